Source: an optimization exercise on an open RTL-to-GDS flow (aim: small area). Production flows keep margins and buffers that such runs may drop. Where RTL was checked, it was by simulation tests only, not by an equivalence proof against the original. Runs are listed by start time; runs that overlapped did not see each other's results, and the first one shown may already differ from the original design. Some runs may be left out. An edit can pass the tests and still lose a function that they never use. No functional check of the RTL was part of runs 1 to 3.

**flow/design.v**
```verilog
module pe #(
  parameter  int unsigned DATA_WIDTH = 16,
  localparam int unsigned PSUM_WIDTH = 2 * DATA_WIDTH
)
(
  input                         clk,
  input                         rstn,  
  input                         en_in,
  input                         w_invalid,
  input                         global_w_wen_in,
  input                         w_wen_in,
  input [DATA_WIDTH-1:0]        in,
  input [DATA_WIDTH-1:0]        w_in,
  input [PSUM_WIDTH-1:0]        psum_in,
  output logic                  w_wen_out,
  output logic                  en_out,
  output logic [DATA_WIDTH-1:0] pass_out,
  output logic [DATA_WIDTH-1:0] w_out,
  output logic [PSUM_WIDTH-1:0] psum_out
);
logic                  m_w_wen;
logic                  m_en;
logic [DATA_WIDTH-1:0] m_pass_out;
logic [PSUM_WIDTH-1:0] m_psum_out;
logic [DATA_WIDTH-1:0] w;   
logic [DATA_WIDTH-1:0] w2;  
logic [DATA_WIDTH-1:0] m_w;
logic [DATA_WIDTH-1:0] m_w2;
logic [DATA_WIDTH-1:0] m_w_out;
logic                  valid, valid2;
logic                  m_valid, m_valid2;
logic                  prev_global_w_wen;
logic                  w_set_done;
always_ff @(posedge clk) begin
  w_wen_out <= m_w_wen;
  en_out <= m_en;
  pass_out <= m_pass_out;
  psum_out <= m_psum_out;
  w <= m_w;
  w2 <= m_w2;
  w_out <= m_w_out;
  valid <= m_valid;
  valid2 <= m_valid2;
end
always_comb begin
  m_en = en_in;
  if (en_in) begin
    m_pass_out = in;
    m_psum_out = in * w + psum_in;
  end else begin
    m_pass_out = pass_out;
    m_psum_out = psum_out;
  end
  if (!rstn) begin
    m_en = 1'b0;
    m_pass_out = {DATA_WIDTH{1'd0}};
    m_psum_out = {PSUM_WIDTH{1'd0}};
  end
end
assign w_set_done = !global_w_wen_in && prev_global_w_wen;
always_ff @(posedge clk) begin
  prev_global_w_wen <= global_w_wen_in;
end
always_comb begin
  m_w_wen = w_wen_in;
  if (global_w_wen_in && w_wen_in) begin
    m_w2 = w_in;
    m_w_out = w_in;
    m_valid2 = 1'b1;
  end else begin
    m_w2 = w2;
    m_w_out = {DATA_WIDTH{1'b0}};
    m_valid2 = valid2;
  end
  if (w_set_done && !valid && valid2) begin
    m_w = w2;
    m_valid = 1'b1;
    m_valid2 = 1'b0;
  end else begin
    m_w = w;
    m_valid = valid;
  end
  if (w_invalid) begin
    if (valid2) begin
      m_w = w2;
      m_valid = 1'b1;
      m_valid2 = 1'b0;
    end else begin
      m_w = {DATA_WIDTH{1'b0}};
      m_valid = 1'b0;
    end
  end
  if (!rstn) begin
    m_w_wen = 1'b0;
    m_w = {DATA_WIDTH{1'b0}};
    m_w2 = {DATA_WIDTH{1'b0}};
    m_w_out = {DATA_WIDTH{1'b0}};
    m_valid = 1'b0;
    m_valid2 = 1'b0;
  end
end
endmodule
module sys_row #(
  parameter  int unsigned SYS_COL = 16,
  parameter  int unsigned DATA_WIDTH = 16,
  localparam int unsigned PSUM_WIDTH = DATA_WIDTH * 2
) (
  input                   clk,
  input                   rstn,
  input [SYS_COL-1:0]     en_in,
  input                   w_invalid,
  input [SYS_COL-1:0]     global_w_wen_in,
  input [SYS_COL-1:0]     w_wen_in,
  input [DATA_WIDTH-1:0]  in,
  input [0:SYS_COL-1][DATA_WIDTH-1:0]  w_in,
  input [0:SYS_COL-1][PSUM_WIDTH-1:0]  psum_in,
  output [SYS_COL-1:0]    w_wen_out,
  output [SYS_COL-1:0]    en_out,
  output [0:SYS_COL-1][DATA_WIDTH-1:0] w_out,
  output [0:SYS_COL-1][PSUM_WIDTH-1:0] psum_out
);
logic [0:SYS_COL-2][DATA_WIDTH-1:0]    m_pass_out;
logic [SYS_COL-1:0]       m_en_out;
assign en_out = m_en_out;
genvar i;
generate
  for (i = 0; i < SYS_COL; i = i + 1) begin : pe_arr
    if (i == 0) begin
      pe #(.DATA_WIDTH(DATA_WIDTH))
      m_first_pe(
        .clk            (clk),
        .rstn           (rstn),
        .en_in          (en_in[0]),
        .w_invalid      (w_invalid),
        .global_w_wen_in(global_w_wen_in[i]),
        .w_wen_in       (w_wen_in[i]),
        .in             (in),
        .w_in           (w_in[i]),
        .psum_in        (psum_in[i]),
        .w_wen_out      (w_wen_out[i]),
        .en_out         (m_en_out[i]),
        .pass_out       (m_pass_out[i]),
        .w_out          (w_out[i]),
        .psum_out       (psum_out[i])
      );
    end else if (i == SYS_COL - 1) begin
      pe #(.DATA_WIDTH(DATA_WIDTH))
      m_last_pe(
        .clk            (clk),
        .rstn           (rstn),
        .en_in          (m_en_out[i-1]),
        .w_invalid      (w_invalid),
        .global_w_wen_in(global_w_wen_in[i]),
        .w_wen_in       (w_wen_in[i]),
        .in             (m_pass_out[i-1]),
        .w_in           (w_in[i]),
        .psum_in        (psum_in[i]),
        .w_wen_out      (w_wen_out[i]),
        .en_out         (m_en_out[i]),
        .pass_out       (),
        .w_out          (w_out[i]),
        .psum_out       (psum_out[i])
      );
    end else begin
      pe #(.DATA_WIDTH(DATA_WIDTH))
      m_middle_pe(
        .clk            (clk),
        .rstn           (rstn),
        .en_in          (m_en_out[i-1]),
        .w_invalid      (w_invalid),
        .global_w_wen_in(global_w_wen_in[i]),
        .w_wen_in       (w_wen_in[i]),
        .in             (m_pass_out[i-1]),
        .w_in           (w_in[i]),
        .psum_in        (psum_in[i]),
        .w_wen_out      (w_wen_out[i]),
        .en_out         (m_en_out[i]),
        .pass_out       (m_pass_out[i]),
        .w_out          (w_out[i]),
        .psum_out       (psum_out[i])
      );
    end
  end
endgenerate
endmodule
module sys_array #(
  parameter  int unsigned SYS_ROW = 16,
  parameter  int unsigned SYS_COL = 16,
  parameter  int unsigned DATA_WIDTH = 16,
  localparam int unsigned PSUM_WIDTH = DATA_WIDTH * 2
) (
  input                   clk,
  input                   rstn,
  input                   en,
  input [SYS_ROW-1:0]     w_invalid,
  input [SYS_COL-1:0]     w_wen,
  input [0:SYS_ROW-1][DATA_WIDTH-1:0]  in,
  input [0:SYS_COL-1][DATA_WIDTH-1:0]  w_in,
  output [0:SYS_COL-1][PSUM_WIDTH-1:0] psum_out,
  output [SYS_COL-1:0]    en_out
);
logic [0:SYS_ROW-2][0:SYS_COL-1][DATA_WIDTH-1:0]    m_w_out;
logic [0:SYS_ROW-2][0:SYS_COL-1][PSUM_WIDTH-1:0]    m_psum_out;
logic [0:SYS_ROW-2][SYS_COL-1:0]       m_en;
logic [0:SYS_ROW-2][SYS_COL-1:0]       m_w_wen;
logic [0:SYS_COL-1][PSUM_WIDTH-1:0]    zero_psum;
genvar i;
generate
  for (i = 0; i < SYS_ROW; i = i + 1) begin : sys_row_arr
    if (i == 0) begin
      sys_row #(
        .SYS_COL(SYS_COL),
        .DATA_WIDTH(DATA_WIDTH)
      ) m_first_sys_row
      (
        .clk        (clk),
        .rstn       (rstn),
        .en_in      ({SYS_COL{en}}),
        .w_invalid  (w_invalid[i]),
        .global_w_wen_in(w_wen),
        .w_wen_in   (w_wen),
        .in         (in[i]),
        .w_in       (w_in),
        .psum_in    (zero_psum),
        .w_wen_out  (m_w_wen[i]),
        .en_out     (m_en[i]),
        .w_out      (m_w_out[i]),
        .psum_out   (m_psum_out[i])
      );
    end else if (i == SYS_ROW - 1) begin
      sys_row #(
        .SYS_COL(SYS_COL),
        .DATA_WIDTH(DATA_WIDTH)
      ) m_last_sys_row 
      (
        .clk        (clk),
        .rstn       (rstn),
        .en_in      (m_en[i-1]),
        .w_invalid  (w_invalid[i]),
        .global_w_wen_in(w_wen),
        .w_wen_in   (m_w_wen[i-1]),
        .in         (in[i]),
        .w_in       (m_w_out[i-1]),
        .psum_in    (m_psum_out[i-1]),
        .w_wen_out  (),
        .en_out     (en_out),
        .w_out      (),
        .psum_out   (psum_out)
      );
    end else begin
      sys_row #(
        .SYS_COL(SYS_COL),
        .DATA_WIDTH(DATA_WIDTH)
      ) m_middle_sys_row 
      (
        .clk        (clk),
        .rstn       (rstn),
        .en_in      (m_en[i-1]),
        .w_invalid  (w_invalid[i]),
        .global_w_wen_in   (w_wen),
        .w_wen_in   (m_w_wen[i-1]),
        .in         (in[i]),
        .w_in       (m_w_out[i-1]),
        .psum_in    (m_psum_out[i-1]),
        .w_wen_out  (m_w_wen[i]),
        .en_out     (m_en[i]),
        .w_out      (m_w_out[i]),
        .psum_out   (m_psum_out[i])
      );
    end
  end
endgenerate
int j;
always_comb begin
  for (j = 0; j < SYS_COL; j = j + 1) begin
    zero_psum[j] = {PSUM_WIDTH{1'b0}};
  end
end
endmodule
module sys_array_top #(
  parameter  int unsigned SYS_ROW = 4,
  parameter  int unsigned SYS_COL = 4,
  parameter  int unsigned DATA_WIDTH = 16,
  localparam int unsigned PSUM_WIDTH = DATA_WIDTH * 2
) (
  input                             clk,
  input                             rstn,
  input                             en,
  input  [SYS_ROW-1:0]              w_invalid,
  input  [SYS_COL-1:0]              w_wen,
  input  [SYS_ROW*DATA_WIDTH-1:0]   in,
  input  [SYS_COL*DATA_WIDTH-1:0]   w_in,
  output [SYS_COL*PSUM_WIDTH-1:0]   psum_out,
  output [SYS_COL-1:0]              en_out
);
logic [0:SYS_ROW-1][DATA_WIDTH-1:0] in_arr;
logic [0:SYS_COL-1][DATA_WIDTH-1:0] w_in_arr;
logic [0:SYS_COL-1][PSUM_WIDTH-1:0] psum_arr;
genvar g;
generate
  for (g = 0; g < SYS_ROW; g = g + 1) begin : in_unpack
    assign in_arr[g] = in[g*DATA_WIDTH +: DATA_WIDTH];
  end
  for (g = 0; g < SYS_COL; g = g + 1) begin : col_unpack
    assign w_in_arr[g] = w_in[g*DATA_WIDTH +: DATA_WIDTH];
    assign psum_out[g*PSUM_WIDTH +: PSUM_WIDTH] = psum_arr[g];
  end
endgenerate
sys_array #(
  .SYS_ROW(SYS_ROW), .SYS_COL(SYS_COL), .DATA_WIDTH(DATA_WIDTH)
) SYS_ARR (
  .clk      (clk),
  .rstn     (rstn),
  .en       (en),
  .w_invalid(w_invalid),
  .w_wen    (w_wen),
  .in       (in_arr),
  .w_in     (w_in_arr),
  .psum_out (psum_arr),
  .en_out   (en_out)
);
endmodule
```
**flow/run.sh**
```bash
#!/bin/bash
# synth_recipe.tcl (not shown) runs the flow's synth.tcl, then flattens the netlist and writes it again
# the make line also repeats each setting of config.mk as NAME=value (left out here)
make -C /OpenROAD-flow-scripts/flow DESIGN_CONFIG=/design/flow/config.mk WORK_HOME=/design/flow/orfs CLKGATE_MAP_FILE= SYNTH_SCRIPT=/design/flow/synth_recipe.tcl finish
```
**flow/config.mk**
```make
export PLATFORM = sky130hd
export DESIGN_NAME = sys_array_top
export DESIGN_NICKNAME = sys_array_top
export VERILOG_FILES = /design/flow/design.v
export SDC_FILE = /design/flow/constraint.sdc
export NUM_CORES = 4
export LEC_CHECK = 0
export CAP_MARGIN = 20
export CORE_MARGIN = 2
export CORE_UTILIZATION = 40
export PLACE_DENSITY = 0.6
export SLEW_MARGIN = 20
```
**flow/constraint.sdc**
```tcl
create_clock -name core_clock -period 10.0 [get_ports {clk}]
set_input_delay 2.0000 -clock core_clock [delete_from_list [all_inputs] [get_ports {clk}]]
set_output_delay 2.0000 -clock core_clock [all_outputs]
set_load 0.01 [all_outputs]
```
==> impl_metrics.ini, run 1 <==
[run_status]
status = finished clean

[setup_path]
slowest_delay_ns = 1.02
crit_top_cell = fa_1
end_kind = flop
arrival_ns = 8.95
crit_buf_inv = 4
crit_required_ns = 10.79
worst_path_max_delay_cell = clkdlybuf4s50_1
critPathMaxFanout = 17
cp_top_family = adder cells
worstSetupStartpointType = input port
crit_type = in -> reg
crit_chain = clkdlybuf4s50_1 > nand2_1 > fa_1 > fa_1 > fa_1 > fa_1 > inv_1 > fa_1 > inv_1 > fa_1 > inv_1 > ha_1 > and4_1 > o21ai_1 > a31oi_1 > a311oi_1 > o41ai_1 > a31oi_1 > o21ai_1 > xnor2_1 > o21ai_1

[final_layout]
area_delta_synth_final_pct = 7.62
final_nets = 26897
drive_gt1_share_pct = 2.74
stdcell_count = 28285

[clocking]
cts_sinks = 1463
htreeDepth = 4
clk_pin_slew_ns = 0.06
cts_resized = 0
cts_hold_buf = 0
cts_setup_buffers = 0
cts_root_buffer = clkbuf_16
clkLatencyLatePin_ns = 0.93
cts_tree = done
numCtsBuffers = 176
cts_buffer_depth = 4

[timing]
finClkSkew_ns = 0.0863
tightest_slew_ns = 1.15
rsz0062_at_grt = no
setup_viol = 0
tns_ns = 0
finalMaxSlewViolations = 0
period_needed_ns = 8.16
relSlewSlack_pct = 23.4
finalCritPeriodShare_pct = 81.6
fmax_ghz = 0.123
hold_viol = 0

[floorplan]
start_util_pct = 40.1
dieHeight_um = 701
core-area_sq_um = 485000
die_area_sq_um = 492000
num_io_pins = 271
die_x_um = 701
num_rows = 256

[synth]
synth.distinct_cells = 89
seq_area_frac_synth_pct = 15.1
syn_area_sq_um = 195000
synth-seq-cells = 1463
async_reset_ff_share_pct = 0
syn_inst = 22023
synth_area_per_cell_sq_um = 8.83
ys_warn_count = 2
synth_flop_cell = dfxtp_1
synth_edf_count = 0

[routing]
drtIter0Drc = 9624
num_vias = 142618
drtAntennaViolNets = 0
avgViaCountPerCell = 5.04
routed_wl_um = 552000
wire_per_inst_um = 19.5
dr.pass1.iters = 5
drc_errors = 0

[placed_design]
port_buffers = 270
gp_congestion = 0.887
hpwlAfterDp_um = 432000
place_inst = 27950

[min_path]
hold_class = reg -> reg

[global_route]
gr-total-overflow = 0
grt_pass1_wl_um = 874000
grt_max_degree = 161
track_usage_pct = 22.5
grt_pass1_vias = 149639
antenna_found_initial = 28

[run]
max_cap_violations = 0
-- cells by family (layout without fill, tap and decap cells) --
family	after synthesis	count (layout)	share of synthesized area, %
compound gates	1905	1905	6.31
xor+xnor	388	388	1.75
fa+ha+maj	5080	5080	46.1
buf+inv	5969	5768	11.5
flops	1463	1463	15.1
mux	574	574	2.96
other cells	0	13	0
simple gates	6644	6644	16.3
-- worst min-delay path: cells and delay by family, from the launching register on --
kind	cells	cell delay (ns)
AOI/OAI and AO/OA	1	0.05
and+or+nand+nor	1	0.05
DFF	1	0.30
-- metrics by stage --
step	utilization [%]	cell area (sq um)	setup WS (ns)	hold slack, ns
finish	43.1	209000	1.84	0.432
floorplan	-	195000	2.30	0.417
global placement	41.9	203000	1.02	0.428
detailed placement	41.9	203000	0.996	0.432
CTS	43.1	209000	1.95	0.439
global route	43.1	209000	1.52	0.452
-- area by class of cell --
type,instances,area [sq um]
multi-input cells,14591,143000
inverters,4976,18700
clock inverters,90,1200
clock buffers,232,4990
fillers,47753,276000
flip-flops and latches,1463,29300
well taps,6450,8070
diodes,13,32.5
repair buffers,470,4220
-- synthesized netlist by cell type, types with 67 or more instances --
master	number	area share, %
nor2_1	953	1.8
and2_1	1989	6.4
and3_1	222	0.71
a22o_1	116	0.52
clkbuf_1	945	1.8
a22oi_1	67	0.26
nand3_1	209	0.54
mux2i_1	563	2.9
dfxtp_1	1463	15
inv_1	4974	9.6
a21o_1	251	0.97
xor2_1	125	0.56
nor2b_1	68	0.22
xnor2_1	263	1.2
fa_1	3476	36
nand2_1	2883	5.6
nor3_1	72	0.19
o21ai_0	229	0.59
a31oi_1	77	0.25
ha_1	1604	10
a21oi_1	724	1.9
-- layout by cell type, fill, tap and decap left out, types with 24 or more instances in the layout --
master	instances
a21o_1	251
xor2_1	125
inv_1	4970
and3_1	222
nand3_1	209
o21bai_1	53
xnor2_1	263
nor2b_1	68
o21ai_1	35
nor2_1	946
o21ai_0	229
mux2i_1	563
and2_1	1989
a211oi_1	58
nand2b_1	55
or3_1	48
fa_1	3476
a21oi_1	722
clkbuf_8	31
a22o_1	116
o211ai_1	34
o31ai_1	24
o21a_1	45
ha_1	1604
a22oi_1	67
a31oi_1	77
nand4_1	53
clkdlybuf4s50_1	263
nor3_1	72
nand2_1	2882
dfxtp_1	1456
clkbuf_16	179
buf_4	198
-- final timing paths --
check,start,end,slack (ns),cells after the start
setup / recovery,in[58],flop,1.84,21
hold reg to reg,flop,flop,0.43,2
hold / removal,flop,flop,0.43,2
setup reg to reg,flop,flop,2.49,22
-- per-layer routing --
metal  track usage [%]  vias up  part of all wire, %
met5                 0        -               0.0049
met2              36.1     3994                   45
li1                  -    65507                    -
met4              4.71        4                  2.2
met3              3.07      626                  6.3
met1              32.6    72487                   47
Power of run 1 is not shown: the default activity estimate is doubtful for this run.
## Run 2: large edit since run 1, in outline
flow/design.v: 322 -> 6114 lines; modules unchanged: 1
  pe: edited, 102 -> 61 lines
  mac_add_c0: new, 1531 lines, shown in part
  mac_add: new, 1506 lines, not shown
  mac_mul_c0: new, 1426 lines, not shown
  mac_mul: new, 1401 lines, not shown
  fa: new, 4 lines
  or2m: new, 3 lines
  nor2m: new, 3 lines
  oai21: new, 3 lines
  aoi21: new, 3 lines
  sys_row: edited, 83 -> 50 lines
  sys_array: edited, 94 -> 80 lines
==> module pe as of run 2 <==
module pe #(
  parameter  int unsigned DATA_WIDTH = 16,
  parameter  bit          FIRST      = 1'b0,   
  parameter  bit          LAST       = 1'b0,   
  parameter  bit          COL0       = 1'b0,   
  localparam int unsigned PSUM_WIDTH = 2 * DATA_WIDTH
)
(
  input                         clk,
  input                         rstn,
  input                         en_in,       
  input                         w_invalid,
  input                         cap,         
  input                         set_done,    
  input [DATA_WIDTH-1:0]        in,
  input [DATA_WIDTH-1:0]        w_in,
  input                         w_in_ok,     
  input [PSUM_WIDTH-1:0]        psum_in_n,   
  output logic [DATA_WIDTH-1:0] w2,
  output logic [PSUM_WIDTH-1:0] psum_out     
);
logic [DATA_WIDTH-1:0] w;
logic                  valid, valid2;
logic                  load, clr;
logic                  w2_ld, w2_keep, w_ld, w_keep;
assign load = (w_invalid | (set_done & !valid)) & valid2;
assign clr  = w_invalid & !valid2;
assign w2_ld   = cap & (FIRST | w_in_ok);
assign w2_keep = !cap;
assign w_ld    = rstn & load;
assign w_keep  = rstn & !load & !clr;
always_ff @(posedge clk) begin
  w2     <= ({DATA_WIDTH{w2_ld}} & w_in) | ({DATA_WIDTH{w2_keep}} & w2);
  w      <= ({DATA_WIDTH{w_ld}}  & w2)   | ({DATA_WIDTH{w_keep}}  & w);
  valid  <= rstn & (load | (valid & !clr));
  valid2 <= rstn & !load & (cap | valid2);
end
logic [PSUM_WIDTH-1:0] mac_n;
generate
  if (FIRST && COL0) begin : g_mul_c0
    mac_mul_c0 u_mac (.x(in), .w(w), .yn(mac_n));
  end else if (FIRST) begin : g_mul
    mac_mul u_mac (.x(in), .w(w), .yn(mac_n));
  end else if (COL0) begin : g_mac_c0
    mac_add_c0 u_mac (.x(in), .w(w), .pn(psum_in_n), .yn(mac_n));
  end else begin : g_mac
    mac_add u_mac (.x(in), .w(w), .pn(psum_in_n), .yn(mac_n));
  end
endgenerate
generate
  if (LAST) begin : g_last
    logic p_ld, p_keep;
    assign p_ld   = rstn & en_in;
    assign p_keep = rstn & !en_in;
    always_ff @(posedge clk)
      psum_out <= ({PSUM_WIDTH{p_ld}} & ~mac_n) | ({PSUM_WIDTH{p_keep}} & psum_out);
  end else begin : g_mid
    always_ff @(posedge clk) psum_out <= mac_n;
  end
endgenerate
endmodule
==> module mac_add_c0 as of run 2, first 156 of 1531 lines <==
module mac_add_c0 (
  input  [15:0] x,
  input  [15:0] w,
  input  [31:0] pn,
  output [31:0] yn
);
wire pp0;
wire pp1;
wire pp2;
wire pp3;
wire pp4;
wire pp5;
wire pp6;
wire pp7;
wire pp8;
wire pp9;
wire pp10;
wire pp11;
wire pp12;
wire pp13;
wire pp14;
wire pp15;
wire pp16;
wire pp17;
wire pp18;
wire pp19;
wire pp20;
wire pp21;
wire pp22;
wire pp23;
wire pp24;
wire pp25;
wire pp26;
wire pp27;
wire pp28;
wire pp29;
wire pp30;
wire pp31;
wire pp32;
wire pp33;
wire pp34;
wire pp35;
wire pp36;
wire pp37;
wire pp38;
wire pp39;
wire pp40;
wire pp41;
wire pp42;
wire pp43;
wire pp44;
wire pp45;
wire pp46;
wire pp47;
wire pp48;
wire pp49;
wire pp50;
wire pp51;
wire pp52;
wire pp53;
wire pp54;
wire pp55;
wire pp56;
wire pp57;
wire pp58;
wire pp59;
wire pp60;
wire pp61;
wire pp62;
wire pp63;
wire pp64;
wire pp65;
wire pp66;
wire pp67;
wire pp68;
wire pp69;
wire pp70;
wire pp71;
wire pp72;
wire pp73;
wire pp74;
wire pp75;
wire pp76;
wire pp77;
wire pp78;
wire pp79;
wire pp80;
wire pp81;
wire pp82;
wire pp83;
wire pp84;
wire pp85;
wire pp86;
wire pp87;
wire pp88;
wire pp89;
wire pp90;
wire pp91;
wire pp92;
wire pp93;
wire pp94;
wire pp95;
wire pp96;
wire pp97;
wire pp98;
wire pp99;
wire pp100;
wire pp101;
wire pp102;
wire pp103;
wire pp104;
wire pp105;
wire pp106;
wire pp107;
wire pp108;
wire pp109;
wire pp110;
wire pp111;
wire pp112;
wire pp113;
wire pp114;
wire pp115;
wire pp116;
wire pp117;
wire pp118;
wire pp119;
wire pp120;
wire pp121;
wire pp122;
wire pp123;
wire pp124;
wire pp125;
wire pp126;
wire pp127;
wire pp128;
wire pp129;
wire pp130;
wire pp131;
wire pp132;
wire pp133;
wire pp134;
wire pp135;
wire pp136;
wire pp137;
wire pp138;
wire pp139;
wire pp140;
wire pp141;
wire pp142;
wire pp143;
wire pp144;
wire pp145;
wire pp146;
wire pp147;
wire pp148;
wire pp149;
==> module fa as of run 2 <==
module fa (input a, b, c, output s, co);
assign s  = a ^ b ^ c;
assign co = (a & b) | (c & (a ^ b));
endmodule
==> module or2m as of run 2 <==
module or2m (input a, b, output y);
assign y = a | b;
endmodule
==> module nor2m as of run 2 <==
module nor2m (input a, b, output y);
assign y = ~(a | b);
endmodule
==> module oai21 as of run 2 <==
module oai21 (input a1, a2, b1, output y);
assign y = ~((a1 | a2) & b1);
endmodule
==> module aoi21 as of run 2 <==
module aoi21 (input a1, a2, b1, output y);
assign y = ~((a1 & a2) | b1);
endmodule
==> module sys_row as of run 2 <==
module sys_row #(
  parameter  int unsigned SYS_COL = 4,
  parameter  int unsigned DATA_WIDTH = 16,
  parameter  bit          FIRST = 1'b0,
  parameter  bit          LAST = 1'b0,
  localparam int unsigned PSUM_WIDTH = DATA_WIDTH * 2
) (
  input                   clk,
  input                   rstn,
  input [SYS_COL-1:0]     en_in,
  input                   w_invalid,
  input [SYS_COL-1:0]     cap,
  input [SYS_COL-1:0]     set_done,
  input [DATA_WIDTH-1:0]  in,
  input [0:SYS_COL-1][DATA_WIDTH-1:0]  w_in,
  input [SYS_COL-1:0]     w_in_ok,
  input [0:SYS_COL-1][PSUM_WIDTH-1:0]  psum_in_n,
  output [0:SYS_COL-1][DATA_WIDTH-1:0] w2,
  output [0:SYS_COL-1][PSUM_WIDTH-1:0] psum_out
);
logic [0:SYS_COL-1][DATA_WIDTH-1:0] x;
logic [0:SYS_COL-2][DATA_WIDTH-1:0] pass;
assign x[0] = in;
always_ff @(posedge clk) begin
  pass[0] <= in;
  for (int k = 1; k < SYS_COL - 1; k++) pass[k] <= pass[k-1];
end
genvar i;
generate
  for (i = 0; i < SYS_COL; i = i + 1) begin : pe_arr
    if (i > 0) begin : g_x
      assign x[i] = pass[i-1];
    end
    pe #(.DATA_WIDTH(DATA_WIDTH), .FIRST(FIRST), .LAST(LAST), .COL0(i == 0)) m_pe (
      .clk      (clk),
      .rstn     (rstn),
      .en_in    (en_in[i]),
      .w_invalid(w_invalid),
      .cap      (cap[i]),
      .set_done (set_done[i]),
      .in       (x[i]),
      .w_in     (w_in[i]),
      .w_in_ok  (w_in_ok[i]),
      .psum_in_n(psum_in_n[i]),
      .w2       (w2[i]),
      .psum_out (psum_out[i])
    );
  end
endgenerate
endmodule
==> module sys_array as of run 2 <==
module sys_array #(
  parameter  int unsigned SYS_ROW = 4,
  parameter  int unsigned SYS_COL = 4,
  parameter  int unsigned DATA_WIDTH = 16,
  localparam int unsigned PSUM_WIDTH = DATA_WIDTH * 2
) (
  input                   clk,
  input                   rstn,
  input                   en,
  input [SYS_ROW-1:0]     w_invalid,
  input [SYS_COL-1:0]     w_wen,
  input [0:SYS_ROW-1][DATA_WIDTH-1:0]  in,
  input [0:SYS_COL-1][DATA_WIDTH-1:0]  w_in,
  output [0:SYS_COL-1][PSUM_WIDTH-1:0] psum_out,
  output [SYS_COL-1:0]    en_out
);
localparam int unsigned NE = SYS_ROW + SYS_COL - 1;
logic [NE:0] e;
logic [NE:1] e_q;
assign e = {e_q, en};
always_ff @(posedge clk) begin
  for (int k = 1; k <= NE; k++) e_q[k] <= rstn & e[k-1];
end
generate
  for (genvar c = 0; c < SYS_COL; c++) begin : g_en_out
    assign en_out[c] = e[SYS_ROW + c];
  end
endgenerate
logic [0:SYS_ROW-1][SYS_COL-1:0] d;
logic [1:SYS_ROW-1][SYS_COL-1:0] d_q;
logic [SYS_COL-1:0] prev_w_wen;    
assign d[0] = w_wen;
always_ff @(posedge clk) begin
  prev_w_wen <= w_wen;
  for (int r = 1; r < SYS_ROW; r++) d_q[r] <= {SYS_COL{rstn}} & d[r-1];
end
generate
  for (genvar r = 1; r < SYS_ROW; r++) begin : g_d
    assign d[r] = d_q[r];
  end
endgenerate
logic [SYS_COL-1:0] set_done;
assign set_done = ~w_wen & prev_w_wen;
logic [0:SYS_ROW-1][0:SYS_COL-1][DATA_WIDTH-1:0] w2;
logic [0:SYS_ROW-1][0:SYS_COL-1][DATA_WIDTH-1:0] wi;
logic [0:SYS_ROW-1][0:SYS_COL-1][PSUM_WIDTH-1:0] ps;
logic [0:SYS_ROW-1][0:SYS_COL-1][PSUM_WIDTH-1:0] pi;
logic [0:SYS_ROW-1][SYS_COL-1:0]                 en_r;
generate
  for (genvar r = 0; r < SYS_ROW; r++) begin : sys_row_arr
    for (genvar c = 0; c < SYS_COL; c++) begin : g_col
      assign en_r[r][c] = e[r + c];
      if (r == 0) begin : g_top
        assign wi[r][c] = w_in[c];
        assign pi[r][c] = '0;
      end else begin : g_below
        assign wi[r][c] = w2[r-1][c];
        assign pi[r][c] = ps[r-1][c];
      end
    end
    sys_row #(
      .SYS_COL(SYS_COL), .DATA_WIDTH(DATA_WIDTH), .FIRST(r == 0), .LAST(r == SYS_ROW - 1)
    ) m_sys_row (
      .clk      (clk),
      .rstn     (rstn),
      .en_in    (en_r[r]),
      .w_invalid(w_invalid[r]),
      .cap      (w_wen & d[r]),
      .set_done (set_done),
      .in       (in[r]),
      .w_in     (wi[r]),
      .w_in_ok  (prev_w_wen),
      .psum_in_n(pi[r]),
      .w2       (w2[r]),
      .psum_out (ps[r])
    );
  end
endgenerate
assign psum_out = ps[SYS_ROW-1];
endmodule
--- a/flow/config.mk
+++ b/flow/config.mk
@@ -7,6 +7,8 @@
 export LEC_CHECK = 0
 export CAP_MARGIN = 20
 export CORE_MARGIN = 2
-export CORE_UTILIZATION = 40
-export PLACE_DENSITY = 0.6
+export CORE_UTILIZATION = 60
+export PLACE_DENSITY = 0.7
 export SLEW_MARGIN = 20
+export SYNTH_HIERARCHICAL = 1
+export SYNTH_MINIMUM_KEEP_SIZE = 0
==> run 2 against run 1 <==
Clock skew is 0.051 ns lower. Register-to-register slack worse by 1.3 ns. Worst hold slack better by 0.011 ns. Sequential share of layout area is 3.1 points higher. Utilization is 19 points higher. Cell area is 27% lower. Critical path depth is 14 higher. Count of clock-buffer cells in the layout is 38 lower. Non-clock buffer count is 129 higher. Global-route usage is 10 points higher. Cell count is 41% lower. Routed wire length is 28% lower.
==> impl_metrics.ini, run 2 <==
[clocking]
clkLatencyLatePin_ns = 0.86
cts_resized = 0
cts_tree = done
cts_setup_buffers = 0
htreeDepth = 4
cts_buffer_depth = 3
numCtsBuffers = 149
cts_sinks = 1271
clk_pin_slew_ns = 0.06
cts_root_buffer = clkbuf_16
cts_hold_buf = 0

[synth]
synth_area_per_cell_sq_um = 10.4
syn_area_sq_um = 148000
syn_inst = 14135
ys_warn_count = 16

[setup_path]
end_kind = flop
crit_type = in -> reg
crit_required_ns = 10.74
rrSetupSlack_ns = 1.17
critPathMaxFanout = 7
timing.rr.start = SYS_ARR.sys_row_arr[3].m_sys_row.pe_arr[1].m_pe.w[0]
cp-startpoint = in[53]
worst-path-stages = 35
worstSetupStartpointType = input port
worst_path_max_delay_cell = clkdlybuf4s50_1
reg2reg_depth = 36
slowest_delay_ns = 0.66
cp_top_family = compound AO/OA/AOI/OAI gates
arrival_ns = 10.01
crit_buf_inv = 1

[routing]
wire_per_inst_um = 23.9
drtAntennaViolNets = 0
dr.pass1.iters = 6
routed_wl_um = 396000
drtIter0Drc = 9056
drc_errors = 0
num_vias = 97685
avgViaCountPerCell = 5.88

[floorplan]
dieHeight_um = 500
start_util_pct = 60.2
die_x_um = 500
num_rows = 182
core-area_sq_um = 245000
die_area_sq_um = 250000
num_io_pins = 271

[final_layout]
top_register = SYS_ARR.sys_row_arr.m_sys_row.pe_arr.m_pe.psum_out
fillerInstances = 19655
area_delta_synth_final_pct = 3.09
drive_gt1_share_pct = 7.36
final_common_cell = nand2_1
largest_reg_flops = 512
final_nets = 16930
final_cell_mix = nand2_1 (4284), fa_1 (3544), dfxtp_1 (1203)
reg_top3 = SYS_ARR.sys_row_arr.m_sys_row.pe_arr.m_pe.psum_out: 512 flops, SYS_ARR.sys_row_arr.m_sys_row.pe_arr.m_pe.w: 256 flops

[timing]
tightest_slew_ns = 1.10
finalCritPeriodShare_pct = 92.6
period_needed_ns = 9.26
finClkSkew_ns = 0.0348
setup_viol = 0
fmax_ghz = 0.108
hold_viol = 0
finalMaxSlewViolations = 0
tns_ns = 0
relSlewSlack_pct = 26.8
rsz0062_at_grt = no

[global_route]
gr-total-overflow = 0
grtUsageMet1_pct = 44.9
busiest_layer = met2
grt_max_degree = 96
met3_usage_pct = 9.59
grt_use_met2_pct = 49.9
antenna_found_initial = 27
grt_pass1_vias = 109305
track_usage_pct = 32.8
grt_pass1_wl_um = 629000

[placed_design]
gp_congestion = 0.948
hpwlAfterDp_um = 310000
port_buffers = 270

[min_path]
hold_class = reg -> reg

[run_status]
status = finished clean

[run]
max_cap_violations = 0
==> run 2: cell types whose count changed in the layout (fill, tap and decap cells not counted), sizes merged, moves of 209 or more <==
cell   change
a21o     -251
a21oi    -511
and2    -1822
and3     -222
dfxtp    -256
ha      -1604
inv     -4627
mux2i    -439
nand2   +1425
nand3    -209
nor2     -756
or2      +453
xnor2    +632
==> run 2: final cells by class <==
cell class / instances / area, sq um / area share [%]
flip-flops and latches: 1271 / 26100 / 17.1
clock buffers: 194 / 4180 / 2.75
repair buffers: 599 / 5180 / 3.40
diodes: 16 / 40.0 / 0.0263
well taps: 3220 / 4030 / 2.65
clock inverters: 83 / 1150 / 0.756
multi-input cells: 10875 / 110000 / 72.4
inverters: 351 / 1320 / 0.866
==> run 2: layer usage <==
| metal | up-vias | part of all wire (%) |
|---|---|---|
| met5 | - | 0.033 |
| met4 | 16 | 4.0 |
| met3 | 1010 | 12 |
| met2 | 5623 | 45 |
| met1 | 50579 | 39 |
| li1 | 40457 | - |
==> run 2: how the worst min path moves through the flow <==
stage	to	slack, ns	startpoint	depth (start not counted)
floorplan	SYS_ARR.sys_row_arr[0].m_sys_row.pass[18]	0.33	SYS_ARR.sys_row_arr[0].m_sys_row.pass[34]	0
global placement	SYS_ARR.e_q[2]	0.44	SYS_ARR.e_q[1]	1
detailed placement	SYS_ARR.e_q[3]	0.43	SYS_ARR.e_q[2]	1
CTS	SYS_ARR.d_q[2]	0.45	SYS_ARR.d_q[6]	1
global route	SYS_ARR.d_q[2]	0.47	SYS_ARR.d_q[6]	1
finish	SYS_ARR.d_q[2]	0.44	SYS_ARR.d_q[6]	1
==> run 2: metrics by stage <==
step	hold slack, ns	instances	util [%]	cell area (sq um)	worst slack [ns]
5_1_grt	0.471	16605	62.0	152000	0.244
3_5_place_dp	0.432	16316	59.9	147000	0.0243
6_report	0.443	16609	62.1	152000	0.735
2_1_floorplan	0.326	14135	-	148000	1.18
3_3_place_gp	0.438	16316	59.9	147000	0.0302
4_1_cts	0.451	16593	62.0	152000	0.869
Power of run 2 is not shown: the default activity estimate is doubtful for this run.
==> run 3, diff against run 2 <==
--- a/flow/config.mk
+++ b/flow/config.mk
@@ -7,8 +7,8 @@
 export LEC_CHECK = 0
 export CAP_MARGIN = 20
 export CORE_MARGIN = 2
-export CORE_UTILIZATION = 60
-export PLACE_DENSITY = 0.7
+export CORE_UTILIZATION = 40
+export PLACE_DENSITY = 0.6
 export SLEW_MARGIN = 20
 export SYNTH_HIERARCHICAL = 1
 export SYNTH_MINIMUM_KEEP_SIZE = 0
==> run 3 against run 2 <==
Sequential share of layout area fell by 0.28 points. Routed wire length grew 2.5%. Flip-flop and latch count unchanged. Still clean on timing, DRC and antenna. Fmax increased by 0.90%. Synthesized cell count unchanged. Area after synthesis unchanged. Utilization decreased by 20 points. Worst hold slack gained 0.0078 ns.
==> impl_metrics.ini, run 3 <==
[final_layout]
utilization_pct = 42.0
final_cell_mix = nand2_1 (4284), fa_1 (3544), dfxtp_1 (1203)
largest_reg_flops = 512
reg_top3 = SYS_ARR.sys_row_arr.m_sys_row.pe_arr.m_pe.psum_out: 512 flops, SYS_ARR.sys_row_arr.m_sys_row.pe_arr.m_pe.w: 256 flops
final_nets = 17004
top_register = SYS_ARR.sys_row_arr.m_sys_row.pe_arr.m_pe.psum_out
area_delta_synth_final_pct = 4.84
final_common_cell = nand2_1
final_area_sq_um = 155000
drive_gt1_share_pct = 7.93

[global_route]
grt_pass1_wl_um = 640000
busiest_layer = met2
gr-total-overflow = 0
antenna_found_initial = 33
grtUsageMet1_pct = 31.1
met3_usage_pct = 4.31
track_usage_pct = 22.3
grt_max_degree = 146
grt_pass1_vias = 104252
grt_use_met2_pct = 34.7

[synth]
ys_warn_count = 16
syn_inst = 14135
synth_area_per_cell_sq_um = 10.4
syn_area_sq_um = 148000

[timing]
relSlewSlack_pct = 20.5
finClkSkew_ns = 0.0700
fmax_ghz = 0.109
finalMaxSlewViolations = 0
fin_hold_ws_ns = 0.451
finalCritPeriodShare_pct = 91.8
setup_slack_ns = 0.818
period_needed_ns = 9.18
setup_viol = 0
rsz0062_at_grt = no
tightest_slew_ns = 1.19
hold_viol = 0

[floorplan]
num_io_pins = 271
die_area_sq_um = 374000
num_rows = 223
core-area_sq_um = 368000
die_x_um = 612
start_util_pct = 40.1
dieHeight_um = 612

[clocking]
cts_buffer_depth = 4
cts_setup_buffers = 0
clkLatencyLatePin_ns = 0.90
cts_hold_buf = 0
cts_resized = 0
clk_pin_slew_ns = 0.07
cts_sinks = 1271
numCtsBuffers = 159
htreeDepth = 4
cts_tree = done
cts_root_buffer = clkbuf_16

[setup_path]
crit_type = in -> reg
rrSetupSlack_ns = 1.28
crit_top_cell = o21ai_1
critPathMaxFanout = 12
worst_path_max_delay_cell = clkdlybuf4s50_1
worstSetupStartpointType = input port
end_kind = flop
cp-startpoint = in[51]
arrival_ns = 9.96
slowest_delay_ns = 0.66
reg2reg_depth = 34
crit_required_ns = 10.78
timing.rr.start = SYS_ARR.sys_row_arr[2].m_sys_row.pe_arr[2].m_pe.w[0]

[placed_design]
gp_congestion = 0.894
place_ws_ns = -0.0695
placed_area_sq_um = 149000
hpwlAfterDp_um = 320000
port_buffers = 270

[routing]
dr.pass1.iters = 6
drtIter0Drc = 7410
avgViaCountPerCell = 5.18
wire_per_inst_um = 22.2
drtAntennaViolNets = 0
drc_errors = 0
num_vias = 94796
routed_wl_um = 406000

[run_status]
status = finished clean

[min_path]
hold_class = reg -> reg

[run]
max_cap_violations = 0
==> run 3: final cells by class <==
cell class	count	area, sq um
repair buffers	663	5660
inverters	351	1320
clock buffers	195	4350
well taps	4837	6050
fillers	34984	214000
multi-input cells	10875	110000
diodes	16	40.0
flip-flops and latches	1271	26100
clock inverters	92	1060
==> run 3: how the worst min path moves through the flow <==
stage,slack [ns],end,from,cells after the start
after detailed placement,0.43,SYS_ARR.e_q[3],SYS_ARR.e_q[2],1
final,0.45,SYS_ARR.e_q[3],SYS_ARR.e_q[2],1
after global placement,0.44,SYS_ARR.e_q[3],SYS_ARR.e_q[2],1
after CTS,0.45,SYS_ARR.e_q[3],SYS_ARR.e_q[2],1
after global routing,0.45,SYS_ARR.sys_row_arr[1].m_sys_row.pass[4],SYS_ARR.sys_row_arr[1].m_sys_row.pass[20],0
after floorplan,0.33,SYS_ARR.sys_row_arr[0].m_sys_row.pass[18],SYS_ARR.sys_row_arr[0].m_sys_row.pass[34],0
==> run 3: critical path: cells and delay by family <==
kind | cells | cell delay, ns
muxes | 1 | 0.08
xor gates and xnor gates | 3 | 0.48
and+or+nand+nor | 2 | 0.27
adders and majority gates | 4 | 1.85
buffers and inverters | 2 | 0.94
AOI/OAI and AO/OA | 23 | 4.32
==> run 3: through the flow <==
stage,TNS [ns],cells
6_report,0,18300
5_1_grt,0,18294
4_1_cts,0,18284
3_5_place_dp,-0.0695,17997
3_3_place_gp,0,17997
2_1_floorplan,0,14135
==> run 3: per-layer routing <==
metal / vias to the layer above / routed length (um)
li1: 40631 / -
met1: 49624 / 174000
met2: 3841 / 183000
met3: 690 / 33600
met4: 10 / 15900
met5: - / 61
Power of run 3 is not shown: the default activity estimate is doubtful for this run.
--- run 4: outline of the changes from run 3 ---
flow/design.v: 6114 -> 7508 lines; modules unchanged: 6
  pe: edited, 61 -> 91 lines
  mac_add_c0: edited, 1531 -> 1011 lines, not shown
  mac_add: edited, 1506 -> 991 lines, not shown
  mac_mul_c0: edited, 1426 -> 906 lines, not shown
  mac_mul: edited, 1401 -> 881 lines, not shown
  mac2_c0: new, 1694 lines, shown in part
  mac2: new, 1674 lines, not shown
  aoi222: new, 3 lines
  times3: new, 17 lines
  ha: new, 4 lines
  hold_reg: new, 3 lines
  sys_row: edited, 50 -> 85 lines
  sys_array: edited, 80 -> 89 lines
==> module pe as of run 4 <==
module pe #(
  parameter  int unsigned DATA_WIDTH = 16,
  parameter  bit          FIRST      = 1'b0,   
  parameter  bit          LAST       = 1'b0,   
  parameter  bit          COL0       = 1'b0,   
  parameter  bit          NOMAC      = 1'b0,   
  parameter  bit          TWO        = 1'b0,   
  localparam int unsigned PSUM_WIDTH = 2 * DATA_WIDTH
)
(
  input                         clk,
  input                         rstn,
  input                         en_in,       
  input                         w_invalid,
  input                         cap,         
  input                         set_done,    
  input [DATA_WIDTH-1:0]        in,
  input [DATA_WIDTH+1:0]        in3,         
  input [DATA_WIDTH-1:0]        w_in,
  input                         w_in_ok,     
  input [PSUM_WIDTH-1:0]        psum_in_n,   
  input [DATA_WIDTH-1:0]        xa,          
  input [DATA_WIDTH+1:0]        xa3,         
  input [DATA_WIDTH-1:0]        wa,          
  output logic [DATA_WIDTH-1:0] w2,
  output logic [DATA_WIDTH-1:0] w_d,         
  output logic [PSUM_WIDTH-1:0] psum_out     
);
logic [DATA_WIDTH-1:0] w;
logic                  valid, valid2;
logic                  load, clr;
logic                  w2_ld, w2_keep, w_ld, w_keep;
assign load = (w_invalid | (set_done & !valid)) & valid2;
assign clr  = w_invalid & !valid2;
assign w2_ld   = cap & (FIRST | w_in_ok);
assign w2_keep = !cap;
assign w_ld    = rstn & load;
assign w_keep  = rstn & !load & !clr;
logic [DATA_WIDTH+1:0] w3;
generate
  if (COL0 && !NOMAC) begin : g_w3
    logic [DATA_WIDTH+1:0] w2x3;
    logic [DATA_WIDTH+1:1] w3_q;
    times3 u_times3 (.x(w2), .y(w2x3));
    always_ff @(posedge clk)
      w3_q <= ({(DATA_WIDTH+1){w_ld}} & w2x3[DATA_WIDTH+1:1]) | ({(DATA_WIDTH+1){w_keep}} & w3_q);
    assign w3 = {w3_q, w[0]};
  end else begin : g_no_w3
    assign w3 = '0;
  end
endgenerate
always_ff @(posedge clk) begin
  w2     <= ({DATA_WIDTH{w2_ld}} & w_in) | ({DATA_WIDTH{w2_keep}} & w2);
  w      <= ({DATA_WIDTH{w_ld}}  & w2)   | ({DATA_WIDTH{w_keep}}  & w);
  valid  <= rstn & (load | (valid & !clr));
  valid2 <= rstn & !load & (cap | valid2);
end
logic [PSUM_WIDTH-1:0] mac_n;
generate
  if (NOMAC) begin : g_nomac
    always_ff @(posedge clk) w_d <= w;
    assign mac_n    = '1;
    assign psum_out = '0;
  end else begin : g_mac
    assign w_d = '0;
    if (TWO && COL0) begin : g_mac2_c0
      mac2_c0 u_mac (.x(w), .x3(w3), .w(in), .xa(xa), .xa3(xa3), .wa(wa), .yn(mac_n));
    end else if (TWO) begin : g_mac2
      mac2 u_mac (.x(in), .x3(in3), .w(w), .xa(xa), .xa3(xa3), .wa(wa), .yn(mac_n));
    end else if (FIRST && COL0) begin : g_mul_c0
      mac_mul_c0 u_mac (.x(w), .x3(w3), .w(in), .yn(mac_n));
    end else if (FIRST) begin : g_mul
      mac_mul u_mac (.x(in), .x3(in3), .w(w), .yn(mac_n));
    end else if (COL0) begin : g_mac_c0
      mac_add_c0 u_mac (.x(w), .x3(w3), .w(in), .pn(psum_in_n), .yn(mac_n));
    end else begin : g_mac_add
      mac_add u_mac (.x(in), .x3(in3), .w(w), .pn(psum_in_n), .yn(mac_n));
    end
    if (LAST) begin : g_last
      logic p_ld_n, p_keep;
      assign p_ld_n = !(rstn & en_in);
      assign p_keep = rstn & !en_in;
      for (genvar k = 0; k < PSUM_WIDTH; k++) begin : g_hold
        hold_reg u_hold (.clk(clk), .dn(mac_n[k]), .ld_n(p_ld_n), .keep(p_keep), .q(psum_out[k]));
      end
    end else begin : g_mid
      always_ff @(posedge clk) psum_out <= mac_n;
    end
  end
endgenerate
endmodule
==> module mac2_c0 as of run 4, first 153 of 1694 lines <==
module mac2_c0 (
  input  [15:0] x,
  input  [17:0] x3,
  input  [15:0] w,
  input  [15:0] xa,
  input  [17:0] xa3,
  input  [15:0] wa,
  output [31:0] yn
);
wire d1_0;
wire d2_1;
wire d3_2;
wire pp3;
wire pp4;
wire pp5;
wire pp6;
wire pp7;
wire pp8;
wire pp9;
wire pp10;
wire pp11;
wire pp12;
wire pp13;
wire pp14;
wire pp15;
wire pp16;
wire pp17;
wire pp18;
wire pp19;
wire pp20;
wire d1_21;
wire d2_22;
wire d3_23;
wire pp24;
wire pp25;
wire pp26;
wire pp27;
wire pp28;
wire pp29;
wire pp30;
wire pp31;
wire pp32;
wire pp33;
wire pp34;
wire pp35;
wire pp36;
wire pp37;
wire pp38;
wire pp39;
wire pp40;
wire pp41;
wire d1_42;
wire d2_43;
wire d3_44;
wire pp45;
wire pp46;
wire pp47;
wire pp48;
wire pp49;
wire pp50;
wire pp51;
wire pp52;
wire pp53;
wire pp54;
wire pp55;
wire pp56;
wire pp57;
wire pp58;
wire pp59;
wire pp60;
wire pp61;
wire pp62;
wire d1_63;
wire d2_64;
wire d3_65;
wire pp66;
wire pp67;
wire pp68;
wire pp69;
wire pp70;
wire pp71;
wire pp72;
wire pp73;
wire pp74;
wire pp75;
wire pp76;
wire pp77;
wire pp78;
wire pp79;
wire pp80;
wire pp81;
wire pp82;
wire pp83;
wire d1_84;
wire d2_85;
wire d3_86;
wire pp87;
wire pp88;
wire pp89;
wire pp90;
wire pp91;
wire pp92;
wire pp93;
wire pp94;
wire pp95;
wire pp96;
wire pp97;
wire pp98;
wire pp99;
wire pp100;
wire pp101;
wire pp102;
wire pp103;
wire pp104;
wire d1_105;
wire d2_106;
wire d3_107;
wire pp108;
wire pp109;
wire pp110;
wire pp111;
wire pp112;
wire pp113;
wire pp114;
wire pp115;
wire pp116;
wire pp117;
wire pp118;
wire pp119;
wire pp120;
wire pp121;
wire pp122;
wire pp123;
wire pp124;
wire pp125;
wire d1_126;
wire d2_127;
wire d3_128;
wire pp129;
wire pp130;
wire pp131;
wire pp132;
wire pp133;
wire pp134;
wire pp135;
wire pp136;
wire pp137;
wire pp138;
wire pp139;
wire pp140;
wire pp141;
wire pp142;
wire pp143;
==> module aoi222 as of run 4 <==
module aoi222 (input a1, a2, b1, b2, c1, c2, output y);
assign y = ~((a1 & a2) | (b1 & b2) | (c1 & c2));
endmodule
==> module times3 as of run 4 <==
module times3 (
  input  [15:0] x,
  output [17:0] y
);
wire [17:0] c;
assign y[0] = x[0];
ha u_h1 (.a(x[1]), .b(x[0]), .s(y[1]), .co(c[2]));
genvar j;
generate
  for (j = 2; j < 16; j = j + 1) begin : g_fa
    fa u_fa (.a(x[j]), .b(x[j-1]), .c(c[j]), .s(y[j]), .co(c[j+1]));
  end
endgenerate
ha u_h16 (.a(x[15]), .b(c[16]), .s(y[16]), .co(y[17]));
assign c[0] = 1'b0;
assign c[1] = 1'b0;
endmodule
==> module ha as of run 4 <==
module ha (input a, b, output s, co);
assign s  = a ^ b;
assign co = a & b;
endmodule
==> module hold_reg as of run 4 <==
module hold_reg (input clk, dn, ld_n, keep, output logic q);
always_ff @(posedge clk) q <= (~dn & ~ld_n) | (keep & q);
endmodule
==> module sys_row as of run 4 <==
module sys_row #(
  parameter  int unsigned SYS_COL = 4,
  parameter  int unsigned DATA_WIDTH = 16,
  parameter  bit          FIRST = 1'b0,
  parameter  bit          LAST = 1'b0,
  parameter  bit          NOMAC = 1'b0,    
  parameter  bit          TWO = 1'b0,      
  localparam int unsigned PSUM_WIDTH = DATA_WIDTH * 2
) (
  input                   clk,
  input                   rstn,
  input [SYS_COL-1:0]     en_in,
  input                   w_invalid,
  input [SYS_COL-1:0]     cap,
  input [SYS_COL-1:0]     set_done,
  input [DATA_WIDTH-1:0]  in,
  input [0:SYS_COL-1][DATA_WIDTH-1:0]  w_in,
  input [SYS_COL-1:0]     w_in_ok,
  input [0:SYS_COL-1][PSUM_WIDTH-1:0]  psum_in_n,
  input [0:SYS_COL-2][DATA_WIDTH-1:0]  xa,     
  input [0:SYS_COL-2][DATA_WIDTH+1:0]  xa3,    
  input [0:SYS_COL-2][DATA_WIDTH-1:0]  wa,     
  output [0:SYS_COL-1][DATA_WIDTH-1:0] w2,
  output [0:SYS_COL-2][DATA_WIDTH-1:0] xp,     
  output [0:SYS_COL-2][DATA_WIDTH+1:0] x3p,    
  output [0:SYS_COL-2][DATA_WIDTH-1:0] wd,     
  output [0:SYS_COL-1][PSUM_WIDTH-1:0] psum_out
);
logic [0:SYS_COL-1][DATA_WIDTH-1:0] x;
logic [0:SYS_COL-1][DATA_WIDTH+1:0] x3;
logic [0:SYS_COL-2][DATA_WIDTH-1:0] pass;
logic [0:SYS_COL-2][DATA_WIDTH+1:1] pass3;
logic [DATA_WIDTH+1:0]              in3;
times3 u_times3 (.x(in), .y(in3));
assign x[0]  = in;
assign x3[0] = '0;
always_ff @(posedge clk) begin
  pass[0]  <= in;
  pass3[0] <= in3[DATA_WIDTH+1:1];
  for (int k = 1; k < SYS_COL - 1; k++) begin
    pass[k]  <= pass[k-1];
    pass3[k] <= pass3[k-1];
  end
end
generate
  for (genvar k = 0; k < SYS_COL - 1; k++) begin : g_xp
    assign xp[k]  = pass[k];
    assign x3p[k] = {pass3[k], pass[k][0]};
  end
endgenerate
logic [0:SYS_COL-1][DATA_WIDTH-1:0] w_d;
genvar i;
generate
  for (i = 0; i < SYS_COL; i = i + 1) begin : pe_arr
    if (i > 0) begin : g_x
      assign x[i]  = pass[i-1];
      assign x3[i] = {pass3[i-1], pass[i-1][0]};
    end
    localparam bit MERGED = (i < SYS_COL - 1);
    if (MERGED) begin : g_wd
      assign wd[i] = w_d[i];
    end
    pe #(.DATA_WIDTH(DATA_WIDTH), .FIRST(FIRST), .LAST(LAST), .COL0(i == 0),
         .NOMAC(NOMAC && MERGED), .TWO(TWO && MERGED)) m_pe (
      .clk      (clk),
      .rstn     (rstn),
      .en_in    (en_in[i]),
      .w_invalid(w_invalid),
      .cap      (cap[i]),
      .set_done (set_done[i]),
      .in       (x[i]),
      .in3      (x3[i]),
      .w_in     (w_in[i]),
      .w_in_ok  (w_in_ok[i]),
      .psum_in_n(psum_in_n[i]),
      .xa       (MERGED ? xa[MERGED ? i : 0] : '0),
      .xa3      (MERGED ? xa3[MERGED ? i : 0] : '0),
      .wa       (MERGED ? wa[MERGED ? i : 0] : '0),
      .w_d      (w_d[i]),
      .w2       (w2[i]),
      .psum_out (psum_out[i])
    );
  end
endgenerate
endmodule
==> module sys_array, changes in run 4 <==
@@ -46,6 +46,8 @@
 logic [0:SYS_ROW-1][0:SYS_COL-1][PSUM_WIDTH-1:0] ps;
 logic [0:SYS_ROW-1][0:SYS_COL-1][PSUM_WIDTH-1:0] pi;
 logic [0:SYS_ROW-1][SYS_COL-1:0]                 en_r;
+logic [0:SYS_ROW-1][0:SYS_COL-2][DATA_WIDTH-1:0] xp, wd;
+logic [0:SYS_ROW-1][0:SYS_COL-2][DATA_WIDTH+1:0] x3p;
 generate
   for (genvar r = 0; r < SYS_ROW; r++) begin : sys_row_arr
     for (genvar c = 0; c < SYS_COL; c++) begin : g_col
@@ -59,7 +61,8 @@
       end
     end
     sys_row #(
-      .SYS_COL(SYS_COL), .DATA_WIDTH(DATA_WIDTH), .FIRST(r == 0), .LAST(r == SYS_ROW - 1)
+      .SYS_COL(SYS_COL), .DATA_WIDTH(DATA_WIDTH), .FIRST(r == 0), .LAST(r == SYS_ROW - 1),
+      .NOMAC(r == 0), .TWO(r == 1)
     ) m_sys_row (
       .clk      (clk),
       .rstn     (rstn),
@@ -71,7 +74,13 @@
       .w_in     (wi[r]),
       .w_in_ok  (prev_w_wen),
       .psum_in_n(pi[r]),
+      .xa       (xp[r == 0 ? 0 : r - 1]),
+      .xa3      (x3p[r == 0 ? 0 : r - 1]),
+      .wa       (wd[r == 0 ? 0 : r - 1]),
       .w2       (w2[r]),
+      .xp       (xp[r]),
+      .x3p      (x3p[r]),
+      .wd       (wd[r]),
       .psum_out (ps[r])
     );
   end
--- a/flow/config.mk
+++ b/flow/config.mk
@@ -6,9 +6,10 @@
 export NUM_CORES = 4
 export LEC_CHECK = 0
 export CAP_MARGIN = 20
+export CELL_PAD_IN_SITES_DETAIL_PLACEMENT = 1
 export CORE_MARGIN = 2
-export CORE_UTILIZATION = 40
-export PLACE_DENSITY = 0.6
+export CORE_UTILIZATION = 30
+export PLACE_DENSITY = 0.45
 export SLEW_MARGIN = 20
 export SYNTH_HIERARCHICAL = 1
 export SYNTH_MINIMUM_KEEP_SIZE = 0
==> run 4 against run 3 <==
Still clean. Synthesized cell count down 31%. Die area up 7.9%. Global-route usage up 2.9 points. First-iteration DRC count rose to 3.0 times the previous value. Clock skew up 0.014 ns. Utilization down 7.8 points. Sequential share of layout area up 5.4 points. Register-to-register slack worse by 0.63 ns.
==> impl_metrics.ini, run 4 <==
[routing]
routed_wl_um = 523000
drtAntennaViolNets = 0
dr.pass1.iters = 17
drtIter0Drc = 22098
num_vias = 98039
avgViaCountPerCell = 6.26
drc_errors = 0
wire_per_inst_um = 33.4

[timing]
hold_viol = 0
period_needed_ns = 9.35
tightest_slew_ns = 1.16
rsz0062_at_grt = no
tns_ns = 0
finalCritPeriodShare_pct = 93.5
finClkSkew_ns = 0.0845
fmax_ghz = 0.107
finalMaxSlewViolations = 0
relSlewSlack_pct = 22.8
setup_viol = 0

[synth]
syn_inst = 9749
ys_warn_count = 21
synth_area_per_cell_sq_um = 12.3
syn_area_sq_um = 120000

[setup_path]
crit_required_ns = 10.68
end_kind = flop
crit_type = reg -> reg
slowest_delay_ns = 0.95
worstSetupStartpointType = flop
arrival_ns = 10.03
worst_path_max_delay_cell = a222oi_1
critPathMaxFanout = 16
rrSetupSlack_ns = 0.65

[final_layout]
final_common_cell = a222oi_1
final_nets = 12297
seq_area_sq_um = 30200
drive_gt1_share_pct = 14.4
fillerInstances = 42425
final_cell_mix = a222oi_1 (1920), fa_1 (1902), dfxtp_1 (1412)
multi_input_area_sq_um = 84500
area_delta_synth_final_pct = 13.5

[floorplan]
num_rows = 231
dieHeight_um = 635
num_io_pins = 271
start_util_pct = 30.2
die_x_um = 635
core-area_sq_um = 396000
die_area_sq_um = 404000

[global_route]
grt_pass1_vias = 104474
grt_pass1_wl_um = 760000
track_usage_pct = 25.2
gr-total-overflow = 0
antenna_found_initial = 40
grt_max_degree = 55

[placed_design]
port_buffers = 270
hpwlAfterDp_um = 398000
gp_congestion = 0.947

[run]
max_cap_violations = 0

[clocking]
cts_root_buffer = clkbuf_16
cts_buffer_depth = 4
numCtsBuffers = 183
htreeDepth = 4
clkLatencyLatePin_ns = 0.93
cts_setup_buffers = 0
clk_pin_slew_ns = 0.06
cts_sinks = 1478
cts_tree = done

[min_path]
hold_class = reg -> reg

[run_status]
status = finished clean
## run 4: area by class of cell
type | instances | area share [%]
Multi-Input combinational cell | 7510 | 62.3
Tap cell | 5242 | 4.83
Sequential cell | 1478 | 22.3
Antenna cell | 23 | 0.0424
Clock inverter | 85 | 0.906
Inverter | 225 | 0.622
Timing Repair Buffer | 844 | 5.20
Clock buffer | 248 | 3.83
## run 4: worst paths after layout
check	startpoint	endpoint	cells past startpoint
min reg2reg	flop	flop	0
max reg2reg	flop	flop	32
min	flop	flop	0
max	flop	flop	32
## run 4: worst max-delay path, delay by kind of cell (launching register included)
kind                     cells  cell delay, ns
XOR/XNOR                     1            0.65
AO/OA/AOI/OAI               25            5.40
flip-flops                   1            0.36
AND/OR/NAND/NOR              1            0.38
adder cells (fa/ha/maj)      5            2.30
## run 4: what timing repair did
action	4_1_cts	5_1_grt
resized for setup	0	1
endpoints found under the hold margin	0	0
hold buffers	0	0
endpoints found under the setup margin	0	1
## run 4: metal layers
layer	routed length, um	GRT usage, %	vias to the layer above	share of wire, %
met5	94	0	-	0.018
met4	38300	15.3	14	7.3
met3	46400	3.97	1289	8.9
met2	244000	41.3	6629	47
met1	194000	31.2	50756	37
li1	-	-	39351	-
## run 4: per-stage QoR
step                      hold slack [ns]  std cells  area (sq um)  utilization [%]  setup slack, ns
after floorplan                     0.326       9749        120000                -             1.24
after global placement              0.340      15296        129000             32.6          -0.0451
after detailed placement            0.338      15296        129000             32.6           0.0820
after CTS                           0.320      15629        136000             34.2            0.666
after global routing                0.313      15647        136000             34.2           0.0344
final                               0.301      15655        136000             34.2            0.652
Power of run 4 is not shown: the default activity estimate is doubtful for this run.
==> run 5, diff against run 4 <==
==> flow/flow/run.sh (new file) <==
#!/bin/bash
# The standard layout (standard.sh: standard synthesis, floorplan,
# placement, CTS, routing, finish) with these changes:
#  - the buffers that synthesis leaves (ABC's and the pass-through ones) are
#    removed at floorplan (REMOVE_ABC_BUFFERS=1), and global placement is not
#    timing driven (GPL_TIMING_DRIVEN=0 in config.mk), so it adds no buffers
#    of its own; later repair steps still fix slew, capacitance and timing;
#  - the port buffers are the smallest buffer (buf_1) instead of the
#    default choice (clkdlybuf4s50_1);
#  - clock tree synthesis without dummy loads.
# make's full output goes to flow.log; ORFS's own per-step logs stay under
# orfs/logs.
set -uo pipefail
bash standard.sh \
  "REMOVE_ABC_BUFFERS=1" \
  "CTS_ARGS=-sink_clustering_enable -repair_clock_nets -dont_use_dummy_load" \
  "BUFFER_PORTS_ARGS=-buffer_cell sky130_fd_sc_hd__buf_1" \
  finish > flow.log 2>&1
status=$?
tail -20 flow.log
exit $status
==> flow/standard.sh (new file) <==
#!/bin/bash
# synth_recipe.tcl (not shown) runs the flow's synth.tcl, then flattens the netlist and writes it again
# the make line also repeats each setting of config.mk as NAME=value (left out here)
make -C /OpenROAD-flow-scripts/flow DESIGN_CONFIG=/design/flow/config.mk WORK_HOME=/design/flow/orfs CLKGATE_MAP_FILE= SYNTH_SCRIPT=/design/flow/synth_recipe.tcl "${@:-finish}"
--- a/flow/config.mk
+++ b/flow/config.mk
@@ -9,6 +9,7 @@
 export CELL_PAD_IN_SITES_DETAIL_PLACEMENT = 1
 export CORE_MARGIN = 2
 export CORE_UTILIZATION = 30
+export GPL_TIMING_DRIVEN = 0
 export PLACE_DENSITY = 0.45
 export SLEW_MARGIN = 20
 export SYNTH_HIERARCHICAL = 1
removed: flow/run.sh
==> run 5 against run 4 <==
Cell count fell by 4.4%. Critical path depth shrank 1. Via count shrank 2.6%. Fmax down 3.1%. Non-clock buffer count shrank 534. Global-route usage down 1.5 points.
==> impl_metrics.ini, run 5 <==
[placed_design]
hpwlAfterDp_um = 368000
port_buffers = 270
gp_congestion = 0.939

[synth]
syn_inst = 9749
syn_area_sq_um = 120000
ys_warn_count = 21
synth_area_per_cell_sq_um = 12.3

[global_route]
grt_pass1_wl_um = 722000
grt_pass1_vias = 102761
track_usage_pct = 23.7
gr-total-overflow = 0
grt_max_degree = 35
antenna_found_initial = 35

[run]
max_cap_violations = 0

[timing]
period_needed_ns = 9.65
tightest_slew_ns = 1.30
tns_ns = 0
finalCritPeriodShare_pct = 96.5
hold_viol = 0
rsz0062_at_grt = yes
finClkSkew_ns = 0.0966
relSlewSlack_pct = 13.4
finalMaxSlewViolations = 0
setup_viol = 0
fin_hold_ws_ns = 0.321
fmax_ghz = 0.104

[routing]
num_vias = 95499
wire_per_inst_um = 32.8
routed_wl_um = 491000
dr.pass1.iters = 17
drc_errors = 0
drtAntennaViolNets = 0
drtIter0Drc = 21420
avgViaCountPerCell = 6.38

[clocking]
cts_tree = done
clkLatencyLatePin_ns = 0.92
htreeDepth = 4
clk_pin_slew_ns = 0.06
cts_setup_buffers = 0
numCtsBuffers = 184
cts_root_buffer = clkbuf_16
cts_sinks = 1478
cts_buffer_depth = 4

[setup_path]
crit_type = in -> reg
rrSetupSlack_ns = 0.44
reg2reg_depth = 34
critPathMaxFanout = 15
arrival_ns = 10.39
end_kind = flop
crit_top_cell = o21ai_1
slowest_delay_ns = 0.79
worstSetupStartpointType = input port
cp-startpoint = in[23]
crit_required_ns = 10.74
worst_path_max_delay_cell = nor2b_2

[final_layout]
final_nets = 11764
final_common_cell = a222oi_1
fillerInstances = 42668
drive_gt1_share_pct = 11.6
final_cell_mix = a222oi_1 (1920), fa_1 (1902), dfxtp_1 (1392)
utilization_pct = 32.6
area_delta_synth_final_pct = 8.12

[floorplan]
die_area_sq_um = 404000
dieHeight_um = 635
start_util_pct = 30.2
die_x_um = 635
num_io_pins = 271
num_rows = 231
core-area_sq_um = 396000

[min_path]
hold_class = reg -> reg
hold_path_depth = 0

[run_status]
status = finished clean
## run 5: metrics by stage
| stage | worst slack (ns) | instance area, sq um | std cells |
|---|---|---|---|
| after floorplan | 1.36 | 116000 | 9213 |
| after global placement | -1.87 | 123000 | 14725 |
| after detailed placement | -1.33 | 124000 | 14765 |
| after CTS | 0.0114 | 129000 | 14949 |
| after global routing | -0.0290 | 129000 | 14961 |
| final | 0.351 | 129000 | 14968 |
## run 5: metal layers
layer | vias up | GRT usage, % | share of wire [%]
met3 | 1281 | 4.51 | 9.5
met2 | 6428 | 38.5 | 46
li1 | 38105 | - | -
met5 | - | 0.118 | 0.028
met1 | 49671 | 29.1 | 37
met4 | 14 | 14.4 | 7.3
## run 5: critical path, delay by kind of cell
kind | cells | cell delay, ns
and+or+nand+nor | 1 | 0.79
buffers and inverters | 1 | 0.65
xor gates and xnor gates | 3 | 0.73
AOI/OAI and AO/OA | 22 | 4.21
adders and majority gates | 4 | 1.97
## run 5: layout make-up
| cell class | instances | area, sq um | area share, % |
|---|---|---|---|
| Antenna cell | 19 | 47.5 | 0.0368 |
| Clock buffer | 184 | 4600 | 3.56 |
| Inverter | 225 | 845 | 0.653 |
| Multi-Input combinational cell | 7510 | 85200 | 65.9 |
| Sequential cell | 1478 | 30300 | 23.4 |
| Tap cell | 5242 | 6560 | 5.07 |
| Timing Repair Buffer | 310 | 1790 | 1.39 |
## run 5: worst max-delay path by stage
stage	endpoint	slack [ns]	depth (start not counted)
after floorplan	flop	1.36	35
after global placement	flop	-1.87	3
after detailed placement	flop	-1.33	33
after CTS	flop	0.01	34
after global routing	flop	-0.03	34
final	flop	0.35	31
## run 5: timing repair
item	4_1_cts	5_1_grt
endpoints found under the setup margin	3	4
hold buffers	0	0
pin swaps	0	0
resized for setup	13	28
Power of run 5 is not shown: the default activity estimate is doubtful for this run.
==> run 6, diff against run 5 <==
--- a/flow/design.v
+++ b/flow/design.v
@@ -657,7 +657,7 @@
 aoi222 u_pp16 (.a1(d1_0), .a2(x[13]), .b1(d2_1), .b2(x[12]), .c1(d3_2), .c2(x3[13]), .y(pp16));
 aoi222 u_pp17 (.a1(d1_0), .a2(x[14]), .b1(d2_1), .b2(x[13]), .c1(d3_2), .c2(x3[14]), .y(pp17));
 aoi222 u_pp18 (.a1(d1_0), .a2(x[15]), .b1(d2_1), .b2(x[14]), .c1(d3_2), .c2(x3[15]), .y(pp18));
-assign pp19 = ~((d2_1 & x[15]) | (d3_2 & x3[16]));
+aoi22 u_pp19 (.a1(d2_1), .a2(x[15]), .b1(d3_2), .b2(x3[16]), .y(pp19));
 assign pp20 = ~((d3_2 & x3[17]));
 assign d1_21 = w[2] & ~w[3];
 assign d2_22 = ~w[2] & w[3];
@@ -678,7 +678,7 @@
 aoi222 u_pp37 (.a1(d1_21), .a2(x[13]), .b1(d2_22), .b2(x[12]), .c1(d3_23), .c2(x3[13]), .y(pp37));
 aoi222 u_pp38 (.a1(d1_21), .a2(x[14]), .b1(d2_22), .b2(x[13]), .c1(d3_23), .c2(x3[14]), .y(pp38));
 aoi222 u_pp39 (.a1(d1_21), .a2(x[15]), .b1(d2_22), .b2(x[14]), .c1(d3_23), .c2(x3[15]), .y(pp39));
-assign pp40 = ~((d2_22 & x[15]) | (d3_23 & x3[16]));
+aoi22 u_pp40 (.a1(d2_22), .a2(x[15]), .b1(d3_23), .b2(x3[16]), .y(pp40));
 assign pp41 = ~((d3_23 & x3[17]));
 assign d1_42 = w[4] & ~w[5];
 assign d2_43 = ~w[4] & w[5];
@@ -699,7 +699,7 @@
 aoi222 u_pp58 (.a1(d1_42), .a2(x[13]), .b1(d2_43), .b2(x[12]), .c1(d3_44), .c2(x3[13]), .y(pp58));
 aoi222 u_pp59 (.a1(d1_42), .a2(x[14]), .b1(d2_43), .b2(x[13]), .c1(d3_44), .c2(x3[14]), .y(pp59));
 aoi222 u_pp60 (.a1(d1_42), .a2(x[15]), .b1(d2_43), .b2(x[14]), .c1(d3_44), .c2(x3[15]), .y(pp60));
-assign pp61 = ~((d2_43 & x[15]) | (d3_44 & x3[16]));
+aoi22 u_pp61 (.a1(d2_43), .a2(x[15]), .b1(d3_44), .b2(x3[16]), .y(pp61));
 assign pp62 = ~((d3_44 & x3[17]));
 assign d1_63 = w[6] & ~w[7];
 assign d2_64 = ~w[6] & w[7];
@@ -720,7 +720,7 @@
 aoi222 u_pp79 (.a1(d1_63), .a2(x[13]), .b1(d2_64), .b2(x[12]), .c1(d3_65), .c2(x3[13]), .y(pp79));
 aoi222 u_pp80 (.a1(d1_63), .a2(x[14]), .b1(d2_64), .b2(x[13]), .c1(d3_65), .c2(x3[14]), .y(pp80));
 aoi222 u_pp81 (.a1(d1_63), .a2(x[15]), .b1(d2_64), .b2(x[14]), .c1(d3_65), .c2(x3[15]), .y(pp81));
-assign pp82 = ~((d2_64 & x[15]) | (d3_65 & x3[16]));
+aoi22 u_pp82 (.a1(d2_64), .a2(x[15]), .b1(d3_65), .b2(x3[16]), .y(pp82));
 assign pp83 = ~((d3_65 & x3[17]));
 assign d1_84 = w[8] & ~w[9];
 assign d2_85 = ~w[8] & w[9];
@@ -741,7 +741,7 @@
 aoi222 u_pp100 (.a1(d1_84), .a2(x[13]), .b1(d2_85), .b2(x[12]), .c1(d3_86), .c2(x3[13]), .y(pp100));
 aoi222 u_pp101 (.a1(d1_84), .a2(x[14]), .b1(d2_85), .b2(x[13]), .c1(d3_86), .c2(x3[14]), .y(pp101));
 aoi222 u_pp102 (.a1(d1_84), .a2(x[15]), .b1(d2_85), .b2(x[14]), .c1(d3_86), .c2(x3[15]), .y(pp102));
-assign pp103 = ~((d2_85 & x[15]) | (d3_86 & x3[16]));
+aoi22 u_pp103 (.a1(d2_85), .a2(x[15]), .b1(d3_86), .b2(x3[16]), .y(pp103));
 assign pp104 = ~((d3_86 & x3[17]));
 assign d1_105 = w[10] & ~w[11];
 assign d2_106 = ~w[10] & w[11];
@@ -762,7 +762,7 @@
 aoi222 u_pp121 (.a1(d1_105), .a2(x[13]), .b1(d2_106), .b2(x[12]), .c1(d3_107), .c2(x3[13]), .y(pp121));
 aoi222 u_pp122 (.a1(d1_105), .a2(x[14]), .b1(d2_106), .b2(x[13]), .c1(d3_107), .c2(x3[14]), .y(pp122));
 aoi222 u_pp123 (.a1(d1_105), .a2(x[15]), .b1(d2_106), .b2(x[14]), .c1(d3_107), .c2(x3[15]), .y(pp123));
-assign pp124 = ~((d2_106 & x[15]) | (d3_107 & x3[16]));
+aoi22 u_pp124 (.a1(d2_106), .a2(x[15]), .b1(d3_107), .b2(x3[16]), .y(pp124));
 assign pp125 = ~((d3_107 & x3[17]));
 assign d1_126 = w[12] & ~w[13];
 assign d2_127 = ~w[12] & w[13];
@@ -783,7 +783,7 @@
 aoi222 u_pp142 (.a1(d1_126), .a2(x[13]), .b1(d2_127), .b2(x[12]), .c1(d3_128), .c2(x3[13]), .y(pp142));
 aoi222 u_pp143 (.a1(d1_126), .a2(x[14]), .b1(d2_127), .b2(x[13]), .c1(d3_128), .c2(x3[14]), .y(pp143));
 aoi222 u_pp144 (.a1(d1_126), .a2(x[15]), .b1(d2_127), .b2(x[14]), .c1(d3_128), .c2(x3[15]), .y(pp144));
-assign pp145 = ~((d2_127 & x[15]) | (d3_128 & x3[16]));
+aoi22 u_pp145 (.a1(d2_127), .a2(x[15]), .b1(d3_128), .b2(x3[16]), .y(pp145));
 assign pp146 = ~((d3_128 & x3[17]));
 assign d1_147 = w[14] & ~w[15];
 assign d2_148 = ~w[14] & w[15];
@@ -804,7 +804,7 @@
 aoi222 u_pp163 (.a1(d1_147), .a2(x[13]), .b1(d2_148), .b2(x[12]), .c1(d3_149), .c2(x3[13]), .y(pp163));
 aoi222 u_pp164 (.a1(d1_147), .a2(x[14]), .b1(d2_148), .b2(x[13]), .c1(d3_149), .c2(x3[14]), .y(pp164));
 aoi222 u_pp165 (.a1(d1_147), .a2(x[15]), .b1(d2_148), .b2(x[14]), .c1(d3_149), .c2(x3[15]), .y(pp165));
-assign pp166 = ~((d2_148 & x[15]) | (d3_149 & x3[16]));
+aoi22 u_pp166 (.a1(d2_148), .a2(x[15]), .b1(d3_149), .b2(x3[16]), .y(pp166));
 assign pp167 = ~((d3_149 & x3[17]));
 assign s168 = ~(pn[10] ^ pp108);
 or2m u_c169 (.a(pn[10]), .b(pp108), .y(c169));
@@ -1660,7 +1660,7 @@
 aoi222 u_pp16 (.a1(d1_0), .a2(x[13]), .b1(d2_1), .b2(x[12]), .c1(d3_2), .c2(x3[13]), .y(pp16));
 aoi222 u_pp17 (.a1(d1_0), .a2(x[14]), .b1(d2_1), .b2(x[13]), .c1(d3_2), .c2(x3[14]), .y(pp17));
 aoi222 u_pp18 (.a1(d1_0), .a2(x[15]), .b1(d2_1), .b2(x[14]), .c1(d3_2), .c2(x3[15]), .y(pp18));
-assign pp19 = ~((d2_1 & x[15]) | (d3_2 & x3[16]));
+aoi22 u_pp19 (.a1(d2_1), .a2(x[15]), .b1(d3_2), .b2(x3[16]), .y(pp19));
 assign pp20 = ~((d3_2 & x3[17]));
 assign d1_21 = w[2] & ~w[3];
 assign d2_22 = ~w[2] & w[3];
@@ -1681,7 +1681,7 @@
 aoi222 u_pp37 (.a1(d1_21), .a2(x[13]), .b1(d2_22), .b2(x[12]), .c1(d3_23), .c2(x3[13]), .y(pp37));
 aoi222 u_pp38 (.a1(d1_21), .a2(x[14]), .b1(d2_22), .b2(x[13]), .c1(d3_23), .c2(x3[14]), .y(pp38));
 aoi222 u_pp39 (.a1(d1_21), .a2(x[15]), .b1(d2_22), .b2(x[14]), .c1(d3_23), .c2(x3[15]), .y(pp39));
-assign pp40 = ~((d2_22 & x[15]) | (d3_23 & x3[16]));
+aoi22 u_pp40 (.a1(d2_22), .a2(x[15]), .b1(d3_23), .b2(x3[16]), .y(pp40));
 assign pp41 = ~((d3_23 & x3[17]));
 assign d1_42 = w[4] & ~w[5];
 assign d2_43 = ~w[4] & w[5];
@@ -1702,7 +1702,7 @@
 aoi222 u_pp58 (.a1(d1_42), .a2(x[13]), .b1(d2_43), .b2(x[12]), .c1(d3_44), .c2(x3[13]), .y(pp58));
 aoi222 u_pp59 (.a1(d1_42), .a2(x[14]), .b1(d2_43), .b2(x[13]), .c1(d3_44), .c2(x3[14]), .y(pp59));
 aoi222 u_pp60 (.a1(d1_42), .a2(x[15]), .b1(d2_43), .b2(x[14]), .c1(d3_44), .c2(x3[15]), .y(pp60));
-assign pp61 = ~((d2_43 & x[15]) | (d3_44 & x3[16]));
+aoi22 u_pp61 (.a1(d2_43), .a2(x[15]), .b1(d3_44), .b2(x3[16]), .y(pp61));
 assign pp62 = ~((d3_44 & x3[17]));
 assign d1_63 = w[6] & ~w[7];
 assign d2_64 = ~w[6] & w[7];
@@ -1723,7 +1723,7 @@
 aoi222 u_pp79 (.a1(d1_63), .a2(x[13]), .b1(d2_64), .b2(x[12]), .c1(d3_65), .c2(x3[13]), .y(pp79));
 aoi222 u_pp80 (.a1(d1_63), .a2(x[14]), .b1(d2_64), .b2(x[13]), .c1(d3_65), .c2(x3[14]), .y(pp80));
 aoi222 u_pp81 (.a1(d1_63), .a2(x[15]), .b1(d2_64), .b2(x[14]), .c1(d3_65), .c2(x3[15]), .y(pp81));
-assign pp82 = ~((d2_64 & x[15]) | (d3_65 & x3[16]));
+aoi22 u_pp82 (.a1(d2_64), .a2(x[15]), .b1(d3_65), .b2(x3[16]), .y(pp82));
 assign pp83 = ~((d3_65 & x3[17]));
 assign d1_84 = w[8] & ~w[9];
 assign d2_85 = ~w[8] & w[9];
@@ -1744,7 +1744,7 @@
 aoi222 u_pp100 (.a1(d1_84), .a2(x[13]), .b1(d2_85), .b2(x[12]), .c1(d3_86), .c2(x3[13]), .y(pp100));
 aoi222 u_pp101 (.a1(d1_84), .a2(x[14]), .b1(d2_85), .b2(x[13]), .c1(d3_86), .c2(x3[14]), .y(pp101));
 aoi222 u_pp102 (.a1(d1_84), .a2(x[15]), .b1(d2_85), .b2(x[14]), .c1(d3_86), .c2(x3[15]), .y(pp102));
-assign pp103 = ~((d2_85 & x[15]) | (d3_86 & x3[16]));
+aoi22 u_pp103 (.a1(d2_85), .a2(x[15]), .b1(d3_86), .b2(x3[16]), .y(pp103));
 assign pp104 = ~((d3_86 & x3[17]));
 assign d1_105 = w[10] & ~w[11];
 assign d2_106 = ~w[10] & w[11];
@@ -1765,7 +1765,7 @@
 aoi222 u_pp121 (.a1(d1_105), .a2(x[13]), .b1(d2_106), .b2(x[12]), .c1(d3_107), .c2(x3[13]), .y(pp121));
 aoi222 u_pp122 (.a1(d1_105), .a2(x[14]), .b1(d2_106), .b2(x[13]), .c1(d3_107), .c2(x3[14]), .y(pp122));
 aoi222 u_pp123 (.a1(d1_105), .a2(x[15]), .b1(d2_106), .b2(x[14]), .c1(d3_107), .c2(x3[15]), .y(pp123));
-assign pp124 = ~((d2_106 & x[15]) | (d3_107 & x3[16]));
+aoi22 u_pp124 (.a1(d2_106), .a2(x[15]), .b1(d3_107), .b2(x3[16]), .y(pp124));
 assign pp125 = ~((d3_107 & x3[17]));
 assign d1_126 = w[12] & ~w[13];
 assign d2_127 = ~w[12] & w[13];
@@ -1786,7 +1786,7 @@
 aoi222 u_pp142 (.a1(d1_126), .a2(x[13]), .b1(d2_127), .b2(x[12]), .c1(d3_128), .c2(x3[13]), .y(pp142));
 aoi222 u_pp143 (.a1(d1_126), .a2(x[14]), .b1(d2_127), .b2(x[13]), .c1(d3_128), .c2(x3[14]), .y(pp143));
 aoi222 u_pp144 (.a1(d1_126), .a2(x[15]), .b1(d2_127), .b2(x[14]), .c1(d3_128), .c2(x3[15]), .y(pp144));
-assign pp145 = ~((d2_127 & x[15]) | (d3_128 & x3[16]));
+aoi22 u_pp145 (.a1(d2_127), .a2(x[15]), .b1(d3_128), .b2(x3[16]), .y(pp145));
 assign pp146 = ~((d3_128 & x3[17]));
 assign d1_147 = w[14] & ~w[15];
 assign d2_148 = ~w[14] & w[15];
@@ -1807,7 +1807,7 @@
 aoi222 u_pp163 (.a1(d1_147), .a2(x[13]), .b1(d2_148), .b2(x[12]), .c1(d3_149), .c2(x3[13]), .y(pp163));
 aoi222 u_pp164 (.a1(d1_147), .a2(x[14]), .b1(d2_148), .b2(x[13]), .c1(d3_149), .c2(x3[14]), .y(pp164));
 aoi222 u_pp165 (.a1(d1_147), .a2(x[15]), .b1(d2_148), .b2(x[14]), .c1(d3_149), .c2(x3[15]), .y(pp165));
-assign pp166 = ~((d2_148 & x[15]) | (d3_149 & x3[16]));
+aoi22 u_pp166 (.a1(d2_148), .a2(x[15]), .b1(d3_149), .b2(x3[16]), .y(pp166));
 assign pp167 = ~((d3_149 & x3[17]));
 assign s168 = ~(pn[10] ^ pp108);
 or2m u_c169 (.a(pn[10]), .b(pp108), .y(c169));
@@ -2591,7 +2591,7 @@
 aoi222 u_pp16 (.a1(d1_0), .a2(x[13]), .b1(d2_1), .b2(x[12]), .c1(d3_2), .c2(x3[13]), .y(pp16));
 aoi222 u_pp17 (.a1(d1_0), .a2(x[14]), .b1(d2_1), .b2(x[13]), .c1(d3_2), .c2(x3[14]), .y(pp17));
 aoi222 u_pp18 (.a1(d1_0), .a2(x[15]), .b1(d2_1), .b2(x[14]), .c1(d3_2), .c2(x3[15]), .y(pp18));
-assign pp19 = ~((d2_1 & x[15]) | (d3_2 & x3[16]));
+aoi22 u_pp19 (.a1(d2_1), .a2(x[15]), .b1(d3_2), .b2(x3[16]), .y(pp19));
 assign pp20 = ~((d3_2 & x3[17]));
 assign d1_21 = w[2] & ~w[3];
 assign d2_22 = ~w[2] & w[3];
@@ -2612,7 +2612,7 @@
 aoi222 u_pp37 (.a1(d1_21), .a2(x[13]), .b1(d2_22), .b2(x[12]), .c1(d3_23), .c2(x3[13]), .y(pp37));
 aoi222 u_pp38 (.a1(d1_21), .a2(x[14]), .b1(d2_22), .b2(x[13]), .c1(d3_23), .c2(x3[14]), .y(pp38));
 aoi222 u_pp39 (.a1(d1_21), .a2(x[15]), .b1(d2_22), .b2(x[14]), .c1(d3_23), .c2(x3[15]), .y(pp39));
-assign pp40 = ~((d2_22 & x[15]) | (d3_23 & x3[16]));
+aoi22 u_pp40 (.a1(d2_22), .a2(x[15]), .b1(d3_23), .b2(x3[16]), .y(pp40));
 assign pp41 = ~((d3_23 & x3[17]));
 assign d1_42 = w[4] & ~w[5];
 assign d2_43 = ~w[4] & w[5];
@@ -2633,7 +2633,7 @@
 aoi222 u_pp58 (.a1(d1_42), .a2(x[13]), .b1(d2_43), .b2(x[12]), .c1(d3_44), .c2(x3[13]), .y(pp58));
 aoi222 u_pp59 (.a1(d1_42), .a2(x[14]), .b1(d2_43), .b2(x[13]), .c1(d3_44), .c2(x3[14]), .y(pp59));
 aoi222 u_pp60 (.a1(d1_42), .a2(x[15]), .b1(d2_43), .b2(x[14]), .c1(d3_44), .c2(x3[15]), .y(pp60));
-assign pp61 = ~((d2_43 & x[15]) | (d3_44 & x3[16]));
+aoi22 u_pp61 (.a1(d2_43), .a2(x[15]), .b1(d3_44), .b2(x3[16]), .y(pp61));
 assign pp62 = ~((d3_44 & x3[17]));
 assign d1_63 = w[6] & ~w[7];
 assign d2_64 = ~w[6] & w[7];
@@ -2654,7 +2654,7 @@
 aoi222 u_pp79 (.a1(d1_63), .a2(x[13]), .b1(d2_64), .b2(x[12]), .c1(d3_65), .c2(x3[13]), .y(pp79));
 aoi222 u_pp80 (.a1(d1_63), .a2(x[14]), .b1(d2_64), .b2(x[13]), .c1(d3_65), .c2(x3[14]), .y(pp80));
 aoi222 u_pp81 (.a1(d1_63), .a2(x[15]), .b1(d2_64), .b2(x[14]), .c1(d3_65), .c2(x3[15]), .y(pp81));
-assign pp82 = ~((d2_64 & x[15]) | (d3_65 & x3[16]));
+aoi22 u_pp82 (.a1(d2_64), .a2(x[15]), .b1(d3_65), .b2(x3[16]), .y(pp82));
 assign pp83 = ~((d3_65 & x3[17]));
 assign d1_84 = w[8] & ~w[9];
 assign d2_85 = ~w[8] & w[9];
@@ -2675,7 +2675,7 @@
 aoi222 u_pp100 (.a1(d1_84), .a2(x[13]), .b1(d2_85), .b2(x[12]), .c1(d3_86), .c2(x3[13]), .y(pp100));
 aoi222 u_pp101 (.a1(d1_84), .a2(x[14]), .b1(d2_85), .b2(x[13]), .c1(d3_86), .c2(x3[14]), .y(pp101));
 aoi222 u_pp102 (.a1(d1_84), .a2(x[15]), .b1(d2_85), .b2(x[14]), .c1(d3_86), .c2(x3[15]), .y(pp102));
-assign pp103 = ~((d2_85 & x[15]) | (d3_86 & x3[16]));
+aoi22 u_pp103 (.a1(d2_85), .a2(x[15]), .b1(d3_86), .b2(x3[16]), .y(pp103));
 assign pp104 = ~((d3_86 & x3[17]));
 assign d1_105 = w[10] & ~w[11];
 assign d2_106 = ~w[10] & w[11];
@@ -2696,7 +2696,7 @@
 aoi222 u_pp121 (.a1(d1_105), .a2(x[13]), .b1(d2_106), .b2(x[12]), .c1(d3_107), .c2(x3[13]), .y(pp121));
 aoi222 u_pp122 (.a1(d1_105), .a2(x[14]), .b1(d2_106), .b2(x[13]), .c1(d3_107), .c2(x3[14]), .y(pp122));
 aoi222 u_pp123 (.a1(d1_105), .a2(x[15]), .b1(d2_106), .b2(x[14]), .c1(d3_107), .c2(x3[15]), .y(pp123));
-assign pp124 = ~((d2_106 & x[15]) | (d3_107 & x3[16]));
+aoi22 u_pp124 (.a1(d2_106), .a2(x[15]), .b1(d3_107), .b2(x3[16]), .y(pp124));
 assign pp125 = ~((d3_107 & x3[17]));
 assign d1_126 = w[12] & ~w[13];
 assign d2_127 = ~w[12] & w[13];
@@ -2717,7 +2717,7 @@
 aoi222 u_pp142 (.a1(d1_126), .a2(x[13]), .b1(d2_127), .b2(x[12]), .c1(d3_128), .c2(x3[13]), .y(pp142));
 aoi222 u_pp143 (.a1(d1_126), .a2(x[14]), .b1(d2_127), .b2(x[13]), .c1(d3_128), .c2(x3[14]), .y(pp143));
 aoi222 u_pp144 (.a1(d1_126), .a2(x[15]), .b1(d2_127), .b2(x[14]), .c1(d3_128), .c2(x3[15]), .y(pp144));
-assign pp145 = ~((d2_127 & x[15]) | (d3_128 & x3[16]));
+aoi22 u_pp145 (.a1(d2_127), .a2(x[15]), .b1(d3_128), .b2(x3[16]), .y(pp145));
 assign pp146 = ~((d3_128 & x3[17]));
 assign d1_147 = w[14] & ~w[15];
 assign d2_148 = ~w[14] & w[15];
@@ -2738,7 +2738,7 @@
 aoi222 u_pp163 (.a1(d1_147), .a2(x[13]), .b1(d2_148), .b2(x[12]), .c1(d3_149), .c2(x3[13]), .y(pp163));
 aoi222 u_pp164 (.a1(d1_147), .a2(x[14]), .b1(d2_148), .b2(x[13]), .c1(d3_149), .c2(x3[14]), .y(pp164));
 aoi222 u_pp165 (.a1(d1_147), .a2(x[15]), .b1(d2_148), .b2(x[14]), .c1(d3_149), .c2(x3[15]), .y(pp165));
-assign pp166 = ~((d2_148 & x[15]) | (d3_149 & x3[16]));
+aoi22 u_pp166 (.a1(d2_148), .a2(x[15]), .b1(d3_149), .b2(x3[16]), .y(pp166));
 assign pp167 = ~((d3_149 & x3[17]));
 assign s168 = ~(pp129 ^ pp15);
 or2m u_c169 (.a(pp129), .b(pp15), .y(c169));
@@ -3487,7 +3487,7 @@
 aoi222 u_pp16 (.a1(d1_0), .a2(x[13]), .b1(d2_1), .b2(x[12]), .c1(d3_2), .c2(x3[13]), .y(pp16));
 aoi222 u_pp17 (.a1(d1_0), .a2(x[14]), .b1(d2_1), .b2(x[13]), .c1(d3_2), .c2(x3[14]), .y(pp17));
 aoi222 u_pp18 (.a1(d1_0), .a2(x[15]), .b1(d2_1), .b2(x[14]), .c1(d3_2), .c2(x3[15]), .y(pp18));
-assign pp19 = ~((d2_1 & x[15]) | (d3_2 & x3[16]));
+aoi22 u_pp19 (.a1(d2_1), .a2(x[15]), .b1(d3_2), .b2(x3[16]), .y(pp19));
 assign pp20 = ~((d3_2 & x3[17]));
 assign d1_21 = w[2] & ~w[3];
 assign d2_22 = ~w[2] & w[3];
@@ -3508,7 +3508,7 @@
 aoi222 u_pp37 (.a1(d1_21), .a2(x[13]), .b1(d2_22), .b2(x[12]), .c1(d3_23), .c2(x3[13]), .y(pp37));
 aoi222 u_pp38 (.a1(d1_21), .a2(x[14]), .b1(d2_22), .b2(x[13]), .c1(d3_23), .c2(x3[14]), .y(pp38));
 aoi222 u_pp39 (.a1(d1_21), .a2(x[15]), .b1(d2_22), .b2(x[14]), .c1(d3_23), .c2(x3[15]), .y(pp39));
-assign pp40 = ~((d2_22 & x[15]) | (d3_23 & x3[16]));
+aoi22 u_pp40 (.a1(d2_22), .a2(x[15]), .b1(d3_23), .b2(x3[16]), .y(pp40));
 assign pp41 = ~((d3_23 & x3[17]));
 assign d1_42 = w[4] & ~w[5];
 assign d2_43 = ~w[4] & w[5];
@@ -3529,7 +3529,7 @@
 aoi222 u_pp58 (.a1(d1_42), .a2(x[13]), .b1(d2_43), .b2(x[12]), .c1(d3_44), .c2(x3[13]), .y(pp58));
 aoi222 u_pp59 (.a1(d1_42), .a2(x[14]), .b1(d2_43), .b2(x[13]), .c1(d3_44), .c2(x3[14]), .y(pp59));
 aoi222 u_pp60 (.a1(d1_42), .a2(x[15]), .b1(d2_43), .b2(x[14]), .c1(d3_44), .c2(x3[15]), .y(pp60));
-assign pp61 = ~((d2_43 & x[15]) | (d3_44 & x3[16]));
+aoi22 u_pp61 (.a1(d2_43), .a2(x[15]), .b1(d3_44), .b2(x3[16]), .y(pp61));
 assign pp62 = ~((d3_44 & x3[17]));
 assign d1_63 = w[6] & ~w[7];
 assign d2_64 = ~w[6] & w[7];
@@ -3550,7 +3550,7 @@
 aoi222 u_pp79 (.a1(d1_63), .a2(x[13]), .b1(d2_64), .b2(x[12]), .c1(d3_65), .c2(x3[13]), .y(pp79));
 aoi222 u_pp80 (.a1(d1_63), .a2(x[14]), .b1(d2_64), .b2(x[13]), .c1(d3_65), .c2(x3[14]), .y(pp80));
 aoi222 u_pp81 (.a1(d1_63), .a2(x[15]), .b1(d2_64), .b2(x[14]), .c1(d3_65), .c2(x3[15]), .y(pp81));
-assign pp82 = ~((d2_64 & x[15]) | (d3_65 & x3[16]));
+aoi22 u_pp82 (.a1(d2_64), .a2(x[15]), .b1(d3_65), .b2(x3[16]), .y(pp82));
 assign pp83 = ~((d3_65 & x3[17]));
 assign d1_84 = w[8] & ~w[9];
 assign d2_85 = ~w[8] & w[9];
@@ -3571,7 +3571,7 @@
 aoi222 u_pp100 (.a1(d1_84), .a2(x[13]), .b1(d2_85), .b2(x[12]), .c1(d3_86), .c2(x3[13]), .y(pp100));
 aoi222 u_pp101 (.a1(d1_84), .a2(x[14]), .b1(d2_85), .b2(x[13]), .c1(d3_86), .c2(x3[14]), .y(pp101));
 aoi222 u_pp102 (.a1(d1_84), .a2(x[15]), .b1(d2_85), .b2(x[14]), .c1(d3_86), .c2(x3[15]), .y(pp102));
-assign pp103 = ~((d2_85 & x[15]) | (d3_86 & x3[16]));
+aoi22 u_pp103 (.a1(d2_85), .a2(x[15]), .b1(d3_86), .b2(x3[16]), .y(pp103));
 assign pp104 = ~((d3_86 & x3[17]));
 assign d1_105 = w[10] & ~w[11];
 assign d2_106 = ~w[10] & w[11];
@@ -3592,7 +3592,7 @@
 aoi222 u_pp121 (.a1(d1_105), .a2(x[13]), .b1(d2_106), .b2(x[12]), .c1(d3_107), .c2(x3[13]), .y(pp121));
 aoi222 u_pp122 (.a1(d1_105), .a2(x[14]), .b1(d2_106), .b2(x[13]), .c1(d3_107), .c2(x3[14]), .y(pp122));
 aoi222 u_pp123 (.a1(d1_105), .a2(x[15]), .b1(d2_106), .b2(x[14]), .c1(d3_107), .c2(x3[15]), .y(pp123));
-assign pp124 = ~((d2_106 & x[15]) | (d3_107 & x3[16]));
+aoi22 u_pp124 (.a1(d2_106), .a2(x[15]), .b1(d3_107), .b2(x3[16]), .y(pp124));
 assign pp125 = ~((d3_107 & x3[17]));
 assign d1_126 = w[12] & ~w[13];
 assign d2_127 = ~w[12] & w[13];
@@ -3613,7 +3613,7 @@
 aoi222 u_pp142 (.a1(d1_126), .a2(x[13]), .b1(d2_127), .b2(x[12]), .c1(d3_128), .c2(x3[13]), .y(pp142));
 aoi222 u_pp143 (.a1(d1_126), .a2(x[14]), .b1(d2_127), .b2(x[13]), .c1(d3_128), .c2(x3[14]), .y(pp143));
 aoi222 u_pp144 (.a1(d1_126), .a2(x[15]), .b1(d2_127), .b2(x[14]), .c1(d3_128), .c2(x3[15]), .y(pp144));
-assign pp145 = ~((d2_127 & x[15]) | (d3_128 & x3[16]));
+aoi22 u_pp145 (.a1(d2_127), .a2(x[15]), .b1(d3_128), .b2(x3[16]), .y(pp145));
 assign pp146 = ~((d3_128 & x3[17]));
 assign d1_147 = w[14] & ~w[15];
 assign d2_148 = ~w[14] & w[15];
@@ -3634,7 +3634,7 @@
 aoi222 u_pp163 (.a1(d1_147), .a2(x[13]), .b1(d2_148), .b2(x[12]), .c1(d3_149), .c2(x3[13]), .y(pp163));
 aoi222 u_pp164 (.a1(d1_147), .a2(x[14]), .b1(d2_148), .b2(x[13]), .c1(d3_149), .c2(x3[14]), .y(pp164));
 aoi222 u_pp165 (.a1(d1_147), .a2(x[15]), .b1(d2_148), .b2(x[14]), .c1(d3_149), .c2(x3[15]), .y(pp165));
-assign pp166 = ~((d2_148 & x[15]) | (d3_149 & x3[16]));
+aoi22 u_pp166 (.a1(d2_148), .a2(x[15]), .b1(d3_149), .b2(x3[16]), .y(pp166));
 assign pp167 = ~((d3_149 & x3[17]));
 assign s168 = ~(pp129 ^ pp15);
 or2m u_c169 (.a(pp129), .b(pp15), .y(c169));
@@ -4844,7 +4844,7 @@
 aoi222 u_pp16 (.a1(d1_0), .a2(x[13]), .b1(d2_1), .b2(x[12]), .c1(d3_2), .c2(x3[13]), .y(pp16));
 aoi222 u_pp17 (.a1(d1_0), .a2(x[14]), .b1(d2_1), .b2(x[13]), .c1(d3_2), .c2(x3[14]), .y(pp17));
 aoi222 u_pp18 (.a1(d1_0), .a2(x[15]), .b1(d2_1), .b2(x[14]), .c1(d3_2), .c2(x3[15]), .y(pp18));
-assign pp19 = ~((d2_1 & x[15]) | (d3_2 & x3[16]));
+aoi22 u_pp19 (.a1(d2_1), .a2(x[15]), .b1(d3_2), .b2(x3[16]), .y(pp19));
 assign pp20 = ~((d3_2 & x3[17]));
 assign d1_21 = w[2] & ~w[3];
 assign d2_22 = ~w[2] & w[3];
@@ -4865,7 +4865,7 @@
 aoi222 u_pp37 (.a1(d1_21), .a2(x[13]), .b1(d2_22), .b2(x[12]), .c1(d3_23), .c2(x3[13]), .y(pp37));
 aoi222 u_pp38 (.a1(d1_21), .a2(x[14]), .b1(d2_22), .b2(x[13]), .c1(d3_23), .c2(x3[14]), .y(pp38));
 aoi222 u_pp39 (.a1(d1_21), .a2(x[15]), .b1(d2_22), .b2(x[14]), .c1(d3_23), .c2(x3[15]), .y(pp39));
-assign pp40 = ~((d2_22 & x[15]) | (d3_23 & x3[16]));
+aoi22 u_pp40 (.a1(d2_22), .a2(x[15]), .b1(d3_23), .b2(x3[16]), .y(pp40));
 assign pp41 = ~((d3_23 & x3[17]));
 assign d1_42 = w[4] & ~w[5];
 assign d2_43 = ~w[4] & w[5];
@@ -4886,7 +4886,7 @@
 aoi222 u_pp58 (.a1(d1_42), .a2(x[13]), .b1(d2_43), .b2(x[12]), .c1(d3_44), .c2(x3[13]), .y(pp58));
 aoi222 u_pp59 (.a1(d1_42), .a2(x[14]), .b1(d2_43), .b2(x[13]), .c1(d3_44), .c2(x3[14]), .y(pp59));
 aoi222 u_pp60 (.a1(d1_42), .a2(x[15]), .b1(d2_43), .b2(x[14]), .c1(d3_44), .c2(x3[15]), .y(pp60));
-assign pp61 = ~((d2_43 & x[15]) | (d3_44 & x3[16]));
+aoi22 u_pp61 (.a1(d2_43), .a2(x[15]), .b1(d3_44), .b2(x3[16]), .y(pp61));
 assign pp62 = ~((d3_44 & x3[17]));
 assign d1_63 = w[6] & ~w[7];
 assign d2_64 = ~w[6] & w[7];
@@ -4907,7 +4907,7 @@
 aoi222 u_pp79 (.a1(d1_63), .a2(x[13]), .b1(d2_64), .b2(x[12]), .c1(d3_65), .c2(x3[13]), .y(pp79));
 aoi222 u_pp80 (.a1(d1_63), .a2(x[14]), .b1(d2_64), .b2(x[13]), .c1(d3_65), .c2(x3[14]), .y(pp80));
 aoi222 u_pp81 (.a1(d1_63), .a2(x[15]), .b1(d2_64), .b2(x[14]), .c1(d3_65), .c2(x3[15]), .y(pp81));
-assign pp82 = ~((d2_64 & x[15]) | (d3_65 & x3[16]));
+aoi22 u_pp82 (.a1(d2_64), .a2(x[15]), .b1(d3_65), .b2(x3[16]), .y(pp82));
 assign pp83 = ~((d3_65 & x3[17]));
 assign d1_84 = w[8] & ~w[9];
 assign d2_85 = ~w[8] & w[9];
@@ -4928,7 +4928,7 @@
 aoi222 u_pp100 (.a1(d1_84), .a2(x[13]), .b1(d2_85), .b2(x[12]), .c1(d3_86), .c2(x3[13]), .y(pp100));
 aoi222 u_pp101 (.a1(d1_84), .a2(x[14]), .b1(d2_85), .b2(x[13]), .c1(d3_86), .c2(x3[14]), .y(pp101));
 aoi222 u_pp102 (.a1(d1_84), .a2(x[15]), .b1(d2_85), .b2(x[14]), .c1(d3_86), .c2(x3[15]), .y(pp102));
-assign pp103 = ~((d2_85 & x[15]) | (d3_86 & x3[16]));
+aoi22 u_pp103 (.a1(d2_85), .a2(x[15]), .b1(d3_86), .b2(x3[16]), .y(pp103));
 assign pp104 = ~((d3_86 & x3[17]));
 assign d1_105 = w[10] & ~w[11];
 assign d2_106 = ~w[10] & w[11];
@@ -4949,7 +4949,7 @@
 aoi222 u_pp121 (.a1(d1_105), .a2(x[13]), .b1(d2_106), .b2(x[12]), .c1(d3_107), .c2(x3[13]), .y(pp121));
 aoi222 u_pp122 (.a1(d1_105), .a2(x[14]), .b1(d2_106), .b2(x[13]), .c1(d3_107), .c2(x3[14]), .y(pp122));
 aoi222 u_pp123 (.a1(d1_105), .a2(x[15]), .b1(d2_106), .b2(x[14]), .c1(d3_107), .c2(x3[15]), .y(pp123));
-assign pp124 = ~((d2_106 & x[15]) | (d3_107 & x3[16]));
+aoi22 u_pp124 (.a1(d2_106), .a2(x[15]), .b1(d3_107), .b2(x3[16]), .y(pp124));
 assign pp125 = ~((d3_107 & x3[17]));
 assign d1_126 = w[12] & ~w[13];
 assign d2_127 = ~w[12] & w[13];
@@ -4970,7 +4970,7 @@
 aoi222 u_pp142 (.a1(d1_126), .a2(x[13]), .b1(d2_127), .b2(x[12]), .c1(d3_128), .c2(x3[13]), .y(pp142));
 aoi222 u_pp143 (.a1(d1_126), .a2(x[14]), .b1(d2_127), .b2(x[13]), .c1(d3_128), .c2(x3[14]), .y(pp143));
 aoi222 u_pp144 (.a1(d1_126), .a2(x[15]), .b1(d2_127), .b2(x[14]), .c1(d3_128), .c2(x3[15]), .y(pp144));
-assign pp145 = ~((d2_127 & x[15]) | (d3_128 & x3[16]));
+aoi22 u_pp145 (.a1(d2_127), .a2(x[15]), .b1(d3_128), .b2(x3[16]), .y(pp145));
 assign pp146 = ~((d3_128 & x3[17]));
 assign d1_147 = w[14] & ~w[15];
 assign d2_148 = ~w[14] & w[15];
@@ -4991,7 +4991,7 @@
 aoi222 u_pp163 (.a1(d1_147), .a2(x[13]), .b1(d2_148), .b2(x[12]), .c1(d3_149), .c2(x3[13]), .y(pp163));
 aoi222 u_pp164 (.a1(d1_147), .a2(x[14]), .b1(d2_148), .b2(x[13]), .c1(d3_149), .c2(x3[14]), .y(pp164));
 aoi222 u_pp165 (.a1(d1_147), .a2(x[15]), .b1(d2_148), .b2(x[14]), .c1(d3_149), .c2(x3[15]), .y(pp165));
-assign pp166 = ~((d2_148 & x[15]) | (d3_149 & x3[16]));
+aoi22 u_pp166 (.a1(d2_148), .a2(x[15]), .b1(d3_149), .b2(x3[16]), .y(pp166));
 assign pp167 = ~((d3_149 & x3[17]));
 assign d1_168 = wa[0] & ~wa[1];
 assign d2_169 = ~wa[0] & wa[1];
@@ -5012,7 +5012,7 @@
 aoi222 u_pp184 (.a1(d1_168), .a2(xa[13]), .b1(d2_169), .b2(xa[12]), .c1(d3_170), .c2(xa3[13]), .y(pp184));
 aoi222 u_pp185 (.a1(d1_168), .a2(xa[14]), .b1(d2_169), .b2(xa[13]), .c1(d3_170), .c2(xa3[14]), .y(pp185));
 aoi222 u_pp186 (.a1(d1_168), .a2(xa[15]), .b1(d2_169), .b2(xa[14]), .c1(d3_170), .c2(xa3[15]), .y(pp186));
-assign pp187 = ~((d2_169 & xa[15]) | (d3_170 & xa3[16]));
+aoi22 u_pp187 (.a1(d2_169), .a2(xa[15]), .b1(d3_170), .b2(xa3[16]), .y(pp187));
 assign pp188 = ~((d3_170 & xa3[17]));
 assign d1_189 = wa[2] & ~wa[3];
 assign d2_190 = ~wa[2] & wa[3];
@@ -5033,7 +5033,7 @@
 aoi222 u_pp205 (.a1(d1_189), .a2(xa[13]), .b1(d2_190), .b2(xa[12]), .c1(d3_191), .c2(xa3[13]), .y(pp205));
 aoi222 u_pp206 (.a1(d1_189), .a2(xa[14]), .b1(d2_190), .b2(xa[13]), .c1(d3_191), .c2(xa3[14]), .y(pp206));
 aoi222 u_pp207 (.a1(d1_189), .a2(xa[15]), .b1(d2_190), .b2(xa[14]), .c1(d3_191), .c2(xa3[15]), .y(pp207));
-assign pp208 = ~((d2_190 & xa[15]) | (d3_191 & xa3[16]));
+aoi22 u_pp208 (.a1(d2_190), .a2(xa[15]), .b1(d3_191), .b2(xa3[16]), .y(pp208));
 assign pp209 = ~((d3_191 & xa3[17]));
 assign d1_210 = wa[4] & ~wa[5];
 assign d2_211 = ~wa[4] & wa[5];
@@ -5054,7 +5054,7 @@
 aoi222 u_pp226 (.a1(d1_210), .a2(xa[13]), .b1(d2_211), .b2(xa[12]), .c1(d3_212), .c2(xa3[13]), .y(pp226));
 aoi222 u_pp227 (.a1(d1_210), .a2(xa[14]), .b1(d2_211), .b2(xa[13]), .c1(d3_212), .c2(xa3[14]), .y(pp227));
 aoi222 u_pp228 (.a1(d1_210), .a2(xa[15]), .b1(d2_211), .b2(xa[14]), .c1(d3_212), .c2(xa3[15]), .y(pp228));
-assign pp229 = ~((d2_211 & xa[15]) | (d3_212 & xa3[16]));
+aoi22 u_pp229 (.a1(d2_211), .a2(xa[15]), .b1(d3_212), .b2(xa3[16]), .y(pp229));
 assign pp230 = ~((d3_212 & xa3[17]));
 assign d1_231 = wa[6] & ~wa[7];
 assign d2_232 = ~wa[6] & wa[7];
@@ -5075,7 +5075,7 @@
 aoi222 u_pp247 (.a1(d1_231), .a2(xa[13]), .b1(d2_232), .b2(xa[12]), .c1(d3_233), .c2(xa3[13]), .y(pp247));
 aoi222 u_pp248 (.a1(d1_231), .a2(xa[14]), .b1(d2_232), .b2(xa[13]), .c1(d3_233), .c2(xa3[14]), .y(pp248));
 aoi222 u_pp249 (.a1(d1_231), .a2(xa[15]), .b1(d2_232), .b2(xa[14]), .c1(d3_233), .c2(xa3[15]), .y(pp249));
-assign pp250 = ~((d2_232 & xa[15]) | (d3_233 & xa3[16]));
+aoi22 u_pp250 (.a1(d2_232), .a2(xa[15]), .b1(d3_233), .b2(xa3[16]), .y(pp250));
 assign pp251 = ~((d3_233 & xa3[17]));
 assign d1_252 = wa[8] & ~wa[9];
 assign d2_253 = ~wa[8] & wa[9];
@@ -5096,7 +5096,7 @@
 aoi222 u_pp268 (.a1(d1_252), .a2(xa[13]), .b1(d2_253), .b2(xa[12]), .c1(d3_254), .c2(xa3[13]), .y(pp268));
 aoi222 u_pp269 (.a1(d1_252), .a2(xa[14]), .b1(d2_253), .b2(xa[13]), .c1(d3_254), .c2(xa3[14]), .y(pp269));
 aoi222 u_pp270 (.a1(d1_252), .a2(xa[15]), .b1(d2_253), .b2(xa[14]), .c1(d3_254), .c2(xa3[15]), .y(pp270));
-assign pp271 = ~((d2_253 & xa[15]) | (d3_254 & xa3[16]));
+aoi22 u_pp271 (.a1(d2_253), .a2(xa[15]), .b1(d3_254), .b2(xa3[16]), .y(pp271));
 assign pp272 = ~((d3_254 & xa3[17]));
 assign d1_273 = wa[10] & ~wa[11];
 assign d2_274 = ~wa[10] & wa[11];
@@ -5117,7 +5117,7 @@
 aoi222 u_pp289 (.a1(d1_273), .a2(xa[13]), .b1(d2_274), .b2(xa[12]), .c1(d3_275), .c2(xa3[13]), .y(pp289));
 aoi222 u_pp290 (.a1(d1_273), .a2(xa[14]), .b1(d2_274), .b2(xa[13]), .c1(d3_275), .c2(xa3[14]), .y(pp290));
 aoi222 u_pp291 (.a1(d1_273), .a2(xa[15]), .b1(d2_274), .b2(xa[14]), .c1(d3_275), .c2(xa3[15]), .y(pp291));
-assign pp292 = ~((d2_274 & xa[15]) | (d3_275 & xa3[16]));
+aoi22 u_pp292 (.a1(d2_274), .a2(xa[15]), .b1(d3_275), .b2(xa3[16]), .y(pp292));
 assign pp293 = ~((d3_275 & xa3[17]));
 assign d1_294 = wa[12] & ~wa[13];
 assign d2_295 = ~wa[12] & wa[13];
@@ -5138,7 +5138,7 @@
 aoi222 u_pp310 (.a1(d1_294), .a2(xa[13]), .b1(d2_295), .b2(xa[12]), .c1(d3_296), .c2(xa3[13]), .y(pp310));
 aoi222 u_pp311 (.a1(d1_294), .a2(xa[14]), .b1(d2_295), .b2(xa[13]), .c1(d3_296), .c2(xa3[14]), .y(pp311));
 aoi222 u_pp312 (.a1(d1_294), .a2(xa[15]), .b1(d2_295), .b2(xa[14]), .c1(d3_296), .c2(xa3[15]), .y(pp312));
-assign pp313 = ~((d2_295 & xa[15]) | (d3_296 & xa3[16]));
+aoi22 u_pp313 (.a1(d2_295), .a2(xa[15]), .b1(d3_296), .b2(xa3[16]), .y(pp313));
 assign pp314 = ~((d3_296 & xa3[17]));
 assign d1_315 = wa[14] & ~wa[15];
 assign d2_316 = ~wa[14] & wa[15];
@@ -5159,7 +5159,7 @@
 aoi222 u_pp331 (.a1(d1_315), .a2(xa[13]), .b1(d2_316), .b2(xa[12]), .c1(d3_317), .c2(xa3[13]), .y(pp331));
 aoi222 u_pp332 (.a1(d1_315), .a2(xa[14]), .b1(d2_316), .b2(xa[13]), .c1(d3_317), .c2(xa3[14]), .y(pp332));
 aoi222 u_pp333 (.a1(d1_315), .a2(xa[15]), .b1(d2_316), .b2(xa[14]), .c1(d3_317), .c2(xa3[15]), .y(pp333));
-assign pp334 = ~((d2_316 & xa[15]) | (d3_317 & xa3[16]));
+aoi22 u_pp334 (.a1(d2_316), .a2(xa[15]), .b1(d3_317), .b2(xa3[16]), .y(pp334));
 assign pp335 = ~((d3_317 & xa3[17]));
 assign s336 = ~(pp297 ^ pp183);
 or2m u_c337 (.a(pp297), .b(pp183), .y(c337));
@@ -6530,7 +6530,7 @@
 aoi222 u_pp16 (.a1(d1_0), .a2(x[13]), .b1(d2_1), .b2(x[12]), .c1(d3_2), .c2(x3[13]), .y(pp16));
 aoi222 u_pp17 (.a1(d1_0), .a2(x[14]), .b1(d2_1), .b2(x[13]), .c1(d3_2), .c2(x3[14]), .y(pp17));
 aoi222 u_pp18 (.a1(d1_0), .a2(x[15]), .b1(d2_1), .b2(x[14]), .c1(d3_2), .c2(x3[15]), .y(pp18));
-assign pp19 = ~((d2_1 & x[15]) | (d3_2 & x3[16]));
+aoi22 u_pp19 (.a1(d2_1), .a2(x[15]), .b1(d3_2), .b2(x3[16]), .y(pp19));
 assign pp20 = ~((d3_2 & x3[17]));
 assign d1_21 = w[2] & ~w[3];
 assign d2_22 = ~w[2] & w[3];
@@ -6551,7 +6551,7 @@
 aoi222 u_pp37 (.a1(d1_21), .a2(x[13]), .b1(d2_22), .b2(x[12]), .c1(d3_23), .c2(x3[13]), .y(pp37));
 aoi222 u_pp38 (.a1(d1_21), .a2(x[14]), .b1(d2_22), .b2(x[13]), .c1(d3_23), .c2(x3[14]), .y(pp38));
 aoi222 u_pp39 (.a1(d1_21), .a2(x[15]), .b1(d2_22), .b2(x[14]), .c1(d3_23), .c2(x3[15]), .y(pp39));
-assign pp40 = ~((d2_22 & x[15]) | (d3_23 & x3[16]));
+aoi22 u_pp40 (.a1(d2_22), .a2(x[15]), .b1(d3_23), .b2(x3[16]), .y(pp40));
 assign pp41 = ~((d3_23 & x3[17]));
 assign d1_42 = w[4] & ~w[5];
 assign d2_43 = ~w[4] & w[5];
@@ -6572,7 +6572,7 @@
 aoi222 u_pp58 (.a1(d1_42), .a2(x[13]), .b1(d2_43), .b2(x[12]), .c1(d3_44), .c2(x3[13]), .y(pp58));
 aoi222 u_pp59 (.a1(d1_42), .a2(x[14]), .b1(d2_43), .b2(x[13]), .c1(d3_44), .c2(x3[14]), .y(pp59));
 aoi222 u_pp60 (.a1(d1_42), .a2(x[15]), .b1(d2_43), .b2(x[14]), .c1(d3_44), .c2(x3[15]), .y(pp60));
-assign pp61 = ~((d2_43 & x[15]) | (d3_44 & x3[16]));
+aoi22 u_pp61 (.a1(d2_43), .a2(x[15]), .b1(d3_44), .b2(x3[16]), .y(pp61));
 assign pp62 = ~((d3_44 & x3[17]));
 assign d1_63 = w[6] & ~w[7];
 assign d2_64 = ~w[6] & w[7];
@@ -6593,7 +6593,7 @@
 aoi222 u_pp79 (.a1(d1_63), .a2(x[13]), .b1(d2_64), .b2(x[12]), .c1(d3_65), .c2(x3[13]), .y(pp79));
 aoi222 u_pp80 (.a1(d1_63), .a2(x[14]), .b1(d2_64), .b2(x[13]), .c1(d3_65), .c2(x3[14]), .y(pp80));
 aoi222 u_pp81 (.a1(d1_63), .a2(x[15]), .b1(d2_64), .b2(x[14]), .c1(d3_65), .c2(x3[15]), .y(pp81));
-assign pp82 = ~((d2_64 & x[15]) | (d3_65 & x3[16]));
+aoi22 u_pp82 (.a1(d2_64), .a2(x[15]), .b1(d3_65), .b2(x3[16]), .y(pp82));
 assign pp83 = ~((d3_65 & x3[17]));
 assign d1_84 = w[8] & ~w[9];
 assign d2_85 = ~w[8] & w[9];
@@ -6614,7 +6614,7 @@
 aoi222 u_pp100 (.a1(d1_84), .a2(x[13]), .b1(d2_85), .b2(x[12]), .c1(d3_86), .c2(x3[13]), .y(pp100));
 aoi222 u_pp101 (.a1(d1_84), .a2(x[14]), .b1(d2_85), .b2(x[13]), .c1(d3_86), .c2(x3[14]), .y(pp101));
 aoi222 u_pp102 (.a1(d1_84), .a2(x[15]), .b1(d2_85), .b2(x[14]), .c1(d3_86), .c2(x3[15]), .y(pp102));
-assign pp103 = ~((d2_85 & x[15]) | (d3_86 & x3[16]));
+aoi22 u_pp103 (.a1(d2_85), .a2(x[15]), .b1(d3_86), .b2(x3[16]), .y(pp103));
 assign pp104 = ~((d3_86 & x3[17]));
 assign d1_105 = w[10] & ~w[11];
 assign d2_106 = ~w[10] & w[11];
@@ -6635,7 +6635,7 @@
 aoi222 u_pp121 (.a1(d1_105), .a2(x[13]), .b1(d2_106), .b2(x[12]), .c1(d3_107), .c2(x3[13]), .y(pp121));
 aoi222 u_pp122 (.a1(d1_105), .a2(x[14]), .b1(d2_106), .b2(x[13]), .c1(d3_107), .c2(x3[14]), .y(pp122));
 aoi222 u_pp123 (.a1(d1_105), .a2(x[15]), .b1(d2_106), .b2(x[14]), .c1(d3_107), .c2(x3[15]), .y(pp123));
-assign pp124 = ~((d2_106 & x[15]) | (d3_107 & x3[16]));
+aoi22 u_pp124 (.a1(d2_106), .a2(x[15]), .b1(d3_107), .b2(x3[16]), .y(pp124));
 assign pp125 = ~((d3_107 & x3[17]));
 assign d1_126 = w[12] & ~w[13];
 assign d2_127 = ~w[12] & w[13];
@@ -6656,7 +6656,7 @@
 aoi222 u_pp142 (.a1(d1_126), .a2(x[13]), .b1(d2_127), .b2(x[12]), .c1(d3_128), .c2(x3[13]), .y(pp142));
 aoi222 u_pp143 (.a1(d1_126), .a2(x[14]), .b1(d2_127), .b2(x[13]), .c1(d3_128), .c2(x3[14]), .y(pp143));
 aoi222 u_pp144 (.a1(d1_126), .a2(x[15]), .b1(d2_127), .b2(x[14]), .c1(d3_128), .c2(x3[15]), .y(pp144));
-assign pp145 = ~((d2_127 & x[15]) | (d3_128 & x3[16]));
+aoi22 u_pp145 (.a1(d2_127), .a2(x[15]), .b1(d3_128), .b2(x3[16]), .y(pp145));
 assign pp146 = ~((d3_128 & x3[17]));
 assign d1_147 = w[14] & ~w[15];
 assign d2_148 = ~w[14] & w[15];
@@ -6677,7 +6677,7 @@
 aoi222 u_pp163 (.a1(d1_147), .a2(x[13]), .b1(d2_148), .b2(x[12]), .c1(d3_149), .c2(x3[13]), .y(pp163));
 aoi222 u_pp164 (.a1(d1_147), .a2(x[14]), .b1(d2_148), .b2(x[13]), .c1(d3_149), .c2(x3[14]), .y(pp164));
 aoi222 u_pp165 (.a1(d1_147), .a2(x[15]), .b1(d2_148), .b2(x[14]), .c1(d3_149), .c2(x3[15]), .y(pp165));
-assign pp166 = ~((d2_148 & x[15]) | (d3_149 & x3[16]));
+aoi22 u_pp166 (.a1(d2_148), .a2(x[15]), .b1(d3_149), .b2(x3[16]), .y(pp166));
 assign pp167 = ~((d3_149 & x3[17]));
 assign d1_168 = wa[0] & ~wa[1];
 assign d2_169 = ~wa[0] & wa[1];
@@ -6698,7 +6698,7 @@
 aoi222 u_pp184 (.a1(d1_168), .a2(xa[13]), .b1(d2_169), .b2(xa[12]), .c1(d3_170), .c2(xa3[13]), .y(pp184));
 aoi222 u_pp185 (.a1(d1_168), .a2(xa[14]), .b1(d2_169), .b2(xa[13]), .c1(d3_170), .c2(xa3[14]), .y(pp185));
 aoi222 u_pp186 (.a1(d1_168), .a2(xa[15]), .b1(d2_169), .b2(xa[14]), .c1(d3_170), .c2(xa3[15]), .y(pp186));
-assign pp187 = ~((d2_169 & xa[15]) | (d3_170 & xa3[16]));
+aoi22 u_pp187 (.a1(d2_169), .a2(xa[15]), .b1(d3_170), .b2(xa3[16]), .y(pp187));
 assign pp188 = ~((d3_170 & xa3[17]));
 assign d1_189 = wa[2] & ~wa[3];
 assign d2_190 = ~wa[2] & wa[3];
@@ -6719,7 +6719,7 @@
 aoi222 u_pp205 (.a1(d1_189), .a2(xa[13]), .b1(d2_190), .b2(xa[12]), .c1(d3_191), .c2(xa3[13]), .y(pp205));
 aoi222 u_pp206 (.a1(d1_189), .a2(xa[14]), .b1(d2_190), .b2(xa[13]), .c1(d3_191), .c2(xa3[14]), .y(pp206));
 aoi222 u_pp207 (.a1(d1_189), .a2(xa[15]), .b1(d2_190), .b2(xa[14]), .c1(d3_191), .c2(xa3[15]), .y(pp207));
-assign pp208 = ~((d2_190 & xa[15]) | (d3_191 & xa3[16]));
+aoi22 u_pp208 (.a1(d2_190), .a2(xa[15]), .b1(d3_191), .b2(xa3[16]), .y(pp208));
 assign pp209 = ~((d3_191 & xa3[17]));
 assign d1_210 = wa[4] & ~wa[5];
 assign d2_211 = ~wa[4] & wa[5];
@@ -6740,7 +6740,7 @@
 aoi222 u_pp226 (.a1(d1_210), .a2(xa[13]), .b1(d2_211), .b2(xa[12]), .c1(d3_212), .c2(xa3[13]), .y(pp226));
 aoi222 u_pp227 (.a1(d1_210), .a2(xa[14]), .b1(d2_211), .b2(xa[13]), .c1(d3_212), .c2(xa3[14]), .y(pp227));
 aoi222 u_pp228 (.a1(d1_210), .a2(xa[15]), .b1(d2_211), .b2(xa[14]), .c1(d3_212), .c2(xa3[15]), .y(pp228));
-assign pp229 = ~((d2_211 & xa[15]) | (d3_212 & xa3[16]));
+aoi22 u_pp229 (.a1(d2_211), .a2(xa[15]), .b1(d3_212), .b2(xa3[16]), .y(pp229));
 assign pp230 = ~((d3_212 & xa3[17]));
 assign d1_231 = wa[6] & ~wa[7];
 assign d2_232 = ~wa[6] & wa[7];
@@ -6761,7 +6761,7 @@
 aoi222 u_pp247 (.a1(d1_231), .a2(xa[13]), .b1(d2_232), .b2(xa[12]), .c1(d3_233), .c2(xa3[13]), .y(pp247));
 aoi222 u_pp248 (.a1(d1_231), .a2(xa[14]), .b1(d2_232), .b2(xa[13]), .c1(d3_233), .c2(xa3[14]), .y(pp248));
 aoi222 u_pp249 (.a1(d1_231), .a2(xa[15]), .b1(d2_232), .b2(xa[14]), .c1(d3_233), .c2(xa3[15]), .y(pp249));
-assign pp250 = ~((d2_232 & xa[15]) | (d3_233 & xa3[16]));
+aoi22 u_pp250 (.a1(d2_232), .a2(xa[15]), .b1(d3_233), .b2(xa3[16]), .y(pp250));
 assign pp251 = ~((d3_233 & xa3[17]));
 assign d1_252 = wa[8] & ~wa[9];
 assign d2_253 = ~wa[8] & wa[9];
@@ -6782,7 +6782,7 @@
 aoi222 u_pp268 (.a1(d1_252), .a2(xa[13]), .b1(d2_253), .b2(xa[12]), .c1(d3_254), .c2(xa3[13]), .y(pp268));
 aoi222 u_pp269 (.a1(d1_252), .a2(xa[14]), .b1(d2_253), .b2(xa[13]), .c1(d3_254), .c2(xa3[14]), .y(pp269));
 aoi222 u_pp270 (.a1(d1_252), .a2(xa[15]), .b1(d2_253), .b2(xa[14]), .c1(d3_254), .c2(xa3[15]), .y(pp270));
-assign pp271 = ~((d2_253 & xa[15]) | (d3_254 & xa3[16]));
+aoi22 u_pp271 (.a1(d2_253), .a2(xa[15]), .b1(d3_254), .b2(xa3[16]), .y(pp271));
 assign pp272 = ~((d3_254 & xa3[17]));
 assign d1_273 = wa[10] & ~wa[11];
 assign d2_274 = ~wa[10] & wa[11];
@@ -6803,7 +6803,7 @@
 aoi222 u_pp289 (.a1(d1_273), .a2(xa[13]), .b1(d2_274), .b2(xa[12]), .c1(d3_275), .c2(xa3[13]), .y(pp289));
 aoi222 u_pp290 (.a1(d1_273), .a2(xa[14]), .b1(d2_274), .b2(xa[13]), .c1(d3_275), .c2(xa3[14]), .y(pp290));
 aoi222 u_pp291 (.a1(d1_273), .a2(xa[15]), .b1(d2_274), .b2(xa[14]), .c1(d3_275), .c2(xa3[15]), .y(pp291));
-assign pp292 = ~((d2_274 & xa[15]) | (d3_275 & xa3[16]));
+aoi22 u_pp292 (.a1(d2_274), .a2(xa[15]), .b1(d3_275), .b2(xa3[16]), .y(pp292));
 assign pp293 = ~((d3_275 & xa3[17]));
 assign d1_294 = wa[12] & ~wa[13];
 assign d2_295 = ~wa[12] & wa[13];
@@ -6824,7 +6824,7 @@
 aoi222 u_pp310 (.a1(d1_294), .a2(xa[13]), .b1(d2_295), .b2(xa[12]), .c1(d3_296), .c2(xa3[13]), .y(pp310));
 aoi222 u_pp311 (.a1(d1_294), .a2(xa[14]), .b1(d2_295), .b2(xa[13]), .c1(d3_296), .c2(xa3[14]), .y(pp311));
 aoi222 u_pp312 (.a1(d1_294), .a2(xa[15]), .b1(d2_295), .b2(xa[14]), .c1(d3_296), .c2(xa3[15]), .y(pp312));
-assign pp313 = ~((d2_295 & xa[15]) | (d3_296 & xa3[16]));
+aoi22 u_pp313 (.a1(d2_295), .a2(xa[15]), .b1(d3_296), .b2(xa3[16]), .y(pp313));
 assign pp314 = ~((d3_296 & xa3[17]));
 assign d1_315 = wa[14] & ~wa[15];
 assign d2_316 = ~wa[14] & wa[15];
@@ -6845,7 +6845,7 @@
 aoi222 u_pp331 (.a1(d1_315), .a2(xa[13]), .b1(d2_316), .b2(xa[12]), .c1(d3_317), .c2(xa3[13]), .y(pp331));
 aoi222 u_pp332 (.a1(d1_315), .a2(xa[14]), .b1(d2_316), .b2(xa[13]), .c1(d3_317), .c2(xa3[14]), .y(pp332));
 aoi222 u_pp333 (.a1(d1_315), .a2(xa[15]), .b1(d2_316), .b2(xa[14]), .c1(d3_317), .c2(xa3[15]), .y(pp333));
-assign pp334 = ~((d2_316 & xa[15]) | (d3_317 & xa3[16]));
+aoi22 u_pp334 (.a1(d2_316), .a2(xa[15]), .b1(d3_317), .b2(xa3[16]), .y(pp334));
 assign pp335 = ~((d3_317 & xa3[17]));
 assign s336 = ~(pp129 ^ pp297);
 or2m u_c337 (.a(pp129), .b(pp297), .y(c337));
@@ -7250,6 +7250,9 @@
 assign s  = a ^ b ^ c;
 assign co = (a & b) | (c & (a ^ b));
 endmodule
+module aoi22 (input a1, a2, b1, b2, output y);
+assign y = ~((a1 & a2) | (b1 & b2));
+endmodule
 module aoi222 (input a1, a2, b1, b2, c1, c2, output y);
 assign y = ~((a1 & a2) | (b1 & b2) | (c1 & c2));
 endmodule
--- a/flow/flow/run.sh
+++ b/flow/flow/run.sh
@@ -7,11 +7,16 @@
 #    of its own; later repair steps still fix slew, capacitance and timing;
 #  - the port buffers are the smallest buffer (buf_1) instead of the
 #    default choice (clkdlybuf4s50_1);
-#  - clock tree synthesis without dummy loads.
+#  - clock tree synthesis without dummy loads;
+#  - synthesis maps with ABC_LOAD_IN_FF=1: the design is synthesized module by
+#    module (SYNTH_HIERARCHICAL), and with the default 5 fF on every module
+#    output ABC picks double-size gates for the one-gate modules. Only the
+#    combinational mapping changes; the registers are the standard ones.
 # make's full output goes to flow.log; ORFS's own per-step logs stay under
 # orfs/logs.
 set -uo pipefail
 bash standard.sh \
+  "ABC_LOAD_IN_FF=1" \
   "REMOVE_ABC_BUFFERS=1" \
   "CTS_ARGS=-sink_clustering_enable -repair_clock_nets -dont_use_dummy_load" \
   "BUFFER_PORTS_ARGS=-buffer_cell sky130_fd_sc_hd__buf_1" \
==> run 6 against run 5 <==
Synthesized cell count decreased by 1.3%. Global-route usage increased by 0.19 points. Routed wire length decreased by 1.5%. Fmax increased by 2.4%. Die area decreased by 2.1%. Cell count decreased by 0.93%. Count of clock-buffer cells in the layout decreased by 4. Register-to-register slack improved by 0.24 ns. First-iteration DRC count increased by 2.8%. Via count increased by 0.11%. Utilization increased by 0.069 points. Critical path type unchanged.
==> impl_metrics.ini, run 6 <==
[clocking]
cts_sinks = 1478
cts_root_buffer = clkbuf_16
cts_tree = done
htreeDepth = 4
clkLatencyLatePin_ns = 0.91
clk_pin_slew_ns = 0.05
cts_buffer_depth = 4
numCtsBuffers = 180

[setup_path]
reg2reg_depth = 34
crit_top_cell = o21ai_1
slowest_delay_ns = 0.61
end_kind = flop
rrSetupSlack_ns = 0.68
crit_required_ns = 10.76
arrival_ns = 10.18
crit_buf_inv = 1
crit_type = in -> reg
critPathMaxFanout = 15
worst_path_max_delay_cell = nor2b_4
cp_top_family = compound AO/OA/AOI/OAI gates
worstSetupStartpointType = input port

[routing]
drc_errors = 0
avgViaCountPerCell = 6.45
drtAntennaViolNets = 0
num_vias = 95600
drtIter0Drc = 22028
wire_per_inst_um = 32.6
routed_wl_um = 484000
dr.pass1.iters = 28

[floorplan]
dieHeight_um = 629
die_area_sq_um = 395000
die_x_um = 629
num_io_pins = 271
num_rows = 229
core-area_sq_um = 389000
start_util_pct = 30.1

[final_layout]
area_delta_synth_final_pct = 8.61
final_area_sq_um = 127000
drive_gt1_share_pct = 7.81
final_cell_mix = a222oi_1 (1920), fa_1 (1902), dfxtp_1 (1388)
final_nets = 11673
final_common_cell = a222oi_1
stdcell_count = 14829

[run]
max_cap_violations = 0

[synth]
synth_area_per_cell_sq_um = 12.2
ys_warn_count = 21
syn_area_sq_um = 117000
syn_inst = 9621

[placed_design]
place_inst = 14622
port_buffers = 270
placed_area_sq_um = 122000
gp_congestion = 0.930
hpwlAfterDp_um = 358000

[timing]
finalCritPeriodShare_pct = 94.2
relSlewSlack_pct = 16.0
hold_viol = 0
finClkSkew_ns = 0.115
setup_viol = 0
period_needed_ns = 9.42
rsz0062_at_grt = yes
fin_hold_ws_ns = 0.327
finalMaxSlewViolations = 0
fmax_ghz = 0.106
tightest_slew_ns = 1.26

[run_status]
status = finished clean

[global_route]
grt_pass1_vias = 103385
gr-total-overflow = 0
grt_max_degree = 35
grt_pass1_wl_um = 712000
antenna_found_initial = 24
track_usage_pct = 23.9

[min_path]
hold_path_depth = 0
hold_class = reg -> reg
-- run 6: layout make-up --
class | instances | area, sq um
fillers | 42015 | 262000
multi-input cells | 7383 | 82700
well taps | 5197 | 6500
clock buffers | 180 | 4500
repair buffers | 351 | 2260
inverters | 224 | 841
diodes | 16 | 40.0
flip-flops and latches | 1478 | 30300
-- run 6: how the worst max path moves through the flow --
stage / startpoint / end / slack [ns] / depth (start not counted)
6_report: in[22] / flop / 0.58 / 31
4_1_cts: flop / flop / 0.08 / 34
3_3_place_gp: rstn / flop / -1.88 / 3
2_1_floorplan: in[16] / flop / 1.26 / 35
3_5_place_dp: in[18] / flop / -1.33 / 33
5_1_grt: in[17] / flop / -0.08 / 36
-- run 6: per-stage QoR --
stage	utilization [%]	worst slack [ns]	setup TNS [ns]
6_report	32.7	0.580	0
5_1_grt	32.7	-0.0794	-0.0794
4_1_cts	32.6	0.0804	0
3_5_place_dp	31.4	-1.33	-3.56
3_3_place_gp	31.0	-1.88	-181.04
2_1_floorplan	-	1.26	0
-- run 6: what timing repair did --
item,4_1_cts,5_1_grt
buffers inserted,0,8
pin swaps,0,0
setup endpoints to repair,1,8
hold buffers,0,0
resized for setup,6,37
-- run 6: routing by layer --
layer	global-route usage [%]	vias to the layer above	part of all wire (%)
li1	-	37897	-
met1	28.5	49406	35
met2	39.1	6846	47
met3	4.52	1445	9.9
met4	16.1	6	8.1
met5	0	-	0.0076
Power of run 6 is not shown: the default activity estimate is doubtful for this run.

## port drivers added, routing unchanged
How much do the figures lean on ideal ports? The routed layouts below were timed once more, with nothing changed but the port constraints.
Step 1, drivers: a clkbuf_16 drives clk and a buf_2 each remaining input, both assumed.
Step 2, shift: input delay + t, output delay - t, t = (earliest + latest rising clock arrival at the registers) / 2. This alone moves slack from input paths to output paths.
a / b / c = ideal / step 1 / step 2; a / b = the first two.
run | t, ns | setup slack, ns | worst setup path after step 2 | worst slew at a driven data input, ns | cell pins on the clock port's net
run 1 | 1.018 | 1.841 / 1.908 / 0.890 | input to register | 0.14 | 1
run 2 | 0.937 | 0.735 / 0.807 / -0.130 | input to register | 0.22 | 1
run 3 | 0.963 | 0.818 / 0.899 / -0.064 | input to register | 0.19 | 1
run 4 | 1.010 | 0.652 / 0.652 / 0.061 | input to register | 0.17 | 1
run 5 | 0.976 | 0.351 / 0.426 / -0.551 | input to register | 0.23 | 1
run 6 | 0.969 | 0.580 / 0.671 / -0.298 | input to register | 0.17 | 1
With both steps, setup timing fails in run 2, run 3, run 5 and run 6, where it was met with ideal ports. For run 1, which loses most, drivers alone change the setup slack by +0.067 ns; drivers and shift together by -0.951 ns.
